What follows belongs to an exercise in optimizing a design on an open flow for small area; a production flow would make more cautious choices.
Only simulation tests tie the RTL to the original design; equivalence was not proved.
The runs stand in the order in which they began. Some may have run side by side, so a run need not build on the results above it, and the first need not be the original design.
Not every run is shown, and edits may drop behaviour that the tests do not exercise.
The flow treats the clock pin as an ideal source. Dropping or thinning the clock tree relies on that and would not hold on a real chip.
No activity file was given, so power comes from the tool's default toggle rates.

===== flow/run.sh =====
#!/bin/bash
# synth_recipe.tcl (not shown) runs the flow's synth.tcl, then flattens the netlist and writes it again
# the make line also repeats each setting of config.mk as NAME=value (left out here)
make -C /OpenROAD-flow-scripts/flow DESIGN_CONFIG=/design/flow/config.mk WORK_HOME=/design/flow/orfs CLKGATE_MAP_FILE= SYNTH_SCRIPT=/design/flow/synth_recipe.tcl finish

===== flow/config.mk =====
export PLATFORM = sky130hd
export DESIGN_NAME = DemoSequentialBreathing
export DESIGN_NICKNAME = DemoSequentialBreathing
export VERILOG_FILES = /design/flow/design.v
export SDC_FILE = /design/flow/constraint.sdc
export NUM_CORES = 4
export LEC_CHECK = 0
export CAP_MARGIN = 20
export CORE_MARGIN = 2
export CORE_UTILIZATION = 40
export SLEW_MARGIN = 20

===== flow/constraint.sdc =====
create_clock -name core_clock -period 5.0 [get_ports {clk}]
set_input_delay 1.0000 -clock core_clock [delete_from_list [all_inputs] [get_ports {clk}]]
set_output_delay 1.0000 -clock core_clock [all_outputs]
set_load 0.01 [all_outputs]

===== flow/design.v =====
(* top *)
module DemoSequentialBreathing #(
  parameter IN_CLK_HZ = 400000,
  parameter DEPTH = 6
) (
  (* iopad_external_pin *) input  nreset,
  (* iopad_external_pin, clkbuf_inhibit *) input clk,
  (* iopad_external_pin *) output osc_en,
  (* iopad_external_pin *) output led_0,
  (* iopad_external_pin *) output led0_oe,
  (* iopad_external_pin *) output led_1,
  (* iopad_external_pin *) output led1_oe,
  (* iopad_external_pin *) output led_2,
  (* iopad_external_pin *) output led2_oe,
  (* iopad_external_pin *) output led_3,
  (* iopad_external_pin *) output led3_oe,
  (* iopad_external_pin *) output reg led_4,
  (* iopad_external_pin *) output led4_oe,
  (* iopad_external_pin *) output reg led_5,
  (* iopad_external_pin *) output led5_oe,
  (* iopad_external_pin *) output reg led_6,
  (* iopad_external_pin *) output led6_oe,
  (* iopad_external_pin *) output reg led_7,
  (* iopad_external_pin *) output led7_oe
);
  assign osc_en = 1'b1;
  assign led0_oe = 1;
  assign led1_oe = 1;
  assign led2_oe = 1;
  assign led3_oe = 1;
  assign led4_oe = 1;
  assign led5_oe = 1;
  assign led6_oe = 1;
  assign led7_oe = 1;
  localparam BLINK_1HZ = IN_CLK_HZ / 2;
  localparam BLINK_2HZ = IN_CLK_HZ / 4;
  localparam BLINK_4HZ = IN_CLK_HZ / 8;
  localparam BLINK_8HZ = IN_CLK_HZ / 16;
  reg [2:0] seq_counter;
  reg [26:0] blink_counter;
  reg [3:0] blink_count;
  reg [2:0] state;
  reg r_led;
  wire [7:0] done;   
  assign done[7:4] = 4'b0000;
  wire next = |done;
  wire [7:0] en;
  assign en = 8'b1 << seq_counter;
  always @(posedge clk) begin
    if (!nreset) begin
      seq_counter <= 0;
    end else if (next) begin
      seq_counter <= seq_counter + 1;
    end
  end
  always @(posedge clk) begin
    if (!nreset) begin
      state <= 3'b000;
      blink_counter <= 0;
      blink_count <= 0;
      r_led <= 0;
      led_4 <= 0;
      led_5 <= 0;
      led_6 <= 0;
      led_7 <= 0;
    end else begin
      case (state)
        3'b000: begin
          blink_counter <= 0;
          blink_count <= 0;
          r_led <= 0;
          led_4 <= 0;
          led_5 <= 0;
          led_6 <= 0;
          led_7 <= 0;
          if (en[4]) state <= 3'b001;
        end
        3'b001: begin
          if (blink_counter == BLINK_1HZ) begin
            blink_counter <= 0;
            r_led <= ~r_led;
            if (blink_count == 9) begin
              state <= 3'b010;
              r_led <= 0;
              blink_count <= 0;
            end else begin
              blink_count <= blink_count + 1;
            end
          end else begin
            blink_counter <= blink_counter + 1;
          end
          led_4 <= r_led;
        end
        3'b010: begin
          if (blink_counter == BLINK_2HZ) begin
            blink_counter <= 0;
            r_led <= ~r_led;
            if (blink_count == 9) begin
              state <= 3'b011;
              r_led <= 0;
              blink_count <= 0;
            end else begin
              blink_count <= blink_count + 1;
            end
          end else begin
            blink_counter <= blink_counter + 1;
          end
          led_5 <= r_led;
        end
        3'b011: begin
          if (blink_counter == BLINK_4HZ) begin
            blink_counter <= 0;
            r_led <= ~r_led;
            if (blink_count == 9) begin
              state <= 3'b100;
              r_led <= 0;
              blink_count <= 0;
            end else begin
              blink_count <= blink_count + 1;
            end
          end else begin
            blink_counter <= blink_counter + 1;
          end
          led_6 <= r_led;
        end
        3'b100: begin
          if (blink_counter == BLINK_8HZ) begin
            blink_counter <= 0;
            r_led <= ~r_led;
            if (blink_count == 9) begin
              state <= 3'b000;
              r_led <= 0;
              blink_count <= 0;
            end else begin
              blink_count <= blink_count + 1;
            end
          end else begin
            blink_counter <= blink_counter + 1;
          end
          led_7 <= r_led;
        end
        default: state <= 3'b000;
      endcase
    end
  end
  breathing #(
    .IN_CLK_HZ(IN_CLK_HZ),
    .DEPTH(DEPTH),
    .PWM_FREQ_HZ(50),
    .RAMP_MULT(1)
  ) breathing_led0 (
    .clk(clk), .nreset(nreset), .en(en[0]), .out(led_0), .done(done[0])
  );
  breathing #(
    .IN_CLK_HZ(IN_CLK_HZ),
    .DEPTH(DEPTH),
    .PWM_FREQ_HZ(100),
    .RAMP_MULT(1)
  ) breathing_led1 (
    .clk(clk), .nreset(nreset), .en(en[1]), .out(led_1), .done(done[1])
  );
  breathing #(
    .IN_CLK_HZ(IN_CLK_HZ),
    .DEPTH(DEPTH),
    .PWM_FREQ_HZ(500),
    .RAMP_MULT(2)
  ) breathing_led2 (
    .clk(clk), .nreset(nreset), .en(en[2]), .out(led_2), .done(done[2])
  );
  breathing #(
    .IN_CLK_HZ(IN_CLK_HZ),
    .DEPTH(DEPTH),
    .PWM_FREQ_HZ(1000),
    .RAMP_MULT(2)
  ) breathing_led3 (
    .clk(clk), .nreset(nreset), .en(en[3]), .out(led_3), .done(done[3])
  );
endmodule
`timescale 1ns / 1ps
module breathing #(
  parameter IN_CLK_HZ = 49000000,
  parameter DEPTH = 8,
  parameter PWM_FREQ_HZ = 400,
  parameter RAMP_MULT = 1
) (
  input clk,
  input nreset,
  input en,
  output reg out,
  output done  
);
  localparam CNT_SLOW = IN_CLK_HZ / PWM_FREQ_HZ / (2**DEPTH);
  localparam CNT_SLOW_WIDTH = $clog2(CNT_SLOW);
  localparam CNT_RAMP_WIDTH = $clog2(RAMP_MULT);
  reg clk_en;
  reg [CNT_SLOW_WIDTH-1:0] cnt_slow_reg;
  reg [DEPTH-1:0] cnt_pwm_reg;
  reg [DEPTH-1:0] cnt_duty_reg;
  reg [CNT_RAMP_WIDTH:0] cnt_ramp_reg;
  reg dir_reg;
  always @(posedge clk) begin
    if (!nreset) begin
      cnt_slow_reg <= 'h0;
      clk_en <= 1'b0;
    end else begin
      if (en) begin
        clk_en <= 1'b0;
        if (cnt_slow_reg < CNT_SLOW) begin
          cnt_slow_reg <= cnt_slow_reg + 1;
        end else begin
          cnt_slow_reg <= 'h0;
          clk_en <= 1'b1;
        end
      end
    end
  end
  always @(posedge clk) begin
    if (!nreset) begin
      cnt_pwm_reg <= 'h0;
      cnt_ramp_reg <= 'h0;
      cnt_duty_reg <= 'h0;
      dir_reg <= 1'b0;
    end else begin
      if (en) begin
        if (clk_en) begin
          cnt_pwm_reg <= cnt_pwm_reg + 1;
          if (&cnt_pwm_reg) begin
            cnt_pwm_reg <= 'h0;
            cnt_ramp_reg <= cnt_ramp_reg + 1;
            if (cnt_ramp_reg >= (RAMP_MULT-1)) begin
              cnt_ramp_reg <= 'h0;
              cnt_duty_reg <= cnt_duty_reg + 1;
              if (&cnt_duty_reg) begin
                cnt_duty_reg <= 'h0;
                dir_reg <= ~dir_reg;
              end
            end
          end
        end
      end
    end
  end
  always @(posedge clk) begin
    if (!nreset) begin
      out <= 1'b0;
    end else begin
      if (en) begin
        out <= (dir_reg==0) ? ((cnt_pwm_reg<cnt_duty_reg) ? 1:0) : ((cnt_pwm_reg<cnt_duty_reg) ? 0:1);
      end else begin
        out <= 1'b0;
      end
    end
  end
  reg [1:0] dir_fedge;
  always @(posedge clk) begin
    if (!nreset) dir_fedge <= 'h0;
    else begin
      dir_fedge[0] <= dir_reg;
      dir_fedge[1] <= dir_fedge[0];
    end
  end
  assign done = ~dir_fedge[0] & dir_fedge[1];
endmodule

==> results of run 1 <==
==> worst reg2reg max path, stage by stage, from the launching register on <==
cell and delay (ns):
dfxtp_1 0.34, inv_1 0.10, ha_1 0.14, nor3b_1 0.28, nand4_1 0.16, or4_4 0.59, a31oi_4 0.46, a21oi_2 0.30
buf_4 0.28, a21oi_1 0.15, mux2i_1 0.09
==> worst paths after layout <==
| path | slack (ns) | depth (start not counted) | from | endpoint |
|---|---|---|---|---|
| worst max register to register | 1.99 | 10 | blink_counter[0]$_SDFFE_PN0P_ | blink_counter[16]$_SDFFE_PN0P_ |
| worst min register to register | 0.44 | 2 | breathing_led2.dir_fedge[0]$_SDFF_PN0_ | breathing_led2.dir_fedge[1]$_SDFF_PN0_ |
| worst min-delay path | 0.44 | 2 | breathing_led2.dir_fedge[0]$_SDFF_PN0_ | breathing_led2.dir_fedge[1]$_SDFF_PN0_ |
| worst max-delay path | 1.99 | 10 | blink_counter[0]$_SDFFE_PN0P_ | blink_counter[16]$_SDFFE_PN0P_ |
==> layout by cell type, fill, tap and decap left out, types with 3 or more instances in the layout <==
cell / synthesis / routed
a211oi_1: 8 / 8
a21o_1: 9 / 9
a21oi_1: 48 / 47
a22oi_1: 3 / 3
a31oi_1: 6 / 6
and2_1: 10 / 11
and3_1: 15 / 15
and4_1: 5 / 5
buf_4: 9 / 5
bufinv_16: 0 / 3
clkbuf_1: 19 / 3
clkbuf_16: 0 / 17
clkdlybuf4s50_1: 0 / 9
clkinv_2: 0 / 3
conb_1: 1 / 9
dfxtp_1: 134 / 134
ha_1: 43 / 43
inv_1: 42 / 42
inv_6: 0 / 3
mux2i_1: 14 / 14
nand2_1: 72 / 72
nand2b_1: 9 / 9
nand3_1: 48 / 48
nand3b_1: 4 / 4
nand4_1: 27 / 27
nor2_1: 98 / 98
nor2b_1: 7 / 7
nor3_1: 19 / 19
nor3b_1: 5 / 5
o21ai_0: 41 / 41
o31ai_1: 7 / 7
or2_2: 3 / 3
or3_1: 6 / 6
xnor2_1: 31 / 31
xor2_1: 22 / 22
==> power by group through the flow <==
| stage | combinational (µW) | clock [µW] | sequential, µW |
|---|---|---|---|
| finish | 27.9 | 1270 | 1070 |
| floorplan | 25.2 | 0 | 1100 |
| global route | 31.8 | 1350 | 1070 |
| CTS | 28.4 | 1300 | 1070 |
| global placement | 28.0 | 0 | 1100 |
| detailed placement | 28.2 | 0 | 1100 |
==> routing by layer <==
metal  vias up  wire length [µm]  global-route usage, %
li1       2803                 -                      -
met1      2490              6760                   21.3
met2        90              5880                   24.8
met3        20               498                   4.57
met4         0               244                   5.56
met5         -                 0                      0
==> per-stage QoR <==
step / power, µW / hold slack, ns / cells / area (µm²) / worst slack (ns)
finish: 2370 / 0.438 / 1046 / 7580 / 1.99
global route: 2450 / 0.465 / 1046 / 7580 / 1.73
CTS: 2400 / 0.444 / 1046 / 7580 / 2.03
detailed placement: 1120 / 0.436 / 1014 / 6990 / 1.89
global placement: 1120 / 0.431 / 1014 / 6990 / 1.85
floorplan: 1120 / 0.411 / 819 / 6770 / 2.59
==> final cells by class <==
| cell class | count | area (µm²) |
|---|---|---|
| fill | 1629 | 8940 |
| timing repair buffer | 14 | 128 |
| clock buffer | 21 | 450 |
| tap | 220 | 275 |
| sequential | 134 | 2680 |
| inverter | 43 | 161 |
| multi-input combinational | 603 | 3740 |
| clock inverter | 11 | 146 |
==> logic make-up after synthesis <==
family,after synthesis,synth area share (%)
simple gates,343,25.3
compound gates,141,12.7
flops,134,39.8
buf+inv,82,5.18
xor+xnor,53,6.89
fa+ha+maj,43,7.99
mux,14,2.08
other cells,1,0.0557
==> impl_metrics.env, run 1 <==
export IMPL_grt_pass1_vias=5031
export IMPL_cts_setup_buffers=0
export IMPL_ys_warn_count=5
export IMPL_fin_crit_ns=3.01
export IMPL_critical_path_max_stage_delay_ns=0.59
export IMPL_ys_flop_type="dfxtp_1"
export IMPL_p_leak_uw=0.00270
export IMPL_worstSkewPairLatency_ns=0.42
export IMPL_max_cap_violations=0
export IMPL_status="timing/DRC/antenna clean"
export IMPL_tns_ns=0
export IMPL_clock_skew_final_ns=0.0119
export IMPL_clk_pin_slew_ns=0.06
export IMPL_p_sw_share_pct=20.9
export IMPL_p_int_uw=1870
export IMPL_fin_crit_sh_pct=60.2
export IMPL_synth_distinct_cells=60
export IMPL_grtUsageTotal_pct=16.0
export IMPL_syn_area_per_cell_um2=8.31
export IMPL_synth_commonest_cells="dfxtp_1 (134), nor2_1 (98), nand2_1 (72)"
export IMPL_dieHeight_um=134
export IMPL_async_flop_share_pct=0
export IMPL_synth_seq_area_share_pct=39.8
export IMPL_gp_congestion=0.786
export IMPL_synth_edff_count=0
export IMPL_path_class="reg2reg"
export IMPL_report_final_slew_viol_count=0
export IMPL_cp_num_buf_inv=2
export IMPL_postCtsHoldBufs=0
export IMPL_p_sw_uw=496
export IMPL_grt_max_degree=67
export IMPL_fin_nets=858
export IMPL_totalWireLength_mm=13.4
export IMPL_cp_start_kind="flop"
export IMPL_ioPinCount=19
export IMPL_route_detailed_drc=0
export IMPL_n_antenna_cell=0
export IMPL_max_slew_margin_pct=42.5
export IMPL_power_density_mw_per_mm2=313
export IMPL_cts_resized_gates=0
export IMPL_cts_root_buf="clkbuf_16"
export IMPL_yosys_area_top_type_share_pct=39.8
export IMPL_crit_path_top_delay_cell="or4_4"
export IMPL_p_seq_share_pct=45.3
export IMPL_path_cells="inv_1 > ha_1 > nor3b_1 > nand4_1 > or4_4 > a31oi_4 > a21oi_2 > buf_4 > a21oi_1 > mux2i_1"
export IMPL_synth_top_area_cell="dfxtp_1"
export IMPL_die_w_um=134
export IMPL_area_delta_synth_final_pct=12.6
export IMPL_dieArea_mm2=0.0179
export IMPL_ys_seq_elements=134
export IMPL_max_freq_ghz=0.332
export IMPL_worstPathArrival_ns=3.31
export IMPL_first_iter_violations=339
export IMPL_path_max_fanout=16
export IMPL_largest_reg_flops=27
export IMPL_wl_per_cell_um=12.8
export IMPL_setup_viol=0
export IMPL_power_share_clock_pct=53.6
export IMPL_ir_worst_vdd_v=0.000248
export IMPL_antenna_found_initial=0
export IMPL_layout_drive_gt1_share_pct=5.45
export IMPL_cts_tree="yes"
export IMPL_path_delay_family="simple AND/OR/NAND/NOR gates"
export IMPL_tightest_slew_ns=0.855
export IMPL_clockBufferDepth=2
export IMPL_coreArea_mm2=0.0165
export IMPL_rsz0062_at_grt="no"
export IMPL_rows=47
export IMPL_portBuffers=9
export IMPL_routed_via_density=5.17
export IMPL_cts_buffers=17
export IMPL_cp_required_ns=5.30
export IMPL_syn_inst=811
export IMPL_synth_most_common_cell="dfxtp_1"
export IMPL_syn_cell_area_mm2=0.00674
export IMPL_initial_utilization_pct=40.8
export IMPL_cts_sinks=134
export IMPL_dp_hpwl_mm=8.88
export IMPL_grt_pass1_wl_mm=23.4
export IMPL_final_antenna_net_count=0
export IMPL_grt_overflow_total=0
export IMPL_end_kind="flop"
export IMPL_fin_util_pct=45.9
export IMPL_combPwrFrac_pct=1.2
export IMPL_via_count=5403
export IMPL_hp_class="reg2reg"
export IMPL_hold_viol_final=0
export IMPL_netlist_top_cells_area="dfxtp_1 (40%), ha_1 (8.0%), nor2_1 (5.5%)"
export IMPL_drt_first_pass_iters=4
export IMPL_htreeDepth=4
==> inputs of run 2 (changes only) <==
==> flow/design.v (replaced) <==
module DemoSequentialBreathing #(
  parameter IN_CLK_HZ = 400000,
  parameter DEPTH = 6
) (
  input  nreset,
  input  clk,
  output osc_en,
  output led_0,
  output led0_oe,
  output led_1,
  output led1_oe,
  output led_2,
  output led2_oe,
  output led_3,
  output led3_oe,
  output led_4,
  output led4_oe,
  output led_5,
  output led5_oe,
  output led_6,
  output led6_oe,
  output led_7,
  output led7_oe
);
  assign osc_en  = 1'b1;
  assign led0_oe = 1'b1;
  assign led1_oe = 1'b1;
  assign led2_oe = 1'b1;
  assign led3_oe = 1'b1;
  assign led4_oe = 1'b1;
  assign led5_oe = 1'b1;
  assign led6_oe = 1'b1;
  assign led7_oe = 1'b1;
  localparam integer S0 = IN_CLK_HZ / 50   / (2**DEPTH);
  localparam integer S1 = IN_CLK_HZ / 100  / (2**DEPTH);
  localparam integer S2 = IN_CLK_HZ / 500  / (2**DEPTH);
  localparam integer S3 = IN_CLK_HZ / 1000 / (2**DEPTH);
  localparam integer H0 = IN_CLK_HZ / 2  + 1;
  localparam integer H1 = IN_CLK_HZ / 4  + 1;
  localparam integer H2 = IN_CLK_HZ / 8  + 1;
  localparam integer H3 = IN_CLK_HZ / 16 + 1;
  localparam [17:0] B0 = 262144 - H0;
  localparam [17:0] B1 = 262144 - H1;
  localparam [17:0] B2 = 262144 - H2;
  localparam [17:0] B3 = 262144 - H3;
  reg [2:0]  ph;
  reg [21:0] x;
  wire blink = ph[2];
  wire w7  = &x[6:0];
  wire w18 = &x[17:0];
  wire w22 = &x[21:0];
  reg [6:0] c_start;
  always @(*) begin
    case (ph[1:0])
      2'd0: c_start = 7'd127 - S0;
      2'd1: c_start = 7'd127 - S1;
      2'd2: c_start = 7'd127 - S2;
      default: c_start = 7'd127 - S3;
    endcase
  end
  reg [21:0] x_init;
  always @(*) begin
    case (ph[1:0])
      2'd0: x_init = {8'd0, 1'b1, 6'd0, 7'd125 - S1};
      2'd1: x_init = {8'd0, 1'b0, 6'd0, 7'd125 - S2};
      2'd2: x_init = {8'd0, 1'b0, 6'd0, 7'd125 - S3};
      default: x_init = {4'd6, B0 - 18'd2};
    endcase
  end
  reg [17:0] b_start;
  always @(*) begin
    case ({w22, ph[1:0]})
      3'b000: b_start = B0;
      3'b001: b_start = B1;
      3'b010: b_start = B2;
      3'b011: b_start = B3;
      3'b100: b_start = B1;
      3'b101: b_start = B2;
      3'b110: b_start = B3;
      default: b_start = B0 - 18'd1;
    endcase
  end
  reg [21:0] x_next;
  reg cy;
  integer i;
  always @(*) begin
    cy = 1'b1;
    for (i = 0; i < 22; i = i + 1) begin
      x_next[i] = x[i] ^ cy;
      cy = cy & x[i];
    end
    if (!blink && !ph[1]) x_next[13] = 1'b1;
    if (!blink && w7) x_next[6:0] = c_start;
    if (blink && w18) x_next[17:0] = b_start;
    if (blink && w22) x_next[21:18] = 4'd6;
    if (!blink && x[21]) x_next = x_init;
  end
  always @(posedge clk) begin
    if (!nreset) begin
      ph <= 3'd0;
      x <= 22'h002000;
    end else begin
      x <= x_next;
      if (!blink && x[21]) ph <= ph + 3'd1;
      else if (blink && w22) ph[1:0] <= ph[1:0] + 2'd1;
    end
  end
  reg lt;
  integer j;
  always @(*) begin
    lt = 1'b0;
    for (j = 0; j < 6; j = j + 1)
      lt = (~x[7+j] & x[14+j]) | (~(x[7+j] ^ x[14+j]) & lt);
  end
  wire pwm_on = x[20] ^ lt;
  assign led_0 = !blink && ph[1:0] == 2'd0 && pwm_on;
  assign led_1 = !blink && ph[1:0] == 2'd1 && pwm_on;
  assign led_2 = !blink && ph[1:0] == 2'd2 && pwm_on;
  assign led_3 = !blink && ph[1:0] == 2'd3 && pwm_on;
  wire r = x[18];
  assign led_4 = blink && (r || ph[1:0] != 2'd0);
  assign led_5 = blink && (ph[1] || (ph[0] && r));
  assign led_6 = blink && ph[1] && (ph[0] || r);
  assign led_7 = blink && ph[1] && ph[0] && r;
endmodule
==> impl_metrics.env, run 2 <==
export IMPL_status="timing/DRC/antenna clean"
export IMPL_gp_congestion=0.824
export IMPL_power_share_clock_pct=36.1
export IMPL_grt_overflow_total=0
export IMPL_hp_class="reg2reg"
export IMPL_final_cell_mix="ha_1 (31), nor2_1 (25), dfxtp_1 (25), inv_1 (12), a21oi_1 (11)"
export IMPL_critical_path_max_stage_delay_ns=0.32
export IMPL_wl_per_cell_um=15.4
export IMPL_netlist_top_cells_area="dfxtp_1 (27%), ha_1 (21%), nor2_1 (5.0%)"
export IMPL_worstReg2RegStart="x[0]$_SDFF_PN0_"
export IMPL_route_detailed_drc=0
export IMPL_synth_seq_area_share_pct=26.6
export IMPL_drt_first_pass_iters=4
export IMPL_ioPinCount=19
export IMPL_grt_pass1_vias=1449
export IMPL_hold_viol_final=0
export IMPL_path_class="reg2reg"
export IMPL_async_flop_share_pct=0
export IMPL_finalWorstSetupSlack_ns=0.612
export IMPL_ys_flop_type="dfxtp_1"
export IMPL_fin_nets=258
export IMPL_top_register="x"
export IMPL_crit_path_top_delay_cell="dfxtp_1"
export IMPL_cp_common_cell="ha_1"
export IMPL_synth_commonest_cells="ha_1 (31), dfxtp_1 (25), nor2_1 (25)"
export IMPL_largest_reg_flops=22
export IMPL_die_w_um=72.5
export IMPL_p_total_uw=338
export IMPL_fin_crit_ns=4.39
export IMPL_first_iter_violations=103
export IMPL_path_delay_family="adder cells"
export IMPL_initial_utilization_pct=42.3
export IMPL_cp_start_kind="flop"
export IMPL_synth_most_common_cell="ha_1"
export IMPL_combPwrFrac_pct=4.2
export IMPL_min_from="x[21]$_SDFF_PP0_"
export IMPL_syn_inst=221
export IMPL_area_delta_synth_final_pct=6.66
export IMPL_ys_warn_count=1
export IMPL_tightest_slew_ns=0.837
export IMPL_cts_resized_gates=0
export IMPL_rows=24
export IMPL_max_slew_margin_pct=43.6
export IMPL_p_sw_share_pct=22.7
export IMPL_clk_pin_slew_ns=0.09
export IMPL_synth_distinct_cells=51
export IMPL_dp_hpwl_mm=3.31
export IMPL_fin_util_pct=45.1
export IMPL_syn_cell_area_mm2=0.00188
export IMPL_worstSkewPairLatency_ns=0.28
export IMPL_cts_sinks=25
export IMPL_grt_pass1_wl_mm=7.06
export IMPL_totalWireLength_mm=4.25
export IMPL_p_int_uw=261
export IMPL_max_freq_ghz=0.228
export IMPL_ys_seq_elements=25
export IMPL_path_cells="ha_1 > ha_1 > ha_1 > ha_1 > ha_1 > ha_1 > ha_1 > ha_1 > ha_1 > ha_1 > ha_1 > ha_1 > ha_1 > ha_1 > ha_1 > ha_1 > ha_1 > ha_1 > ha_1 > ha_1 > inv_1 > nand3_1 > o22ai_1 > and2_1"
export IMPL_pre_cts_slack_ns=0.613
export IMPL_fin_crit_sh_pct=87.8
export IMPL_portBuffers=9
export IMPL_cts_root_buf="clkbuf_8"
export IMPL_layout_commonest_cell="ha_1"
export IMPL_p_sw_uw=76.7
export IMPL_n_antenna_cell=0
export IMPL_yosys_area_top_type_share_pct=26.6
export IMPL_dieHeight_um=72.5
export IMPL_coreArea_mm2=0.00444
export IMPL_clockBufferDepth=2
export IMPL_report_final_slew_viol_count=0
export IMPL_synth_edff_count=0
export IMPL_rsz0062_at_grt="no"
export IMPL_final_antenna_net_count=0
export IMPL_grt_max_degree=17
export IMPL_layout_drive_gt1_share_pct=5.36
export IMPL_power_density_mw_per_mm2=169
export IMPL_ir_worst_vdd_v=0.000116
export IMPL_startpoint="x[0]$_SDFF_PN0_"
export IMPL_antenna_found_initial=0
export IMPL_worstPathArrival_ns=4.61
export IMPL_cp_num_buf_inv=1
export IMPL_routed_via_density=5.75
export IMPL_end_kind="flop"
export IMPL_cp_required_ns=5.23
export IMPL_grtUsageTotal_pct=17.2
export IMPL_clock_skew_final_ns=0.0116
export IMPL_cts_tree="yes"
export IMPL_syn_area_per_cell_um2=8.50
export IMPL_postCtsHoldBufs=0
export IMPL_max_cap_violations=0
export IMPL_cts_buffers=3
export IMPL_tns_ns=0
export IMPL_setup_viol=0
export IMPL_p_leak_uw=0.000832
export IMPL_synth_top_area_cell="dfxtp_1"
export IMPL_p_seq_share_pct=59.7
export IMPL_htreeDepth=1
export IMPL_cts_setup_buffers=0
export IMPL_via_count=1586
export IMPL_dieArea_mm2=0.00526
export IMPL_path_max_fanout=2
-- run 2: final cells by class --
cell class / instances / area, µm²
clock buffer: 3 / 41.3
clock inverter: 1 / 5.00
fill: 468 / 2440
inverter: 13 / 48.8
multi-input combinational: 172 / 1250
sequential: 25 / 500
tap: 52 / 65.1
timing repair buffer: 10 / 97.6
-- run 2: worst paths after layout --
check                            end  slack (ns)  cells after the start
hold reg to reg   ph[2]$_SDFFE_PN0P_        0.58                      2
setup / recovery    x[21]$_SDFF_PP0_        0.61                     24
setup reg to reg    x[21]$_SDFF_PP0_        0.61                     24
hold / removal    ph[2]$_SDFFE_PN0P_        0.58                      2
-- run 2: power by group through the flow --
stage / sequential [µW] / combinational (µW) / clock, µW
3_3_place_gp: 207 / 14.1 / 0
6_report: 202 / 14.2 / 122
3_5_place_dp: 207 / 14.0 / 0
2_1_floorplan: 206 / 15.3 / 0
4_1_cts: 202 / 14.0 / 126
5_1_grt: 202 / 15.9 / 134
-- run 2: cells by family after synthesis --
logic type	after synthesis	synth area share (%)
buf+inv	32	8.65
mux	7	3.80
xor+xnor	1	0.466
other cells	1	0.200
fa+ha+maj	31	20.6
flops	25	26.6
compound gates	44	16.4
simple gates	80	23.2
-- run 2: metal layers --
metal | vias up | global-route usage [%] | share of wire [%]
met4 | 0 | 6.38 | 2.0
met1 | 738 | 24.8 | 48
met2 | 45 | 26.2 | 46
met3 | 9 | 2.08 | 4.5
li1 | 794 | - | -
met5 | - | 0 | 0
-- run 2: worst reg2reg max path: stages (launching register included) --
cell and delay, ns:
dfxtp_1 0.32, ha_1 0.22, ha_1 0.19, ha_1 0.18
ha_1 0.18, ha_1 0.18, ha_1 0.18, ha_1 0.18
ha_1 0.18, ha_1 0.18, ha_1 0.18, ha_1 0.18
ha_1 0.18, ha_1 0.18, ha_1 0.18, ha_1 0.18
ha_1 0.17, ha_1 0.19, ha_1 0.18, ha_1 0.18
ha_1 0.17, inv_1 0.07, nand3_1 0.08, o22ai_1 0.13
and2_1 0.13
-- run 2: metrics by stage --
stage,cell area [µm²],hold slack (ns),cells
floorplan,1910,0.511,229
global placement,1960,0.566,272
detailed placement,1960,0.572,272
CTS,2000,0.589,276
global route,2000,0.612,276
finish,2000,0.581,276
==> inputs of run 3 (changes only) <==
==> flow/design.v (replaced) <==
module DemoSequentialBreathing #(
  parameter IN_CLK_HZ = 400000,
  parameter DEPTH = 6
) (
  input  nreset,
  input  clk,
  output osc_en,
  output led_0,
  output led0_oe,
  output led_1,
  output led1_oe,
  output led_2,
  output led2_oe,
  output led_3,
  output led3_oe,
  output led_4,
  output led4_oe,
  output led_5,
  output led5_oe,
  output led_6,
  output led6_oe,
  output led_7,
  output led7_oe
);
  assign osc_en  = 1'b1;
  assign led0_oe = 1'b1;
  assign led1_oe = 1'b1;
  assign led2_oe = 1'b1;
  assign led3_oe = 1'b1;
  assign led4_oe = 1'b1;
  assign led5_oe = 1'b1;
  assign led6_oe = 1'b1;
  assign led7_oe = 1'b1;
  localparam [17:0] R = 262144 - (IN_CLK_HZ / 2 + 1);
  reg [2:0]  ph;
  reg [21:0] x;
  wire blink = ph[2];
  wire [1:0] q = ph[1:0];
  wire [22:0] cy;
  assign cy[0] = 1'b1;
  genvar g;
  generate
    for (g = 0; g < 22; g = g + 1) begin : chain
      assign cy[g+1] = cy[g] & x[g];
    end
  endgenerate
  wire [21:0] inc = x ^ cy[21:0];
  wire w7  = cy[7];     
  wire w18 = cy[18];    
  wire w22 = cy[22];    
  wire t_next  = !blink && x[21];                
  wire t_blink = t_next && q == 2'd3;            
  wire p_wrap  = !blink && w7;                   
  wire h_wrap  = blink && w18;                   
  wire c_wrap  = blink && w22;                   
  wire r_end   = c_wrap && q == 2'd3;            
  wire load_r  = h_wrap || t_blink;
  reg [21:0] force1;
  always @(*) begin
    force1 = 22'd0;
    force1[0]  = q != 2'd0;
    force1[1]  = blink && q[1];
    force1[2]  = blink && q == 2'd3;
    force1[4]  = !blink && q == 2'd3;
    force1[5]  = !blink && q[1];
    force1[6]  = !blink && q[1];
    force1[13] = !blink && !q[1];
  end
  reg [21:0] clr;
  always @(*) begin
    clr = 22'd0;
    clr[6:0] = {7{t_next}};
    clr[13]  = t_next;
    clr[21]  = t_next;
    clr[0]   = t_next || r_end;
  end
  reg [21:0] set1;
  always @(*) begin
    set1 = 22'd0;
    set1[17:0] = {18{load_r}} & R;
    set1[0]  = load_r && !r_end;                        
    set1[1]  = h_wrap || p_wrap;                        
    set1[2]  = load_r || (p_wrap && q == 2'd2) || (t_next && q == 2'd1);
    set1[19] = c_wrap || t_blink;
    set1[20] = c_wrap || t_blink;
  end
  always @(posedge clk) begin
    if (!nreset) begin
      ph <= 3'd0;
      x <= 22'd0;
    end else begin
      x <= ((inc | force1) & ~clr) | set1;
      if (t_next || c_wrap) ph <= {ph[2] | t_blink, q + 2'd1};
    end
  end
  reg lt;
  integer j;
  always @(*) begin
    lt = 1'b0;
    for (j = 0; j < 6; j = j + 1)
      lt = (~x[7+j] & x[14+j]) | (~(x[7+j] ^ x[14+j]) & lt);
  end
  wire pwm_on = x[20] ^ lt;
  assign led_0 = !blink && q == 2'd0 && pwm_on;
  assign led_1 = !blink && q == 2'd1 && pwm_on;
  assign led_2 = !blink && q == 2'd2 && pwm_on;
  assign led_3 = !blink && q == 2'd3 && pwm_on;
  wire r = x[18];
  assign led_4 = blink && (r || q != 2'd0);
  assign led_5 = blink && (q[1] || (q[0] && r));
  assign led_6 = blink && q[1] && (q[0] || r);
  assign led_7 = blink && q[1] && q[0] && r;
endmodule
==> impl_metrics.env, run 3 <==
export IMPL_synth_top_family_by_area="adder cells"
export IMPL_totalWireLength_mm=2.69
export IMPL_power_share_clock_pct=35.6
export IMPL_p_leak_uw=0.000808
export IMPL_synthAdderAreaFrac_pct=24.3
export IMPL_hp_class="reg2reg"
export IMPL_fin_crit_sh_pct=94.8
export IMPL_dieHeight_um=66.2
export IMPL_dieArea_mm2=0.00438
export IMPL_clock_skew_final_ns=0.00241
export IMPL_r2r_worst_path_cells=25
export IMPL_clk_pin_slew_ns=0.09
export IMPL_rsz0062_at_grt="no"
export IMPL_final_antenna_net_count=0
export IMPL_initial_utilization_pct=41.9
export IMPL_coreArea_mm2=0.00369
export IMPL_finalWorstSetupSlack_ns=0.262
export IMPL_htreeDepth=1
export IMPL_ys_seq_elements=25
export IMPL_antenna_found_initial=0
export IMPL_worstSkewPairLatency_ns=0.27
export IMPL_die_w_um=66.2
export IMPL_grt_max_degree=27
export IMPL_fin_crit_ns=4.74
export IMPL_regArea_um2=502
export IMPL_p_sw_uw=75.3
export IMPL_fillers=384
export IMPL_p_seq_share_pct=59.7
export IMPL_syn_inst=157
export IMPL_setup_viol=0
export IMPL_numPlacedInstances=207
export IMPL_synth_edff_count=0
export IMPL_max_slew_margin_pct=48.6
export IMPL_fin_util_pct=46.0
export IMPL_ioPinCount=19
export IMPL_synth_distinct_cells=32
export IMPL_yosys_area_top_type_share_pct=32.4
export IMPL_drt_first_pass_iters=4
export IMPL_largest_reg_flops=22
export IMPL_netlist_top_cells_area="dfxtp_1 (32%), ha_1 (24%), o21a_1 (5.3%)"
export IMPL_syn_area_per_cell_um2=9.85
export IMPL_fin_nets=196
export IMPL_rows=22
export IMPL_synth_top_area_cell="dfxtp_1"
export IMPL_synth_most_common_cell="ha_1"
export IMPL_tns_ns=0
export IMPL_cts_root_buf="clkbuf_8"
export IMPL_max_cap_violations=0
export IMPL_syn_cell_area_mm2=0.00155
export IMPL_area_delta_synth_final_pct=9.63
export IMPL_ys_flop_type="dfxtp_1"
export IMPL_multi_input_area_um2=967
export IMPL_worstHoldPathCells=3
export IMPL_async_flop_share_pct=0
export IMPL_cts_sinks=25
export IMPL_cts_buffers=3
export IMPL_n_antenna_cell=0
export IMPL_dp_hpwl_mm=2.03
export IMPL_portBuffers=9
export IMPL_p_int_uw=264
export IMPL_synth_commonest_cells="ha_1 (30), dfxtp_1 (25), o21a_1 (11)"
export IMPL_report_final_slew_viol_count=0
export IMPL_final_cell_mix="ha_1 (24), dfxtp_1 (24), o21a_1 (11)"
export IMPL_cts_tree="yes"
export IMPL_cp_required_ns=5.17
export IMPL_route_detailed_drc=0
export IMPL_routed_via_density=5.05
export IMPL_synth_xor_xnor_area_share_pct=0.566
export IMPL_via_count=1065
export IMPL_worstReg2RegStart="x[1]$_SDFF_PN0_"
export IMPL_max_freq_ghz=0.211
export IMPL_ir_worst_vdd_v=0.000132
export IMPL_power_density_mw_per_mm2=200
export IMPL_cp_start_kind="flop"
export IMPL_layout_drive_gt1_share_pct=12.3
export IMPL_min_from="x[0]$_SDFF_PN0_"
export IMPL_path_class="reg2reg"
export IMPL_path_max_fanout=4
export IMPL_synth_simple_area_share_pct=16.4
export IMPL_clockBufferDepth=2
export IMPL_top_register="x"
export IMPL_hold_viol_final=0
export IMPL_ys_warn_count=1
export IMPL_synth_mux_area_share_pct=4.21
export IMPL_grt_pass1_vias=1065
export IMPL_p_total_uw=339
export IMPL_synth_compound_area_share_pct=13.1
export IMPL_status="timing/DRC/antenna clean"
export IMPL_combPwrFrac_pct=4.7
export IMPL_gp_congestion=0.755
export IMPL_wl_per_cell_um=12.7
export IMPL_p_sw_share_pct=22.2
export IMPL_synth_seq_area_share_pct=32.4
export IMPL_first_iter_violations=35
export IMPL_grt_pass1_wl_mm=4.68
export IMPL_grt_overflow_total=0
export IMPL_startpoint="x[1]$_SDFF_PN0_"
export IMPL_end_kind="flop"
export IMPL_fin_cells=211
export IMPL_tightest_slew_ns=0.768
export IMPL_worstPathArrival_ns=4.90
export IMPL_grtUsageTotal_pct=13.8
export IMPL_pre_cts_slack_ns=0.00570
-- run 3: final timing paths --
path                                            to  slack [ns]
worst min-delay path               x[0]$_SDFF_PN0_        0.57
worst max-delay path            ph[1]$_SDFFE_PN0P_        0.26
worst max register to register  ph[1]$_SDFFE_PN0P_        0.26
worst min register to register     x[0]$_SDFF_PN0_        0.57
-- run 3: stage by stage --
step	hold WS [ns]	instance area, µm²
floorplan	0.512	1580
global placement	0.534	1620
detailed placement	0.549	1620
CTS	0.572	1670
global route	0.625	1700
finish	0.569	1700
-- run 3: critical path, stage by stage, from the launching register on --
cell     delay [ns]
dfxtp_1        0.32
ha_1           0.19
ha_1           0.19
ha_1           0.18
ha_1           0.19
ha_1           0.19
ha_2           0.19
ha_1           0.20
ha_1           0.19
ha_1           0.18
ha_1           0.18
ha_1           0.18
ha_2           0.17
ha_2           0.17
ha_1           0.18
ha_1           0.18
ha_2           0.19
ha_4           0.18
ha_1           0.18
ha_1           0.18
ha_1           0.18
ha_2           0.18
nand2_1        0.08
and2_4         0.17
mux2i_1        0.17
nor2b_1        0.06
-- run 3: what timing repair did --
item	4_1_cts	5_1_grt
setup endpoints to repair	1	4
hold buffers	0	0
pin swaps	0	0
setup buffers	0	0
resized for setup	1	8
-- run 3: kinds of logic after synthesis --
kind of cell	Yosys count
compound gates	28
buf+inv	23
flops	25
mux	6
xor+xnor	1
other cells	1
simple gates	43
fa+ha+maj	30
-- run 3: area by class of cell --
class,instances,area share [%]
flip-flops and latches,25,29.6
clock buffers,3,2.44
multi-input cells,117,57.0
well taps,48,3.54
clock inverters,1,0.295
repair buffers,9,5.31
inverters,8,1.77
-- run 3: per-layer routing --
| metal | part of all wire (%) | GRT usage, % | vias to the layer above | wire (µm) |
|---|---|---|---|---|
| met3 | 2.6 | 2.04 | 2 | 71 |
| met5 | 0 | 0 | - | 0 |
| met2 | 50 | 24.3 | 15 | 1340 |
| met1 | 47 | 17.4 | 512 | 1260 |
| li1 | - | - | 536 | - |
| met4 | 0.63 | 3.83 | 0 | 17 |
-- run 3: power by group through the flow --
stage / combinational (µW) / sequential, µW / clock [µW]
floorplan: 17.8 / 207 / 0
global placement: 15.4 / 207 / 0
detailed placement: 16.2 / 207 / 0
CTS: 16.4 / 203 / 123
global route: 18.1 / 203 / 133
finish: 16.1 / 203 / 121
==> inputs of run 4 (changes only) <==
--- a/flow/design.v
+++ b/flow/design.v
@@ -36,6 +36,10 @@
   reg [21:0] x;
   wire blink = ph[2];
   wire [1:0] q = ph[1:0];
+  wire n0 = q == 2'b00;
+  wire n1 = q == 2'b01;
+  wire n2 = q == 2'b11;
+  wire n3 = q == 2'b10;
   wire [22:0] cy;
   assign cy[0] = 1'b1;
   genvar g;
@@ -49,22 +53,22 @@
   wire w18 = cy[18];    
   wire w22 = cy[22];    
   wire t_next  = !blink && x[21];                
-  wire t_blink = t_next && q == 2'd3;            
+  wire t_blink = t_next && n3;            
   wire p_wrap  = !blink && w7;                   
   wire h_wrap  = blink && w18;                   
   wire c_wrap  = blink && w22;                   
-  wire r_end   = c_wrap && q == 2'd3;            
+  wire r_end   = c_wrap && n3;            
   wire load_r  = h_wrap || t_blink;
   reg [21:0] force1;
   always @(*) begin
     force1 = 22'd0;
-    force1[0]  = q != 2'd0;
-    force1[1]  = blink && q[1];
-    force1[2]  = blink && q == 2'd3;
-    force1[4]  = !blink && q == 2'd3;
-    force1[5]  = !blink && q[1];
-    force1[6]  = !blink && q[1];
-    force1[13] = !blink && !q[1];
+    force1[0]  = !n0;
+    force1[1]  = blink && (n2 || n3);
+    force1[2]  = blink && n3;
+    force1[4]  = !blink && n3;
+    force1[5]  = !blink && (n2 || n3);
+    force1[6]  = !blink && (n2 || n3);
+    force1[13] = !blink && (n0 || n1);
   end
   reg [21:0] clr;
   always @(*) begin
@@ -80,7 +84,7 @@
     set1[17:0] = {18{load_r}} & R;
     set1[0]  = load_r && !r_end;                        
     set1[1]  = h_wrap || p_wrap;                        
-    set1[2]  = load_r || (p_wrap && q == 2'd2) || (t_next && q == 2'd1);
+    set1[2]  = load_r || (p_wrap && n2) || (t_next && n1);
     set1[19] = c_wrap || t_blink;
     set1[20] = c_wrap || t_blink;
   end
@@ -90,7 +94,7 @@
       x <= 22'd0;
     end else begin
       x <= ((inc | force1) & ~clr) | set1;
-      if (t_next || c_wrap) ph <= {ph[2] | t_blink, q + 2'd1};
+      if (t_next || c_wrap) ph <= {ph[2] | t_blink, q[0], ~q[1]};
     end
   end
   reg lt;
@@ -98,16 +102,16 @@
   always @(*) begin
     lt = 1'b0;
     for (j = 0; j < 6; j = j + 1)
-      lt = (~x[7+j] & x[14+j]) | (~(x[7+j] ^ x[14+j]) & lt);
+      lt = (~x[7+j] & x[14+j]) | (~x[7+j] & lt) | (x[14+j] & lt);
   end
   wire pwm_on = x[20] ^ lt;
-  assign led_0 = !blink && q == 2'd0 && pwm_on;
-  assign led_1 = !blink && q == 2'd1 && pwm_on;
-  assign led_2 = !blink && q == 2'd2 && pwm_on;
-  assign led_3 = !blink && q == 2'd3 && pwm_on;
+  assign led_0 = !blink && n0 && pwm_on;
+  assign led_1 = !blink && n1 && pwm_on;
+  assign led_2 = !blink && n2 && pwm_on;
+  assign led_3 = !blink && n3 && pwm_on;
   wire r = x[18];
-  assign led_4 = blink && (r || q != 2'd0);
-  assign led_5 = blink && (q[1] || (q[0] && r));
-  assign led_6 = blink && q[1] && (q[0] || r);
-  assign led_7 = blink && q[1] && q[0] && r;
+  assign led_4 = blink && (r || !n0);
+  assign led_5 = blink && (n2 || n3 || (n1 && r));
+  assign led_6 = blink && (n3 || (n2 && r));
+  assign led_7 = blink && n3 && r;
 endmodule
--- a/flow/config.mk
+++ b/flow/config.mk
@@ -5,7 +5,11 @@
 export SDC_FILE = /design/flow/constraint.sdc
 export NUM_CORES = 4
 export LEC_CHECK = 0
+export ABC_AREA = 1
 export CAP_MARGIN = 20
 export CORE_MARGIN = 2
 export CORE_UTILIZATION = 40
+export CTS_BUF_LIST = sky130_fd_sc_hd__clkbuf_8
+export CTS_CLUSTER_DIAMETER = 200
+export CTS_CLUSTER_SIZE = 30
 export SLEW_MARGIN = 20
==> impl_metrics.env, run 4 <==
export IMPL_cts_sinks=25
export IMPL_final_cell_mix="nand2_1 (35), inv_1 (33), dfxtp_1 (25), ha_1 (19), a21oi_1 (12)"
export IMPL_power_density_mw_per_mm2=210
export IMPL_area_delta_synth_final_pct=9.76
export IMPL_tightest_slew_ns=0.794
export IMPL_layout_drive_gt1_share_pct=11.5
export IMPL_totalWireLength_mm=2.66
export IMPL_fin_nets=216
export IMPL_synth_distinct_cells=25
export IMPL_netlist_top_cells_area="dfxtp_1 (35%), ha_1 (18%), nand2_1 (9.1%)"
export IMPL_via_count=1126
export IMPL_async_flop_share_pct=0
export IMPL_synth_mux_area_share_pct=0
export IMPL_end_kind="flop"
export IMPL_synth_seq_area_share_pct=34.5
export IMPL_max_cap_violations=0
export IMPL_path_max_fanout=4
export IMPL_wl_per_cell_um=11.2
export IMPL_synth_compound_area_share_pct=13.6
export IMPL_syn_area_per_cell_um2=7.87
export IMPL_synth_commonest_cells="nand2_1 (35), inv_1 (33), dfxtp_1 (25)"
export IMPL_worstPathArrival_ns=4.85
export IMPL_syn_inst=184
export IMPL_rows=21
export IMPL_synthAdderAreaFrac_pct=18.1
export IMPL_worstHoldPathCells=3
export IMPL_syn_cell_area_mm2=0.00145
export IMPL_portBuffers=9
export IMPL_hp_class="reg2reg"
export IMPL_report_final_slew_viol_count=0
export IMPL_n_antenna_cell=0
export IMPL_drt_first_pass_iters=4
export IMPL_synth_simple_area_share_pct=17.3
export IMPL_synth_edff_count=0
export IMPL_first_iter_violations=39
export IMPL_fin_util_pct=46.6
export IMPL_grtUsageTotal_pct=14.6
export IMPL_clockBufferDepth=2
export IMPL_cts_tree="yes"
export IMPL_worstReg2RegStart="x[0]$_SDFF_PN0_"
export IMPL_ys_seq_elements=25
export IMPL_clk_pin_slew_ns=0.09
export IMPL_htreeDepth=1
export IMPL_synth_top_area_cell="dfxtp_1"
export IMPL_dp_hpwl_mm=2.12
export IMPL_max_freq_ghz=0.215
export IMPL_grt_max_degree=21
export IMPL_cts_buffers=3
export IMPL_rrSetupSlack_ns=0.35
export IMPL_antenna_found_initial=0
export IMPL_ioPinCount=19
export IMPL_cp_required_ns=5.20
export IMPL_status="timing/DRC/antenna clean"
export IMPL_clock_skew_final_ns=0.00428
export IMPL_grt_pass1_vias=1050
export IMPL_cts_setup_buffers=0
export IMPL_cp_start_kind="flop"
export IMPL_yosys_area_top_type_share_pct=34.5
export IMPL_multi_input_area_um2=753
export IMPL_hold_viol_final=0
export IMPL_setup_viol=0
export IMPL_dieArea_mm2=0.00412
export IMPL_min_to="x[18]$_SDFF_PN0_"
export IMPL_path_class="reg2reg"
export IMPL_die_w_um=64.2
export IMPL_top_register="x"
export IMPL_final_antenna_net_count=0
export IMPL_max_slew_margin_pct=46.9
export IMPL_gp_congestion=0.851
export IMPL_place_area_mm2=0.00154
export IMPL_ys_flop_type="dfxtp_1"
export IMPL_routed_via_density=4.73
export IMPL_fin_area_mm2=0.00159
export IMPL_initial_utilization_pct=42.4
export IMPL_regArea_um2=500
export IMPL_synth_most_common_cell="nand2_1"
export IMPL_worstSkewPairLatency_ns=0.27
export IMPL_rsz0062_at_grt="no"
export IMPL_largest_reg_flops=22
export IMPL_ir_worst_vdd_v=0.0000733
export IMPL_p_leak_uw=0.000878
export IMPL_r2r_end="ph[1]$_SDFFE_PN0P_"
export IMPL_grt_overflow_total=0
export IMPL_grt_pass1_wl_mm=4.63
export IMPL_ys_warn_count=1
export IMPL_fin_crit_ns=4.65
export IMPL_cts_root_buf="clkbuf_8"
export IMPL_synth_xor_xnor_area_share_pct=0
export IMPL_dieHeight_um=64.2
export IMPL_synth_top_family_by_area="adder cells"
export IMPL_r2r_worst_path_cells=26
export IMPL_tns_ns=0
export IMPL_fillers=346
export IMPL_layout_commonest_cell="nand2_1"
export IMPL_min_from="x[18]$_SDFF_PN0_"
export IMPL_fin_crit_sh_pct=93.0
export IMPL_route_detailed_drc=0
export IMPL_coreArea_mm2=0.00342
-- run 4: stage by stage --
step	std cells	hold WS (ns)	total power, µW	setup slack, ns
after global routing	238	0.639	349	0.00318
after floorplan	192	0.536	224	0.545
after CTS	238	0.599	338	0.186
after global placement	234	0.555	221	0.277
after detailed placement	234	0.574	221	0.214
final	238	0.594	335	0.351
-- run 4: what timing repair did --
item                                   in CTS  in global routing
hold buffers                                0                  0
endpoints found under the hold margin       0                  0
resized for setup                           0                  4
setup endpoints to repair                   0                  2
-- run 4: how the worst max path moves through the flow --
stage	start	to	slack, ns	cells after the start
floorplan	x[1]$_SDFF_PN0_	ph[1]$_SDFFE_PN0P_	0.54	26
global placement	x[1]$_SDFF_PN0_	ph[0]$_SDFFE_PN0P_	0.28	26
detailed placement	x[0]$_SDFF_PN0_	ph[1]$_SDFFE_PN0P_	0.21	26
CTS	x[0]$_SDFF_PN0_	ph[1]$_SDFFE_PN0P_	0.19	26
global route	x[1]$_SDFF_PN0_	ph[1]$_SDFFE_PN0P_	0.003	26
finish	x[0]$_SDFF_PN0_	ph[1]$_SDFFE_PN0P_	0.35	26
-- run 4: area by class of cell --
cell class	instances	share of cell area (%)
timing repair buffer	9	5.66
clock inverter	1	0.236
tap	46	3.62
inverter	37	9.05
sequential	25	31.5
multi-input combinational	117	47.4
clock buffer	3	2.60
-- run 4: routing by layer --
layer | share of wire (%) | track usage [%]
met1 | 47 | 17.9
met2 | 47 | 24.6
met3 | 4.3 | 3.17
met4 | 2.1 | 6.38
met5 | 0 | 0
-- run 4: power breakdown --
group	total [µW]	switching, µW	internal [µW]
Sequential	202	1.03	201
Combinational	14.0	9.60	4.41
Clock	118	63.3	55.0
Total	335	73.9	261
-- run 4: critical path, cell delays in order (launching register included) --
cell     delay, ns
dfxtp_1       0.33
ha_1          0.18
ha_1          0.18
ha_1          0.18
ha_1          0.18
ha_1          0.18
ha_2          0.18
ha_1          0.18
ha_1          0.18
ha_1          0.18
ha_1          0.17
ha_1          0.18
ha_1          0.18
ha_1          0.18
ha_1          0.18
ha_1          0.18
ha_1          0.18
ha_2          0.18
ha_1          0.18
ha_1          0.18
ha_1          0.19
ha_1          0.18
nand2_1       0.09
inv_2         0.07
nor2_4        0.10
o21ai_0       0.08
a21oi_1       0.16
-- run 4: cell families (layout without fill, tap and decap cells) --
family                     Yosys count  count (layout)
and+or+nand+nor                     54              54
buffers and inverters               50              50
AOI/OAI and AO/OA                   33              33
DFF                                 25              25
adders and majority gates           21              21
other                                1               9
==> inputs of run 5 (changes only) <==
--- a/flow/config.mk
+++ b/flow/config.mk
@@ -10,6 +10,4 @@
 export CORE_MARGIN = 2
 export CORE_UTILIZATION = 40
 export CTS_BUF_LIST = sky130_fd_sc_hd__clkbuf_8
-export CTS_CLUSTER_DIAMETER = 200
-export CTS_CLUSTER_SIZE = 30
 export SLEW_MARGIN = 20
==> impl_metrics.env, run 5 <==
export IMPL_pre_cts_slack_ns=0.214
export IMPL_cp_num_buf_inv=1
export IMPL_totalWireLength_mm=2.66
export IMPL_dp_hpwl_mm=2.12
export IMPL_p_leak_uw=0.000878
export IMPL_grt_pass1_vias=1050
export IMPL_grtUsageTotal_pct=14.6
export IMPL_initial_utilization_pct=42.4
export IMPL_min_to="x[18]$_SDFF_PN0_"
export IMPL_yosys_area_top_type_share_pct=34.5
export IMPL_power_density_mw_per_mm2=210
export IMPL_wl_per_cell_um=11.2
export IMPL_area_delta_synth_final_pct=9.76
export IMPL_min_from="x[18]$_SDFF_PN0_"
export IMPL_fin_crit_sh_pct=93.0
export IMPL_cp_common_cell="ha_1"
export IMPL_cts_buffers=3
export IMPL_final_cell_mix="nand2_1 (35), inv_1 (33), dfxtp_1 (25), ha_1 (19), a21oi_1 (12)"
export IMPL_grt_util_met1_pct=17.9
export IMPL_cts_setup_buffers=0
export IMPL_portBuffers=9
export IMPL_ys_warn_count=1
export IMPL_combPwrFrac_pct=4.2
export IMPL_async_flop_share_pct=0
export IMPL_r2r_end="ph[1]$_SDFFE_PN0P_"
export IMPL_hold_viol_final=0
export IMPL_dieArea_mm2=0.00412
export IMPL_setup_viol=0
export IMPL_grt_max_degree=21
export IMPL_cts_root_buf="clkbuf_8"
export IMPL_max_cap_violations=0
export IMPL_whs_ns=0.594
export IMPL_cp_start_kind="flop"
export IMPL_p_sw_share_pct=22.1
export IMPL_ir_worst_vdd_v=0.0000733
export IMPL_rrSetupSlack_ns=0.35
export IMPL_coreArea_mm2=0.00342
export IMPL_syn_cell_area_mm2=0.00145
export IMPL_p_seq_share_pct=60.5
export IMPL_fin_crit_ns=4.65
export IMPL_top_usage_layer="met2"
export IMPL_antenna_found_initial=0
export IMPL_drt_first_pass_iters=4
export IMPL_worstHoldPathCells=3
export IMPL_crit_path_top_delay_cell="dfxtp_1"
export IMPL_clk_pin_slew_ns=0.09
export IMPL_max_freq_ghz=0.215
export IMPL_rsz0062_at_grt="no"
export IMPL_worstSkewPairLatency_ns=0.27
export IMPL_largest_reg_flops=22
export IMPL_max_slew_margin_pct=46.9
export IMPL_path_delay_family="adder cells"
export IMPL_worstPathArrival_ns=4.85
export IMPL_status="timing/DRC/antenna clean"
export IMPL_final_antenna_net_count=0
export IMPL_dieHeight_um=64.2
export IMPL_top_register="x"
export IMPL_rows=21
export IMPL_grt_use_met2_pct=24.6
export IMPL_n_antenna_cell=0
export IMPL_cts_sinks=25
export IMPL_end_kind="flop"
export IMPL_ioPinCount=19
export IMPL_fin_nets=216
export IMPL_first_iter_violations=39
export IMPL_gp_congestion=0.851
export IMPL_tns_ns=0
export IMPL_p_total_uw=335
export IMPL_grtUsageMet3_pct=3.17
export IMPL_via_count=1126
export IMPL_cts_tree="yes"
export IMPL_synth_top_area_cell="dfxtp_1"
export IMPL_syn_inst=184
export IMPL_r2r_worst_path_cells=26
export IMPL_route_detailed_drc=0
export IMPL_fillers=346
export IMPL_synth_edff_count=0
export IMPL_finalWorstSetupSlack_ns=0.351
export IMPL_cp_required_ns=5.20
export IMPL_clockBufferDepth=2
export IMPL_layout_drive_gt1_share_pct=11.5
export IMPL_ys_flop_type="dfxtp_1"
export IMPL_path_class="reg2reg"
export IMPL_path_max_fanout=4
export IMPL_syn_area_per_cell_um2=7.87
export IMPL_ys_seq_elements=25
export IMPL_die_w_um=64.2
export IMPL_synth_seq_area_share_pct=34.5
export IMPL_htreeDepth=1
export IMPL_p_sw_uw=73.9
export IMPL_synth_distinct_cells=25
export IMPL_grt_overflow_total=0
export IMPL_synth_commonest_cells="nand2_1 (35), inv_1 (33), dfxtp_1 (25)"
export IMPL_critical_path_max_stage_delay_ns=0.33
export IMPL_worstReg2RegStart="x[0]$_SDFF_PN0_"
export IMPL_p_int_uw=261
export IMPL_hp_class="reg2reg"
export IMPL_synth_most_common_cell="nand2_1"
export IMPL_power_share_clock_pct=35.3
export IMPL_netlist_top_cells_area="dfxtp_1 (35%), ha_1 (18%), nand2_1 (9.1%)"
export IMPL_clock_skew_final_ns=0.00428
export IMPL_report_final_slew_viol_count=0
export IMPL_routed_via_density=4.73
export IMPL_grt_pass1_wl_mm=4.63
export IMPL_layout_commonest_cell="nand2_1"
export IMPL_tightest_slew_ns=0.794
## run 5: per-layer routing
layer,vias up,share of wire (%)
met5,-,0
met4,0,2.1
met3,6,4.3
met2,32,47
met1,512,47
li1,576,-
## run 5: final cells by class
cell class                      count  area, µm²  share of cell area, %
Clock buffer                        3       41.3                   2.60
Clock inverter                      1       3.75                  0.236
Inverter                           37        144                   9.05
Multi-Input combinational cell    117        753                   47.4
Sequential cell                    25        500                   31.5
Tap cell                           46       57.6                   3.62
Timing Repair Buffer                9       90.1                   5.66
## run 5: tightest hold or removal path: cells and delay by family, from the launching register on
| kind | cells | cell delay, ns |
|---|---|---|
| flip-flops | 1 | 0.35 |
| adder cells (fa/ha/maj) | 1 | 0.14 |
| AND/OR/NAND/NOR | 1 | 0.05 |
| buffers and inverters | 1 | 0.04 |
## run 5: metrics by stage
stage / utilization, % / cells / area, µm²
floorplan: - / 192 / 1480
detailed placement: 44.9 / 234 / 1540
CTS: 46.3 / 238 / 1580
finish: 46.6 / 238 / 1590
global route: 46.6 / 238 / 1590
global placement: 44.9 / 234 / 1540
## run 5: repair_timing
| item | 4_1_cts | 5_1_grt |
|---|---|---|
| hold endpoints to repair | 0 | 0 |
| resized for setup | 0 | 4 |
| hold buffers | 0 | 0 |
| setup endpoints to repair | 0 | 2 |
## run 5: worst max path at each step
| stage | from | end | slack, ns | cells past startpoint |
|---|---|---|---|---|
| after CTS | x[0]$_SDFF_PN0_ | ph[1]$_SDFFE_PN0P_ | 0.19 | 26 |
| after global routing | x[1]$_SDFF_PN0_ | ph[1]$_SDFFE_PN0P_ | 0.003 | 26 |
| after floorplan | x[1]$_SDFF_PN0_ | ph[1]$_SDFFE_PN0P_ | 0.54 | 26 |
| final | x[0]$_SDFF_PN0_ | ph[1]$_SDFFE_PN0P_ | 0.35 | 26 |
| after detailed placement | x[0]$_SDFF_PN0_ | ph[1]$_SDFFE_PN0P_ | 0.21 | 26 |
| after global placement | x[1]$_SDFF_PN0_ | ph[0]$_SDFFE_PN0P_ | 0.28 | 26 |
## run 5: logic make-up (layout without fill, tap and decap cells)
| kind of cell | count (synthesis) | after routing | share of synthesized area, % |
|---|---|---|---|
| and+or+nand+nor | 54 | 54 | 17.3 |
| buffers and inverters | 50 | 50 | 16.2 |
| AOI/OAI and AO/OA | 33 | 33 | 13.6 |
| DFF | 25 | 25 | 34.5 |
| adders and majority gates | 21 | 21 | 18.1 |
| other | 1 | 9 | 0.259 |
## run 5: power groups by stage
stage               Clock (µW)  Sequential (µW)  Combinational, µW
floorplan                    0              207               17.0
global route               130              203               16.3
detailed placement           0              207               13.8
CTS                        122              202               13.9
global placement             0              207               13.9
finish                     118              202               14.0
==> inputs of run 6 (changes only) <==
==> flow/flow/run.sh (new file) <==
#!/bin/bash
# Layout flow: the standard flow (standard.sh), with two changes:
#  - synthesis maps the logic with an area-oriented ABC script (flow/area.abc)
#    in place of ORFS's; everything else in synthesis is the standard flow's own script;
#  - the port buffers are sky130_fd_sc_hd__buf_1.
# Each tool's output goes to a log file in the work folder.
set -euo pipefail
W=$PWD
{
  echo 'proc abc {args} {'
  echo '  set i [lsearch -exact $args -script]'
  echo "  if {\$i >= 0} { lset args [expr {\$i + 1}] $W/flow/area.abc }"
  echo '  yosys abc {*}$args'
  echo '}'
  cat "$W/synth_recipe.tcl"
} > "$W/area_synth.tcl"
bash "$W/standard.sh" SYNTH_SCRIPT="$W/area_synth.tcl" \
  "BUFFER_PORTS_ARGS=-buffer_cell sky130_fd_sc_hd__buf_1" finish > "$W/flow.log" 2>&1
==> flow/flow/area.abc (new file) <==
strash
&get -n
&dch -f
&nf -p -a
&put
topo
==> flow/standard.sh (new file) <==
#!/bin/bash
# synth_recipe.tcl (not shown) runs the flow's synth.tcl, then flattens the netlist and writes it again
# the make line also repeats each setting of config.mk as NAME=value (left out here)
make -C /OpenROAD-flow-scripts/flow DESIGN_CONFIG=/design/flow/config.mk WORK_HOME=/design/flow/orfs CLKGATE_MAP_FILE= SYNTH_SCRIPT=/design/flow/synth_recipe.tcl "${@:-finish}"
--- a/flow/config.mk
+++ b/flow/config.mk
@@ -5,7 +5,6 @@
 export SDC_FILE = /design/flow/constraint.sdc
 export NUM_CORES = 4
 export LEC_CHECK = 0
-export ABC_AREA = 1
 export CAP_MARGIN = 20
 export CORE_MARGIN = 2
 export CORE_UTILIZATION = 40
removed: flow/run.sh
==> impl_metrics.env, run 6 <==
export IMPL_status="timing/DRC/antenna clean"
export IMPL_max_freq_ghz=0.212
export IMPL_synth_edff_count=0
export IMPL_routed_via_density=4.82
export IMPL_fin_nets=178
export IMPL_fin_crit_ns=4.71
export IMPL_layout_drive_gt1_share_pct=5.84
export IMPL_synth_most_common_cell="dfxtp_1"
export IMPL_fin_crit_sh_pct=94.2
export IMPL_hp_class="reg2reg"
export IMPL_cts_tree="yes"
export IMPL_worstPathArrival_ns=4.86
export IMPL_path_max_fanout=4
export IMPL_ys_warn_count=1
export IMPL_syn_inst=142
export IMPL_cts_root_buf="clkbuf_8"
export IMPL_clk_pin_slew_ns=0.09
export IMPL_ys_seq_elements=25
export IMPL_ioPinCount=19
export IMPL_yosys_area_top_type_share_pct=39.1
export IMPL_dieArea_mm2=0.00367
export IMPL_initial_utilization_pct=41.9
export IMPL_synth_seq_area_share_pct=39.1
export IMPL_cts_buffers=3
export IMPL_syn_area_per_cell_um2=9.01
export IMPL_portBuffers=9
export IMPL_antenna_found_initial=0
export IMPL_grtUsageMet3_pct=4.48
export IMPL_hold_viol_final=0
export IMPL_via_count=955
export IMPL_max_slew_margin_pct=63.3
export IMPL_ys_flop_type="dfxtp_1"
export IMPL_grt_overflow_total=0
export IMPL_grtUsageTotal_pct=14.9
export IMPL_p_total_uw=333
export IMPL_dp_hpwl_mm=1.74
export IMPL_coreArea_mm2=0.00305
export IMPL_syn_cell_area_mm2=0.00128
export IMPL_tns_ns=0
export IMPL_fin_util_pct=45.9
export IMPL_netlist_top_cells_area="dfxtp_1 (39%), ha_1 (21%), nor2_1 (7.0%)"
export IMPL_grt_util_met1_pct=18.5
export IMPL_dieHeight_um=60.6
export IMPL_final_antenna_net_count=0
export IMPL_report_final_slew_viol_count=0
export IMPL_cts_sinks=25
export IMPL_end_kind="flop"
export IMPL_wl_per_cell_um=11.8
export IMPL_synth_top_area_cell="dfxtp_1"
export IMPL_postCtsHoldBufs=0
export IMPL_p_leak_uw=0.000650
export IMPL_grt_pass1_wl_mm=4.06
export IMPL_setup_viol=0
export IMPL_cts_setup_buffers=0
export IMPL_first_iter_violations=29
export IMPL_grt_use_met2_pct=25.7
export IMPL_n_antenna_cell=0
export IMPL_ir_worst_vdd_v=0.000189
export IMPL_tightest_slew_ns=0.550
export IMPL_grt_pass1_vias=916
export IMPL_path_class="reg2reg"
export IMPL_top_register="x"
export IMPL_clockBufferDepth=2
export IMPL_clock_skew_final_ns=0.00882
export IMPL_die_w_um=60.6
export IMPL_synth_commonest_cells="dfxtp_1 (25), nor2_1 (24), ha_1 (21)"
export IMPL_totalWireLength_mm=2.33
export IMPL_drt_first_pass_iters=4
export IMPL_power_density_mw_per_mm2=238
export IMPL_cp_start_kind="flop"
export IMPL_final_cell_mix="dfxtp_1 (25), nor2_1 (24), ha_1 (17), a21oi_1 (10)"
export IMPL_grt_max_degree=17
export IMPL_area_delta_synth_final_pct=9.38
export IMPL_synth_distinct_cells=29
export IMPL_rows=20
export IMPL_max_cap_violations=0
export IMPL_rsz0062_at_grt="no"
export IMPL_async_flop_share_pct=0
export IMPL_route_detailed_drc=0
export IMPL_cp_required_ns=5.15
export IMPL_gp_congestion=0.700
export IMPL_largest_reg_flops=22
export IMPL_top_usage_layer="met2"
export IMPL_worstSkewPairLatency_ns=0.27
export IMPL_htreeDepth=1
export IMPL_layout_commonest_cell="dfxtp_1"
## run 6: changes by cell type after synthesis, sizes merged, moves of 3 or more
cell / previous run / this run
buf: 12 / 9
a21oi: 13 / 10
o21ai: 17 / 8
and2: 0 / 6
inv: 37 / 0
nand2b: 0 / 3
nor2b: 0 / 4
nand2: 37 / 7
nor2: 13 / 24
clkinv: 0 / 5
## run 6: final timing paths
check / end / slack, ns / cells after the start / from
max: ph[0]$_SDFFE_PN0P_ / 0.29 / 25 / x[1]$_SDFF_PN0_
min: ph[0]$_SDFFE_PN0P_ / 0.59 / 1 / ph[1]$_SDFFE_PN0P_
max reg2reg: ph[0]$_SDFFE_PN0P_ / 0.29 / 25 / x[1]$_SDFF_PN0_
min reg2reg: ph[0]$_SDFFE_PN0P_ / 0.59 / 1 / ph[1]$_SDFFE_PN0P_
## run 6: per-layer routing
layer  up-vias  wire, µm
li1        504         -
met2        11      1170
met1       438      1080
met4         0        17
met5         -         0
met3         2        70
## run 6: area by class of cell
type	instances	area, µm²
flip-flops and latches	25	500
clock buffers	3	41.3
well taps	44	55.1
repair buffers	9	33.8
fillers	327	1650
clock inverters	1	5.00
multi-input cells	111	746
inverters	5	18.8
## run 6: metrics by stage
stage,hold WS [ns],std cells,setup slack [ns],instance area [µm²]
6_report,0.590,198,0.290,1400
3_3_place_gp,0.569,194,0.162,1330
2_1_floorplan,0.510,150,0.535,1310
5_1_grt,0.641,198,0.0211,1400
4_1_cts,0.588,198,0.0517,1380
3_5_place_dp,0.567,194,0.0882,1330
## run 6: logic make-up (layout without fill, tap and decap cells)
kind of cell	count (synthesis)	after routing	synth area share, %
AOI/OAI and AO/OA	29	29	13.8
xor gates and xnor gates	1	1	0.684
adders and majority gates	21	21	20.5
buffers and inverters	14	18	6.74
DFF	25	25	39.1
other	1	9	0.293
and+or+nand+nor	51	51	18.9
## run 6: worst max-delay path, cell delays in order (launching register included)
cell     delay, ns
dfxtp_1       0.31
ha_1          0.19
ha_1          0.18
ha_1          0.19
ha_1          0.19
ha_1          0.18
ha_2          0.20
ha_1          0.19
ha_1          0.18
ha_1          0.18
ha_1          0.19
ha_1          0.18
ha_1          0.19
ha_1          0.19
ha_1          0.19
ha_1          0.19
ha_2          0.19
ha_4          0.17
ha_1          0.18
ha_1          0.18
ha_1          0.18
ha_2          0.18
nand2_2       0.08
nand2_1       0.09
o21ai_1       0.17
a21oi_1       0.05
## run 6: where the power goes
group          internal [µW]  leakage [µW]  switching, µW
registers                201      0.000202          0.851
logic                   3.23      0.000422           8.35
clock network           55.7     0.0000255           63.2
total                    260      0.000650           72.4
## run 6: repair_timing
action,in CTS,in global routing
endpoints found under the hold margin,0,0
resized for setup,0,8
endpoints found under the setup margin,0,4
==> inputs of run 7 (changes only) <==
==> flow/flow/run.sh (replaced) <==
#!/bin/bash
# Layout flow: the standard flow (standard.sh), with these changes:
#  - synthesis maps the logic with an area-oriented ABC script (flow/area.abc)
#    in place of ORFS's; everything else in synthesis is the standard flow's own script;
#  - the port buffers are sky130_fd_sc_hd__buf_1;
#  - the clock tree is one clkbuf_16 driving all flip-flops (flow/post_cts.tcl),
#    with no dummy load cells.
# Each tool's output goes to a log file in the work folder (ORFS's own
# per-step logs are under orfs/logs).
set -euo pipefail
W=$PWD
{
  echo 'proc abc {args} {'
  echo '  set i [lsearch -exact $args -script]'
  echo "  if {\$i >= 0} { lset args [expr {\$i + 1}] $W/flow/area.abc }"
  echo '  yosys abc {*}$args'
  echo '}'
  cat "$W/synth_recipe.tcl"
} > "$W/area_synth.tcl"
bash "$W/standard.sh" SYNTH_SCRIPT="$W/area_synth.tcl" \
  "BUFFER_PORTS_ARGS=-buffer_cell sky130_fd_sc_hd__buf_1" \
  "CTS_ARGS=-sink_clustering_enable -repair_clock_nets -buf_list sky130_fd_sc_hd__clkbuf_8 -dont_use_dummy_load" \
  POST_CTS_TCL="$W/flow/post_cts.tcl" \
  finish > "$W/flow.log" 2>&1
==> flow/flow/post_cts.tcl (new file) <==
# Runs at the end of ORFS's CTS step (POST_CTS_TCL). The design has only 25
# flip-flops, so one clock buffer can drive them all: move the loads of the
# clock tree's second-level buffers onto the root buffer's net, remove those
# buffers, and size the root buffer to drive all the flip-flops.
set block [ord::get_db_block]
set port_net [[$block findBTerm clk] getNet]
set root ""
foreach it [$port_net getITerms] {
  if {[string match "sky130_fd_sc_hd__clkbuf_*" [[[$it getInst] getMaster] getName]]} {
    set root [$it getInst]
  }
}
if {$root eq ""} { error "post_cts: no root clock buffer" }
set root_net [[$root findITerm X] getNet]
foreach it [$root_net getITerms] {
  set inst [$it getInst]
  if {$inst == $root} continue
  if {![string match "sky130_fd_sc_hd__clkbuf_*" [[$inst getMaster] getName]]} continue
  set leaf_net [[$inst findITerm X] getNet]
  foreach lt [$leaf_net getITerms] {
    if {[$lt getInst] == $inst} continue
    $lt disconnect
    $lt connect $root_net
  }
  puts "post_cts: removing [$inst getName]"
  odb::dbInst_destroy $inst
  odb::dbNet_destroy $leaf_net
}
replace_cell [$root getName] sky130_fd_sc_hd__clkbuf_16
detailed_placement
check_placement -verbose
estimate_parasitics -placement
report_clock_skew
report_worst_slack -min
report_worst_slack -max
==> impl_metrics.env, run 7 <==
export IMPL_area_delta_synth_final_pct=7.72
export IMPL_yosys_area_top_type_share_pct=39.1
export IMPL_min_to="ph[0]$_SDFFE_PN0P_"
export IMPL_initial_utilization_pct=41.9
export IMPL_wl_per_cell_um=12.0
export IMPL_grt_pass1_wl_mm=4.03
export IMPL_max_freq_ghz=0.213
export IMPL_final_antenna_net_count=0
export IMPL_path_class="reg2reg"
export IMPL_layout_drive_gt1_share_pct=3.97
export IMPL_critical_path_max_stage_delay_ns=0.31
export IMPL_grtUsageMet3_pct=2.13
export IMPL_syn_inst=142
export IMPL_cp_num_buf_inv=0
export IMPL_antenna_found_initial=0
export IMPL_grt_overflow_total=0
export IMPL_r2r_worst_path_cells=25
export IMPL_path_max_fanout=4
export IMPL_largest_reg_flops=22
export IMPL_fin_crit_sh_pct=94.0
export IMPL_clk_pin_slew_ns=0.10
export IMPL_routed_via_density=5.07
export IMPL_p_leak_uw=0.000637
export IMPL_max_cap_violations=0
export IMPL_ys_seq_elements=25
export IMPL_setup_viol=0
export IMPL_top_register="x"
export IMPL_grt_util_met1_pct=23.1
export IMPL_hp_class="reg2reg"
export IMPL_grt_max_degree=26
export IMPL_worstPathArrival_ns=4.74
export IMPL_multi_input_area_um2=746
export IMPL_totalWireLength_mm=2.33
export IMPL_layout_commonest_cell="dfxtp_1"
export IMPL_coreArea_mm2=0.00305
export IMPL_syn_area_per_cell_um2=9.01
export IMPL_report_final_slew_viol_count=0
export IMPL_first_iter_violations=53
export IMPL_cp_required_ns=5.05
export IMPL_synth_seq_area_share_pct=39.1
export IMPL_ioPinCount=19
export IMPL_synth_commonest_cells="dfxtp_1 (25), nor2_1 (24), ha_1 (21)"
export IMPL_power_density_mw_per_mm2=220
export IMPL_clock_skew_final_ns=0.00349
export IMPL_route_detailed_drc=0
export IMPL_r2r_end="ph[0]$_SDFFE_PN0P_"
export IMPL_async_flop_share_pct=0
export IMPL_ys_warn_count=1
export IMPL_final_cell_mix="dfxtp_1 (25), nor2_1 (24), ha_1 (17), a21oi_1 (10)"
export IMPL_p_sw_share_pct=20.3
export IMPL_fin_nets=176
export IMPL_fin_crit_ns=4.70
export IMPL_fillers=326
export IMPL_worstReg2RegStart="x[1]$_SDFF_PN0_"
export IMPL_cts_sinks=25
export IMPL_syn_cell_area_mm2=0.00128
export IMPL_power_share_clock_pct=29.4
export IMPL_end_kind="flop"
export IMPL_synth_top_area_cell="dfxtp_1"
export IMPL_pre_cts_slack_ns=0.0882
export IMPL_rows=20
export IMPL_n_antenna_cell=0
export IMPL_cp_common_cell="ha_1"
export IMPL_hold_viol_final=0
export IMPL_gp_congestion=0.700
export IMPL_synth_edff_count=0
export IMPL_combPwrFrac_pct=3.8
export IMPL_path_delay_family="adder cells"
export IMPL_worstSkewPairLatency_ns=0.16
export IMPL_synth_distinct_cells=29
export IMPL_crit_path_top_delay_cell="dfxtp_1"
export IMPL_portBuffers=9
export IMPL_p_int_uw=242
export IMPL_dp_hpwl_mm=1.74
export IMPL_rrSetupSlack_ns=0.30
export IMPL_max_slew_margin_pct=63.6
export IMPL_regArea_um2=500
export IMPL_dieArea_mm2=0.00367
export IMPL_p_sw_uw=61.5
export IMPL_netlist_top_cells_area="dfxtp_1 (39%), ha_1 (21%), nor2_1 (7.0%)"
export IMPL_p_seq_share_pct=66.8
export IMPL_grt_pass1_vias=911
export IMPL_grt_use_met2_pct=29.6
export IMPL_drt_first_pass_iters=6
export IMPL_dieHeight_um=60.6
export IMPL_status="timing/DRC/antenna clean"
export IMPL_synth_most_common_cell="dfxtp_1"
export IMPL_grtUsageTotal_pct=17.2
export IMPL_ir_worst_vdd_v=0.0000871
export IMPL_cp_start_kind="flop"
export IMPL_tightest_slew_ns=0.545
export IMPL_finalWorstSetupSlack_ns=0.302
export IMPL_ys_flop_type="dfxtp_1"
export IMPL_worstHoldPathCells=1
export IMPL_min_from="ph[1]$_SDFFE_PN0P_"
export IMPL_top_usage_layer="met2"
export IMPL_via_count=989
export IMPL_die_w_um=60.6
export IMPL_rsz0062_at_grt="no"
export IMPL_tns_ns=0
==> run 7: cell counts after synthesis <==
No cell type changed its count.
==> run 7: area by class of cell <==
class                   instances  area share, %
multi-input cells             111           54.1
flip-flops and latches         25           36.3
well taps                      44           3.99
repair buffers                  9           2.45
clock buffers                   1           1.81
inverters                       5           1.36
==> run 7: worst max-delay path by stage <==
| stage | startpoint | to | slack [ns] | depth (start not counted) |
|---|---|---|---|---|
| 5_1_grt | x[0]$_SDFF_PN0_ | ph[0]$_SDFFE_PN0P_ | 0.02 | 25 |
| 2_1_floorplan | x[1]$_SDFF_PN0_ | ph[0]$_SDFFE_PN0P_ | 0.54 | 25 |
| 3_5_place_dp | x[0]$_SDFF_PN0_ | ph[0]$_SDFFE_PN0P_ | 0.09 | 25 |
| 6_report | x[1]$_SDFF_PN0_ | ph[0]$_SDFFE_PN0P_ | 0.30 | 25 |
| 3_3_place_gp | x[1]$_SDFF_PN0_ | ph[0]$_SDFFE_PN0P_ | 0.16 | 25 |
==> run 7: cell families after synthesis <==
group	count (synthesis)	share of synthesized area (%)
AOI/OAI and AO/OA	29	13.8
buffers and inverters	14	6.74
adders and majority gates	21	20.5
other	1	0.293
xor gates and xnor gates	1	0.684
and+or+nand+nor	51	18.9
DFF	25	39.1
==> run 7: routing by layer <==
metal | vias up | part of all wire (%)
met5 | - | 0
met4 | 0 | 0.90
met3 | 4 | 5.6
met2 | 30 | 49
met1 | 459 | 45
li1 | 496 | -
==> run 7: worst reg2reg max path, cell delays in order (launching register included) <==
cell	delay, ns
dfxtp_1	0.31
ha_1	0.19
ha_1	0.18
ha_1	0.19
ha_1	0.19
ha_1	0.18
ha_2	0.20
ha_1	0.19
ha_1	0.18
ha_1	0.18
ha_1	0.19
ha_1	0.18
ha_1	0.19
ha_1	0.18
ha_1	0.19
ha_1	0.19
ha_2	0.18
ha_4	0.17
ha_1	0.18
ha_1	0.18
ha_1	0.18
ha_2	0.18
nand2_2	0.08
nand2_1	0.09
o21ai_1	0.17
a21oi_1	0.05
==> run 7: power by group through the flow <==
stage                     logic, µW  registers (µW)  clock network [µW]
final                          11.6             202                89.2
after floorplan                13.9             207                   0
after detailed placement       11.4             207                   0
after global placement         11.3             207                   0
after global routing           13.2             203                99.6
==> run 7: per-stage QoR <==
stage	util, %	hold WS, ns	instances	total power (µW)	cell area, µm²
2_1_floorplan	-	0.510	150	221	1310
3_3_place_gp	43.6	0.569	194	218	1330
3_5_place_dp	43.6	0.567	194	218	1330
5_1_grt	45.2	0.648	195	315	1380
6_report	45.2	0.594	195	303	1380
==> inputs of run 8 (changes only) <==
--- a/flow/config.mk
+++ b/flow/config.mk
@@ -7,6 +7,7 @@
 export LEC_CHECK = 0
 export CAP_MARGIN = 20
 export CORE_MARGIN = 2
-export CORE_UTILIZATION = 40
+export CORE_UTILIZATION = 70
 export CTS_BUF_LIST = sky130_fd_sc_hd__clkbuf_8
+export PLACE_DENSITY = 0.8
 export SLEW_MARGIN = 20
==> impl_metrics.env, run 8 <==
export IMPL_p_total_uw=302
export IMPL_grt_pass1_vias=845
export IMPL_synth_seq_area_share_pct=39.1
export IMPL_status="timing/DRC/antenna clean"
export IMPL_coreArea_mm2=0.00173
export IMPL_critical_path_max_stage_delay_ns=0.33
export IMPL_yosys_area_top_type_share_pct=39.1
export IMPL_die_w_um=46.8
export IMPL_dp_hpwl_mm=1.85
export IMPL_layout_commonest_cell="dfxtp_1"
export IMPL_max_slew_margin_pct=66.6
export IMPL_route_detailed_drc=0
export IMPL_rows=15
export IMPL_end_kind="flop"
export IMPL_dieHeight_um=46.8
export IMPL_fin_nets=176
export IMPL_largest_reg_flops=22
export IMPL_cp_start_kind="flop"
export IMPL_syn_area_per_cell_um2=9.01
export IMPL_grt_max_degree=26
export IMPL_fin_util_pct=78.3
export IMPL_portBuffers=9
export IMPL_clock_skew_final_ns=0.00675
export IMPL_final_antenna_net_count=0
export IMPL_crit_path_top_delay_cell="dfxtp_1"
export IMPL_fin_crit_sh_pct=95.1
export IMPL_finalWorstSetupSlack_ns=0.243
export IMPL_max_freq_ghz=0.210
export IMPL_tightest_slew_ns=0.500
export IMPL_ir_worst_vdd_v=0.000197
export IMPL_drt_first_pass_iters=6
export IMPL_power_density_mw_per_mm2=224
export IMPL_cp_required_ns=5.05
export IMPL_path_max_fanout=4
export IMPL_ys_warn_count=1
export IMPL_netlist_top_cells_area="dfxtp_1 (39%), ha_1 (21%), nor2_1 (7.0%)"
export IMPL_max_cap_violations=0
export IMPL_grt_overflow_total=0
export IMPL_ioPinCount=19
export IMPL_syn_inst=142
export IMPL_path_class="reg2reg"
export IMPL_synth_commonest_cells="dfxtp_1 (25), nor2_1 (24), ha_1 (21)"
export IMPL_synth_most_common_cell="dfxtp_1"
export IMPL_grt_pass1_wl_mm=3.77
export IMPL_antenna_found_initial=0
export IMPL_tns_ns=0
export IMPL_totalWireLength_mm=2.51
export IMPL_initial_utilization_pct=74.1
export IMPL_hp_class="reg2reg"
export IMPL_clk_pin_slew_ns=0.10
export IMPL_final_cell_mix="dfxtp_1 (25), nor2_1 (24), ha_1 (18), a21oi_1 (10)"
export IMPL_synth_distinct_cells=29
export IMPL_synth_top_area_cell="dfxtp_1"
export IMPL_rsz0062_at_grt="no"
export IMPL_n_antenna_cell=0
export IMPL_fin_crit_ns=4.76
export IMPL_p_leak_uw=0.000640
export IMPL_pre_cts_slack_ns=0.123
export IMPL_routed_via_density=6.02
export IMPL_dieArea_mm2=0.00219
export IMPL_layout_drive_gt1_share_pct=3.31
export IMPL_hold_viol_final=0
export IMPL_fillers=129
export IMPL_syn_cell_area_mm2=0.00128
export IMPL_cts_sinks=25
export IMPL_cp_common_cell="ha_1"
export IMPL_wl_per_cell_um=14.3
export IMPL_via_count=1060
export IMPL_worstSkewPairLatency_ns=0.16
export IMPL_async_flop_share_pct=0
export IMPL_worstPathArrival_ns=4.80
export IMPL_ys_seq_elements=25
export IMPL_area_delta_synth_final_pct=5.67
export IMPL_ys_flop_type="dfxtp_1"
export IMPL_top_register="x"
export IMPL_report_final_slew_viol_count=0
export IMPL_synth_edff_count=0
export IMPL_gp_congestion=0.803
export IMPL_first_iter_violations=67
export IMPL_grtUsageTotal_pct=28.1
export IMPL_setup_viol=0
## run 8: cell type report
class                   instances  area (µm²)  share of cell area [%]
multi-input cells             111         743                    54.9
flip-flops and latches         25         500                    37.0
repair buffers                  9        33.8                    2.50
well taps                      25        31.3                    2.31
clock buffers                   1        25.0                    1.85
inverters                       5        18.8                    1.39
## run 8: worst paths after layout
path / from / end / slack [ns] / cells past startpoint
setup / recovery: x[0]$_SDFF_PN0_ / ph[0]$_SDFFE_PN0P_ / 0.24 / 25
hold / removal: ph[1]$_SDFFE_PN0P_ / ph[0]$_SDFFE_PN0P_ / 0.59 / 1
setup reg to reg: x[0]$_SDFF_PN0_ / ph[0]$_SDFFE_PN0P_ / 0.24 / 25
hold reg to reg: ph[1]$_SDFFE_PN0P_ / ph[0]$_SDFFE_PN0P_ / 0.59 / 1
## run 8: worst max-delay path: cells and delay by family, from the launching register on
kind,cells,cell delay [ns]
AOI/OAI and AO/OA,2,0.22
adders and majority gates,21,3.93
DFF,1,0.33
and+or+nand+nor,2,0.18
## run 8: cells by family (layout without fill, tap and decap cells)
family                   count (synthesis)  in the layout  synth area share (%)
XOR/XNOR                                 1              1                 0.684
AO/OA/AOI/OAI                           29             29                  13.8
other                                    1              9                 0.293
buffers and inverters                   14             15                  6.74
adder cells (fa/ha/maj)                 21             21                  20.5
AND/OR/NAND/NOR                         51             51                  18.9
flip-flops                              25             25                  39.1
## run 8: metrics by stage
step	cell area [µm²]	hold slack, ns	std cells
after floorplan	1310	0.510	150
after global placement	1310	0.563	175
after detailed placement	1310	0.571	175
after global routing	1350	0.636	176
final	1350	0.589	176
## run 8: routing by layer
metal,vias up,share of wire (%),global-route usage (%)
li1,497,-,-
met1,489,41,42.0
met2,67,48,43.8
met5,-,0,0
met4,0,1.6,6.11
met3,7,9.0,2.69
## run 8: where the power goes
part / switching, µW / leakage [µW] / internal, µW
clock: 51.2 / 0.0000123 / 36.9
combinational: 8.60 / 0.000426 / 3.26
sequential: 1.01 / 0.000202 / 201
total: 60.8 / 0.000640 / 242
==> inputs of run 9 (changes only) <==
--- a/flow/design.v
+++ b/flow/design.v
@@ -51,7 +51,7 @@
   wire [21:0] inc = x ^ cy[21:0];
   wire w7  = cy[7];     
   wire w18 = cy[18];    
-  wire w22 = cy[22];    
+  wire w22 = w18 && (&x[21:18]);    
   wire t_next  = !blink && x[21];                
   wire t_blink = t_next && n3;            
   wire p_wrap  = !blink && w7;                   
--- a/flow/config.mk
+++ b/flow/config.mk
@@ -7,7 +7,6 @@
 export LEC_CHECK = 0
 export CAP_MARGIN = 20
 export CORE_MARGIN = 2
-export CORE_UTILIZATION = 70
+export CORE_UTILIZATION = 40
 export CTS_BUF_LIST = sky130_fd_sc_hd__clkbuf_8
-export PLACE_DENSITY = 0.8
 export SLEW_MARGIN = 20
==> impl_metrics.env, run 9 <==
export IMPL_path_max_fanout=8
export IMPL_syn_area_per_cell_um2=8.84
export IMPL_antenna_found_initial=0
export IMPL_hold_viol_final=0
export IMPL_ys_seq_elements=25
export IMPL_totalWireLength_mm=2.31
export IMPL_fin_area_mm2=0.00135
export IMPL_rsz0062_at_grt="no"
export IMPL_largest_reg_flops=22
export IMPL_area_delta_synth_final_pct=6.00
export IMPL_initial_utilization_pct=42.0
export IMPL_synth_commonest_cells="dfxtp_1 (25), nor2_1 (24), ha_1 (20)"
export IMPL_coreArea_mm2=0.00303
export IMPL_synthAdderAreaFrac_pct=19.7
export IMPL_final_cell_mix="dfxtp_1 (25), nor2_1 (24), ha_1 (20), nand2_1 (10)"
export IMPL_synth_compound_area_share_pct=11.7
export IMPL_worstSkewPairLatency_ns=0.16
export IMPL_combPwrFrac_pct=3.9
export IMPL_grt_pass1_wl_mm=4.18
export IMPL_netlist_top_cells_area="dfxtp_1 (39%), ha_1 (20%), nor2_1 (7.1%)"
export IMPL_p_sw_uw=60.3
export IMPL_power_density_mw_per_mm2=224
export IMPL_worstPathArrival_ns=4.47
export IMPL_grt_overflow_total=0
export IMPL_p_seq_share_pct=67.1
export IMPL_p_leak_uw=0.000618
export IMPL_end_kind="flop"
export IMPL_grt_pass1_vias=903
export IMPL_clk_pin_slew_ns=0.10
export IMPL_top_register="x"
export IMPL_die_w_um=60.4
export IMPL_grt_max_degree=26
export IMPL_synth_simple_area_share_pct=20.6
export IMPL_max_cap_violations=0
export IMPL_async_flop_share_pct=0
export IMPL_setup_viol=0
export IMPL_final_antenna_net_count=0
export IMPL_report_final_slew_viol_count=0
export IMPL_tns_ns=0
export IMPL_fin_crit_sh_pct=88.4
export IMPL_layout_drive_gt1_share_pct=0.654
export IMPL_grtUsageTotal_pct=17.7
export IMPL_synth_top_family_by_area="simple AND/OR/NAND/NOR gates"
export IMPL_max_slew_margin_pct=44.3
export IMPL_synth_mux_area_share_pct=0
export IMPL_syn_inst=144
export IMPL_ys_warn_count=1
export IMPL_synth_most_common_cell="dfxtp_1"
export IMPL_cp_start_kind="flop"
export IMPL_path_class="reg2reg"
export IMPL_route_detailed_drc=0
export IMPL_first_iter_violations=56
export IMPL_ys_flop_type="dfxtp_1"
export IMPL_portBuffers=9
export IMPL_n_antenna_cell=0
export IMPL_synth_top_area_cell="dfxtp_1"
export IMPL_tightest_slew_ns=0.826
export IMPL_layout_commonest_cell="dfxtp_1"
export IMPL_wl_per_cell_um=11.7
export IMPL_hp_class="reg2reg"
export IMPL_synth_distinct_cells=26
export IMPL_via_count=976
export IMPL_p_int_uw=241
export IMPL_fin_crit_ns=4.42
export IMPL_drt_first_pass_iters=8
export IMPL_p_sw_share_pct=20.0
export IMPL_ir_worst_vdd_v=0.000120
export IMPL_p_total_uw=302
export IMPL_ioPinCount=19
export IMPL_max_freq_ghz=0.226
export IMPL_status="timing/DRC/antenna clean"
export IMPL_synth_seq_area_share_pct=39.3
export IMPL_cp_required_ns=5.04
export IMPL_dieHeight_um=60.4
export IMPL_routed_via_density=4.95
export IMPL_power_share_clock_pct=29.0
export IMPL_dieArea_mm2=0.00365
export IMPL_fin_util_pct=44.5
export IMPL_gp_congestion=0.897
export IMPL_rows=20
export IMPL_dp_hpwl_mm=1.82
export IMPL_synth_edff_count=0
export IMPL_syn_cell_area_mm2=0.00127
export IMPL_synth_xor_xnor_area_share_pct=1.38
export IMPL_fin_nets=177
export IMPL_clock_skew_final_ns=0.00289
export IMPL_place_area_mm2=0.00132
export IMPL_yosys_area_top_type_share_pct=39.3
export IMPL_cts_sinks=25
-- run 9: cell types whose count changed in the layout (fill, tap and decap cells not counted), sizes merged, moves of 2 or more --
cell and delta:
a21oi -4, nor3 +4, nand2 +3, a31oi -2, o22ai +2
-- run 9: layer usage --
layer	vias to the layer above	GRT usage, %	share of wire (%)
met4	0	3.49	0.86
met5	-	0	0
met2	45	29.0	48
met3	2	2.56	7.7
li1	499	-	-
met1	430	25.0	44
-- run 9: layout make-up --
cell class              instances  area [µm²]
fillers                       304        1680
multi-input cells             112         712
inverters                       6        22.5
flip-flops and latches         25         500
well taps                      44        55.1
clock buffers                   1        25.0
repair buffers                  9        33.8
-- run 9: worst max-delay path, stage by stage, from the launching register on --
cell and delay (ns):
dfxtp_1 0.33, ha_1 0.18, ha_1 0.18, ha_1 0.18
ha_1 0.18, ha_1 0.18, ha_1 0.21, ha_1 0.20
ha_1 0.19, ha_1 0.19, ha_1 0.18, ha_1 0.18
ha_1 0.18, ha_1 0.18, ha_1 0.18, ha_1 0.20
ha_1 0.19, ha_1 0.20, nand2_1 0.15, o21ai_0 0.32
nand2_1 0.23, o21ai_0 0.10
-- run 9: path summary, 6_finish.rpt --
| check | slack (ns) | end | depth (start not counted) | from |
|---|---|---|---|---|
| min reg2reg | 0.56 | x[21]$_SDFF_PN0_ | 2 | x[21]$_SDFF_PN0_ |
| max | 0.58 | x[4]$_SDFF_PN0_ | 21 | x[0]$_SDFF_PN0_ |
| max reg2reg | 0.58 | x[4]$_SDFF_PN0_ | 21 | x[0]$_SDFF_PN0_ |
| min | 0.56 | x[21]$_SDFF_PN0_ | 2 | x[21]$_SDFF_PN0_ |
-- run 9: power groups by stage --
stage	sequential (µW)	combinational (µW)	clock, µW
after floorplan	207	13.5	0
after global routing	203	13.8	99.2
final	202	11.7	87.5
after detailed placement	207	11.7	0
after global placement	207	11.5	0
-- run 9: kinds of logic after synthesis --
| kind of cell | Yosys count |
|---|---|
| buf+inv | 15 |
| flops | 25 |
| other cells | 1 |
| compound gates | 24 |
| xor+xnor | 2 |
| fa+ha+maj | 20 |
| simple gates | 57 |
-- run 9: stage by stage --
stage / hold slack, ns / setup WS, ns / cells
2_1_floorplan: 0.505 / 0.909 / 152
3_3_place_gp: 0.541 / 0.646 / 196
3_5_place_dp: 0.531 / 0.553 / 196
5_1_grt: 0.591 / 0.240 / 197
6_report: 0.560 / 0.579 / 197
==> inputs of run 10 (changes only) <==
==> flow/flow/area.abc (replaced) <==
strash
dc2
dc2
strash
&get -n
&dch -f
&nf -R 1000
&put
topo
==> impl_metrics.env, run 10 <==
export IMPL_status="timing/DRC/antenna clean"
export IMPL_grtUsageTotal_pct=18.1
export IMPL_synth_commonest_cells="dfxtp_1 (25), ha_1 (20), nor2_1 (18)"
export IMPL_fin_crit_sh_pct=89.2
export IMPL_dp_hpwl_mm=1.78
export IMPL_p_leak_uw=0.000642
export IMPL_portBuffers=9
export IMPL_synth_most_common_cell="dfxtp_1"
export IMPL_grt_overflow_total=0
export IMPL_max_freq_ghz=0.224
export IMPL_ys_seq_elements=25
export IMPL_fillers=296
export IMPL_synth_compound_area_share_pct=13.0
export IMPL_layout_drive_gt1_share_pct=1.31
export IMPL_wl_per_cell_um=12.1
export IMPL_numPlacedInstances=196
export IMPL_tightest_slew_ns=0.646
export IMPL_power_density_mw_per_mm2=225
export IMPL_ys_flop_type="dfxtp_1"
export IMPL_dieHeight_um=60.0
export IMPL_max_slew_margin_pct=57.0
export IMPL_setup_viol=0
export IMPL_ir_worst_vdd_v=0.000136
export IMPL_synth_top_area_cell="dfxtp_1"
export IMPL_totalWireLength_mm=2.38
export IMPL_p_int_uw=242
export IMPL_place_area_mm2=0.00132
export IMPL_syn_inst=143
export IMPL_hp_class="reg2reg"
export IMPL_grt_pass1_wl_mm=4.24
export IMPL_grt_max_degree=26
export IMPL_fin_area_mm2=0.00134
export IMPL_synth_seq_area_share_pct=39.8
export IMPL_fin_crit_ns=4.46
export IMPL_p_seq_share_pct=67.2
export IMPL_path_class="reg2reg"
export IMPL_cp_start_kind="flop"
export IMPL_largest_reg_flops=22
export IMPL_ioPinCount=19
export IMPL_layout_commonest_cell="dfxtp_1"
export IMPL_synth_xor_xnor_area_share_pct=1.39
export IMPL_synth_top_family_by_area="adder cells"
export IMPL_syn_cell_area_mm2=0.00126
export IMPL_rows=20
export IMPL_clk_pin_slew_ns=0.09
export IMPL_fin_cells=197
export IMPL_p_sw_share_pct=19.7
export IMPL_hold_viol_final=0
export IMPL_n_antenna_cell=0
export IMPL_power_share_clock_pct=28.8
export IMPL_ys_warn_count=1
export IMPL_clock_skew_final_ns=0.00229
export IMPL_drt_first_pass_iters=4
export IMPL_async_flop_share_pct=0
export IMPL_top_register="x"
export IMPL_tns_ns=0
export IMPL_synth_simple_area_share_pct=17.4
export IMPL_routed_via_density=5.15
export IMPL_yosys_area_top_type_share_pct=39.8
export IMPL_antenna_found_initial=0
export IMPL_synth_mux_area_share_pct=0
export IMPL_cts_sinks=25
export IMPL_fin_nets=177
export IMPL_worstSkewPairLatency_ns=0.16
export IMPL_worstPathArrival_ns=4.52
export IMPL_report_final_slew_viol_count=0
export IMPL_gp_congestion=0.836
export IMPL_cp_required_ns=5.06
export IMPL_netlist_top_cells_area="dfxtp_1 (40%), ha_1 (20%), buf_4 (5.4%)"
export IMPL_area_delta_synth_final_pct=6.67
export IMPL_end_kind="flop"
export IMPL_combPwrFrac_pct=4.0
export IMPL_max_cap_violations=0
export IMPL_path_max_fanout=3
export IMPL_whs_ns=0.562
export IMPL_grt_pass1_vias=926
export IMPL_final_antenna_net_count=0
export IMPL_coreArea_mm2=0.00303
export IMPL_initial_utilization_pct=41.5
export IMPL_via_count=1014
export IMPL_fin_util_pct=44.3
export IMPL_route_detailed_drc=0
export IMPL_first_iter_violations=57
export IMPL_final_cell_mix="dfxtp_1 (25), ha_1 (20), nor2_1 (18), nand2_1 (17)"
export IMPL_syn_area_per_cell_um2=8.78
export IMPL_synthAdderAreaFrac_pct=19.9
export IMPL_rsz0062_at_grt="no"
export IMPL_die_w_um=60.0
export IMPL_p_sw_uw=59.2
export IMPL_synth_edff_count=0
export IMPL_synth_distinct_cells=24
export IMPL_dieArea_mm2=0.00360
run 10: cell types whose count changed in the layout (fill, tap and decap cells not counted), moves of 2 or more:
| cell | before | now |
|---|---|---|
| nor3_1 | 6 | 4 |
| nand2_1 | 10 | 17 |
| a32oi_1 | 0 | 2 |
| clkinv_1 | 6 | 9 |
| a21oi_1 | 6 | 8 |
| a221oi_1 | 0 | 2 |
| nor2b_1 | 3 | 1 |
| nor2_1 | 24 | 18 |
| a31oi_1 | 0 | 2 |
| nand2b_1 | 4 | 0 |
run 10: power by group through the flow:
stage          Clock, µW  Sequential, µW  Combinational, µW
2_1_floorplan          0             207               13.7
3_3_place_gp           0             207               11.9
3_5_place_dp           0             207               11.9
5_1_grt             97.8             203               14.6
6_report            86.6             202               12.1
run 10: critical path: stages (launching register included):
cell	delay [ns]
dfxtp_1	0.33
ha_1	0.18
ha_1	0.18
ha_1	0.17
ha_1	0.18
ha_1	0.18
ha_1	0.23
ha_1	0.20
ha_1	0.18
ha_1	0.18
ha_1	0.17
ha_1	0.18
ha_1	0.18
ha_1	0.18
ha_1	0.18
ha_1	0.20
ha_1	0.19
ha_1	0.19
ha_1	0.18
ha_1	0.17
ha_1	0.27
nor3_1	0.19
nor2_1	0.06
run 10: path summary, 6_finish.rpt:
check,start,to,slack [ns],cells past startpoint
worst min register to register,x[0]$_SDFF_PN0_,x[0]$_SDFF_PN0_,0.56,2
worst min-delay path,x[0]$_SDFF_PN0_,x[0]$_SDFF_PN0_,0.56,2
worst max register to register,x[0]$_SDFF_PN0_,x[20]$_SDFF_PN0_,0.54,22
worst max-delay path,x[0]$_SDFF_PN0_,x[20]$_SDFF_PN0_,0.54,22
run 10: final cells by class:
class / instances / area (µm²) / share of cell area (%)
tap: 44 / 55.1 / 4.11
sequential: 25 / 500 / 37.3
inverter: 9 / 33.8 / 2.52
multi-input combinational: 108 / 684 / 51.1
timing repair buffer: 10 / 41.3 / 3.08
clock buffer: 1 / 25.0 / 1.87
run 10: layer usage:
layer / wire [µm] / track usage, % / vias to the layer above
met5: 0 / 0 / -
met1: 933 / 24.2 / 476
met3: 158 / 1.95 / 4
met4: 33 / 2.86 / 0
met2: 1250 / 31.8 / 30
li1: - / - / 504
run 10: kinds of logic (layout without fill, tap and decap cells):
family,after synthesis,in the layout
simple gates,50,50
flops,25,25
xor+xnor,2,2
buf+inv,18,20
fa+ha+maj,20,20
other cells,1,9
compound gates,27,27
run 10: metrics by stage:
stage          power [µW]  setup WS [ns]
2_1_floorplan         220          0.703
3_3_place_gp          219          0.558
3_5_place_dp          219          0.521
5_1_grt               315          0.250
6_report              301          0.538
==> inputs of run 11 (changes only) <==
--- a/flow/flow/run.sh
+++ b/flow/flow/run.sh
@@ -4,7 +4,8 @@
 #    in place of ORFS's; everything else in synthesis is the standard flow's own script;
 #  - the port buffers are sky130_fd_sc_hd__buf_1;
 #  - the clock tree is one clkbuf_16 driving all flip-flops (flow/post_cts.tcl),
-#    with no dummy load cells.
+#    with no dummy load cells;
+#  - the constant outputs share one tie cell (SKIP_REPAIR_TIE_FANOUT).
 # Each tool's output goes to a log file in the work folder (ORFS's own
 # per-step logs are under orfs/logs).
 set -euo pipefail
@@ -21,4 +22,5 @@
   "BUFFER_PORTS_ARGS=-buffer_cell sky130_fd_sc_hd__buf_1" \
   "CTS_ARGS=-sink_clustering_enable -repair_clock_nets -buf_list sky130_fd_sc_hd__clkbuf_8 -dont_use_dummy_load" \
   POST_CTS_TCL="$W/flow/post_cts.tcl" \
+  SKIP_REPAIR_TIE_FANOUT=1 \
   finish > "$W/flow.log" 2>&1
==> impl_metrics.env, run 11 <==
export IMPL_status="timing/DRC/antenna clean"
export IMPL_drt_first_pass_iters=5
export IMPL_tightest_slew_ns=0.662
export IMPL_path_class="reg2reg"
export IMPL_clock_skew_final_ns=0.00206
export IMPL_p_leak_uw=0.000616
export IMPL_antenna_found_initial=0
export IMPL_p_int_uw=242
export IMPL_fin_nets=169
export IMPL_yosys_area_top_type_share_pct=39.8
export IMPL_combPwrFrac_pct=4.2
export IMPL_clk_pin_slew_ns=0.09
export IMPL_final_cell_mix="dfxtp_1 (25), ha_1 (20), nor2_1 (18), nand2_1 (17)"
export IMPL_fin_crit_sh_pct=91.0
export IMPL_ioPinCount=19
export IMPL_grt_max_degree=26
export IMPL_portBuffers=9
export IMPL_hold_viol_final=0
export IMPL_grt_pass1_vias=952
export IMPL_top_register="x"
export IMPL_end_kind="flop"
export IMPL_dp_hpwl_mm=1.74
export IMPL_syn_inst=143
export IMPL_critical_path_max_stage_delay_ns=0.33
export IMPL_p_sw_uw=59.2
export IMPL_coreArea_mm2=0.00303
export IMPL_netlist_top_cells_area="dfxtp_1 (40%), ha_1 (20%), buf_4 (5.4%)"
export IMPL_r2r_worst_path_cells=22
export IMPL_cp_start_kind="flop"
export IMPL_async_flop_share_pct=0
export IMPL_fin_crit_ns=4.55
export IMPL_highest_layer="met4"
export IMPL_die_w_um=60.0
export IMPL_dieHeight_um=60.0
export IMPL_ys_seq_elements=25
export IMPL_cts_sinks=25
export IMPL_first_iter_violations=59
export IMPL_crit_path_top_delay_cell="dfxtp_1"
export IMPL_ys_flop_type="dfxtp_1"
export IMPL_power_share_clock_pct=28.6
export IMPL_synth_most_common_cell="dfxtp_1"
export IMPL_totalWireLength_mm=2.30
export IMPL_wl_per_cell_um=12.1
export IMPL_gp_congestion=0.803
export IMPL_routed_via_density=5.15
export IMPL_rsz0062_at_grt="no"
export IMPL_route_detailed_drc=0
export IMPL_layout_commonest_cell="dfxtp_1"
export IMPL_path_cells="ha_1 > ha_1 > ha_1 > ha_1 > ha_1 > ha_1 > ha_1 > ha_1 > ha_1 > ha_1 > ha_1 > ha_1 > ha_1 > ha_1 > ha_1 > ha_1 > ha_1 > ha_1 > ha_1 > ha_1 > nor3_1 > nor2_1"
export IMPL_p_sw_share_pct=19.7
export IMPL_synth_commonest_cells="dfxtp_1 (25), ha_1 (20), nor2_1 (18)"
export IMPL_cp_common_cell="ha_1"
export IMPL_initial_utilization_pct=41.5
export IMPL_p_seq_share_pct=67.2
export IMPL_worstHoldPathCells=2
export IMPL_worstPathArrival_ns=4.60
export IMPL_syn_cell_area_mm2=0.00126
export IMPL_syn_area_per_cell_um2=8.78
export IMPL_wl_met1_um=968
export IMPL_largest_reg_flops=22
export IMPL_synth_edff_count=0
export IMPL_fillers=314
export IMPL_max_cap_violations=0
export IMPL_hp_class="reg2reg"
export IMPL_via_count=973
export IMPL_grt_pass1_wl_mm=4.02
export IMPL_grtUsageTotal_pct=17.0
export IMPL_report_final_slew_viol_count=0
export IMPL_cp_required_ns=5.06
export IMPL_synth_top_area_cell="dfxtp_1"
export IMPL_met2_length_mm=1.15
export IMPL_synth_distinct_cells=24
export IMPL_wl_met3_um=126
export IMPL_p_total_uw=301
export IMPL_dieArea_mm2=0.00360
export IMPL_path_max_fanout=3
export IMPL_max_freq_ghz=0.220
export IMPL_synth_seq_area_share_pct=39.8
export IMPL_rows=20
export IMPL_ir_worst_vdd_v=0.000128
export IMPL_layout_drive_gt1_share_pct=1.38
export IMPL_ys_warn_count=1
export IMPL_setup_viol=0
export IMPL_tns_ns=0
export IMPL_max_slew_margin_pct=55.8
export IMPL_final_antenna_net_count=0
export IMPL_power_density_mw_per_mm2=230
export IMPL_n_antenna_cell=0
export IMPL_worstSkewPairLatency_ns=0.16
export IMPL_grt_overflow_total=0
export IMPL_area_delta_synth_final_pct=4.28
-- run 11: final cells by class --
cell class,instances,area (µm²),share of cell area (%)
clock buffer,1,25.0,1.91
tap,44,55.1,4.20
timing repair buffer,10,41.3,3.15
sequential,25,500,38.2
inverter,9,33.8,2.58
multi-input combinational,100,654,50.0
-- run 11: layer usage --
layer  vias to the layer above  global-route usage, %
met5                         -                      0
met4                         0                   4.44
met3                         7                   1.95
met2                        29                   29.0
met1                       451                   22.8
li1                        486                      -
-- run 11: cells by family after synthesis --
kind of cell	count (synthesis)	share of synthesized area, %
simple gates	50	17.4
compound gates	27	13.0
flops	25	39.8
fa+ha+maj	20	19.9
buf+inv	18	8.07
xor+xnor	2	1.39
other cells	1	0.299
-- run 11: through the flow --
stage | setup WS (ns) | cells | util, % | area [µm²] | hold slack, ns
floorplan | 0.703 | 143 | - | 1260 | 0.498
global placement | 0.546 | 188 | 42.4 | 1280 | 0.523
detailed placement | 0.448 | 188 | 42.4 | 1280 | 0.527
global route | 0.219 | 189 | 43.3 | 1310 | 0.596
finish | 0.452 | 189 | 43.3 | 1310 | 0.539
-- run 11: power groups by stage --
stage,logic (µW),clock network [µW],registers (µW)
floorplan,13.7,0,207
global placement,12.3,0,207
detailed placement,12.2,0,207
global route,14.4,98.4,203
finish,12.6,86.3,202
-- run 11: worst paths after layout --
kind,to,startpoint,slack (ns)
worst max-delay path,x[20]$_SDFF_PN0_,x[0]$_SDFF_PN0_,0.45
worst min-delay path,x[0]$_SDFF_PN0_,x[0]$_SDFF_PN0_,0.54
worst max register to register,x[20]$_SDFF_PN0_,x[0]$_SDFF_PN0_,0.45
worst min register to register,x[0]$_SDFF_PN0_,x[0]$_SDFF_PN0_,0.54
-- run 11: critical path, delay by kind of cell, from the launching register on --
family	cells	cell delay, ns
and+or+nand+nor	2	0.26
adders and majority gates	20	3.86
DFF	1	0.33
==> inputs of run 12 (changes only) <==
--- a/flow/design.v
+++ b/flow/design.v
@@ -33,7 +33,9 @@
   assign led7_oe = 1'b1;
   localparam [17:0] R = 262144 - (IN_CLK_HZ / 2 + 1);
   reg [2:0]  ph;
-  reg [21:0] x;
+  localparam [21:0] INV = 22'h001f80;
+  reg [21:0] xs;
+  wire [21:0] x = xs ^ INV;
   wire blink = ph[2];
   wire [1:0] q = ph[1:0];
   wire n0 = q == 2'b00;
@@ -91,9 +93,9 @@
   always @(posedge clk) begin
     if (!nreset) begin
       ph <= 3'd0;
-      x <= 22'd0;
+      xs <= INV;
     end else begin
-      x <= ((inc | force1) & ~clr) | set1;
+      xs <= (((inc | force1) & ~clr) | set1) ^ INV;
       if (t_next || c_wrap) ph <= {ph[2] | t_blink, q[0], ~q[1]};
     end
   end
==> impl_metrics.env, run 12 <==
export IMPL_cp_start_kind="flop"
export IMPL_worstPathArrival_ns=4.62
export IMPL_ir_worst_vdd_v=0.000117
export IMPL_fillers=307
export IMPL_dp_hpwl_mm=1.71
export IMPL_final_antenna_net_count=0
export IMPL_portBuffers=9
export IMPL_totalWireLength_mm=2.29
export IMPL_hold_viol_final=0
export IMPL_synth_commonest_cells="dfxtp_1 (25), ha_1 (20), nand2_1 (15)"
export IMPL_dieArea_mm2=0.00359
export IMPL_end_kind="flop"
export IMPL_grt_pass1_wl_mm=3.83
export IMPL_max_cap_violations=0
export IMPL_rows=20
export IMPL_largest_reg_flops=22
export IMPL_first_iter_violations=78
export IMPL_area_delta_synth_final_pct=3.20
export IMPL_worstSkewPairLatency_ns=0.16
export IMPL_netlist_top_cells_area="dfxtp_1 (40%), ha_1 (20%), buf_4 (5.4%)"
export IMPL_fin_util_pct=43.0
export IMPL_cp_required_ns=5.06
export IMPL_grt_pass1_vias=837
export IMPL_setup_viol=0
export IMPL_synth_seq_area_share_pct=40.0
export IMPL_path_delay_family="adder cells"
export IMPL_report_final_slew_viol_count=0
export IMPL_gp_congestion=0.777
export IMPL_path_class="reg2reg"
export IMPL_coreArea_mm2=0.00300
export IMPL_cp_num_buf_inv=0
export IMPL_grtUsageTotal_pct=16.5
export IMPL_ys_flop_type="dfxtp_1"
export IMPL_synth_most_common_cell="dfxtp_1"
export IMPL_routed_via_density=5.57
export IMPL_die_w_um=59.9
export IMPL_ys_seq_elements=25
export IMPL_clock_skew_final_ns=0.00268
export IMPL_dieHeight_um=59.9
export IMPL_final_cell_mix="dfxtp_1 (25), ha_1 (20), nand2_1 (15), nor2_1 (13), o21ai_0 (13)"
export IMPL_hp_class="reg2reg"
export IMPL_drt_first_pass_iters=7
export IMPL_cts_sinks=25
export IMPL_tns_ns=0
export IMPL_async_flop_share_pct=0
export IMPL_rsz0062_at_grt="no"
export IMPL_fin_crit_ns=4.56
export IMPL_power_density_mw_per_mm2=235
export IMPL_top_register="xs"
export IMPL_cp_common_cell="ha_1"
export IMPL_grt_max_degree=26
export IMPL_fin_nets=165
export IMPL_ys_warn_count=1
export IMPL_wl_per_cell_um=13.1
export IMPL_synth_edff_count=0
export IMPL_tightest_slew_ns=0.637
export IMPL_status="timing/DRC/antenna clean"
export IMPL_crit_path_top_delay_cell="dfxtp_1"
export IMPL_ioPinCount=19
export IMPL_via_count=969
export IMPL_max_slew_margin_pct=57.1
export IMPL_synth_top_area_cell="dfxtp_1"
export IMPL_route_detailed_drc=0
export IMPL_p_leak_uw=0.000603
export IMPL_grt_overflow_total=0
export IMPL_path_max_fanout=2
export IMPL_antenna_found_initial=0
export IMPL_critical_path_max_stage_delay_ns=0.33
export IMPL_clk_pin_slew_ns=0.10
export IMPL_path_cells="ha_1 > ha_1 > ha_1 > ha_1 > ha_1 > ha_1 > ha_1 > ha_1 > ha_1 > ha_1 > ha_1 > ha_1 > ha_1 > ha_1 > ha_1 > ha_1 > ha_1 > ha_1 > ha_1 > ha_1 > o31a_1"
export IMPL_syn_inst=139
export IMPL_max_freq_ghz=0.219
export IMPL_yosys_area_top_type_share_pct=40.0
export IMPL_syn_cell_area_mm2=0.00125
export IMPL_layout_drive_gt1_share_pct=1.42
export IMPL_fin_crit_sh_pct=91.2
export IMPL_synth_distinct_cells=26
export IMPL_n_antenna_cell=0
export IMPL_initial_utilization_pct=41.7
export IMPL_syn_area_per_cell_um2=9.00
export IMPL_layout_commonest_cell="dfxtp_1"
## run 12: path summary, 6_finish.rpt
path | end | start | depth (start not counted) | slack [ns]
worst min-delay path | xs[8]$_SDFF_PN1_ | xs[8]$_SDFF_PN1_ | 3 | 0.57
worst max-delay path | xs[20]$_SDFF_PN0_ | xs[0]$_SDFF_PN0_ | 21 | 0.44
worst max register to register | xs[20]$_SDFF_PN0_ | xs[0]$_SDFF_PN0_ | 21 | 0.44
worst min register to register | xs[8]$_SDFF_PN1_ | xs[8]$_SDFF_PN1_ | 3 | 0.57
## run 12: per-layer routing
layer	share of wire [%]	up-vias	track usage, %	routed length [µm]
met5	0	-	0	0
met4	1.2	0	4.13	27
met3	6.1	4	1.95	140
met2	51	29	28.6	1170
met1	42	448	21.6	950
li1	-	488	-	-
## run 12: worst min-delay path, stage by stage, from the launching register on
cell and delay [ns]:
dfxtp_1 0.34, clkinv_1 0.05, ha_1 0.11, nand2_1 0.04
## run 12: area by class of cell
class,instances,area (µm²),share of cell area (%)
Multi-Input combinational cell,96,649,50.3
Timing Repair Buffer,10,41.3,3.20
Clock buffer,1,25.0,1.94
Sequential cell,25,500,38.8
Tap cell,33,41.3,3.20
Inverter,9,33.8,2.62
## run 12: power by group
group | switching (µW) | total, µW | internal [µW]
clock network | 50.9 | 87.7 | 36.8
registers | 1.04 | 203 | 201
logic | 8.55 | 12.7 | 4.13
## run 12: through the flow
stage | std cells | worst slack (ns) | hold slack [ns] | power [µW] | cell area, µm²
after floorplan | 139 | 0.756 | 0.510 | 220 | 1250
after global placement | 173 | 0.483 | 0.550 | 219 | 1270
after detailed placement | 173 | 0.449 | 0.562 | 220 | 1270
after global routing | 174 | 0.187 | 0.610 | 314 | 1290
final | 174 | 0.439 | 0.571 | 303 | 1290
## run 12: kinds of logic after synthesis
family,share of synthesized area [%]
AOI/OAI and AO/OA,16.2
and+or+nand+nor,14.0
buffers and inverters,8.10
adders and majority gates,20.0
DFF,40.0
xor gates and xnor gates,1.40
other,0.300
==> inputs of run 13 (changes only) <==
--- a/flow/flow/run.sh
+++ b/flow/flow/run.sh
@@ -5,9 +5,7 @@
 #  - the port buffers are sky130_fd_sc_hd__buf_1;
 #  - the clock tree is one clkbuf_16 driving all flip-flops (flow/post_cts.tcl),
 #    with no dummy load cells;
-#  - the constant outputs share one tie cell (SKIP_REPAIR_TIE_FANOUT).
-# Each tool's output goes to a log file in the work folder (ORFS's own
-# per-step logs are under orfs/logs).
+#  - the constant outputs share one tie cell (SKIP_REPAIR_TIE_FANOUT);
 set -euo pipefail
 W=$PWD
 {
@@ -23,4 +21,5 @@
   "CTS_ARGS=-sink_clustering_enable -repair_clock_nets -buf_list sky130_fd_sc_hd__clkbuf_8 -dont_use_dummy_load" \
   POST_CTS_TCL="$W/flow/post_cts.tcl" \
   SKIP_REPAIR_TIE_FANOUT=1 \
+  REMOVE_ABC_BUFFERS=1 \
   finish > "$W/flow.log" 2>&1
==> flow/flow/area.abc (replaced) <==
strash
dc2
dc2
strash
&get -n
&dch -f
&nf -R 1000
&put
topo
strash
dc2
&get -n
&dch -f
&nf -R 1000
&put
topo
--- a/flow/config.mk
+++ b/flow/config.mk
@@ -9,4 +9,5 @@
 export CORE_MARGIN = 2
 export CORE_UTILIZATION = 40
 export CTS_BUF_LIST = sky130_fd_sc_hd__clkbuf_8
+export GPL_TIMING_DRIVEN = 0
 export SLEW_MARGIN = 20
==> impl_metrics.env, run 13 <==
export IMPL_status="timing/DRC/antenna clean"
export IMPL_worstPathArrival_ns=4.47
export IMPL_synth_seq_area_share_pct=40.1
export IMPL_synth_most_common_cell="dfxtp_1"
export IMPL_worstSkewPairLatency_ns=0.15
export IMPL_dp_hpwl_mm=1.72
export IMPL_worstHoldPathCells=2
export IMPL_p_int_uw=241
export IMPL_top_register="xs"
export IMPL_path_cells="ha_1 > ha_1 > ha_1 > ha_1 > ha_1 > ha_1 > ha_1 > ha_1 > ha_1 > ha_1 > ha_1 > ha_1 > ha_1 > ha_1 > ha_1 > ha_1 > ha_1 > ha_1 > ha_1 > ha_1 > nor2_1 > nor2_1"
export IMPL_first_iter_violations=56
export IMPL_yosys_area_top_type_share_pct=40.1
export IMPL_power_density_mw_per_mm2=233
export IMPL_p_sw_uw=57.5
export IMPL_cp_start_kind="flop"
export IMPL_totalWireLength_mm=2.18
export IMPL_path_delay_family="adder cells"
export IMPL_cp_common_cell="ha_1"
export IMPL_finalWorstSetupSlack_ns=0.588
export IMPL_via_count=962
export IMPL_grt_overflow_total=0
export IMPL_tns_ns=0
export IMPL_syn_inst=144
export IMPL_largest_reg_flops=22
export IMPL_initial_utilization_pct=41.5
export IMPL_max_freq_ghz=0.227
export IMPL_p_seq_share_pct=67.7
export IMPL_hold_viol_final=0
export IMPL_final_cell_mix="dfxtp_1 (25), nor2_1 (21), ha_1 (20), nand2_1 (17), o21ai_0 (11)"
export IMPL_wl_per_cell_um=12.2
export IMPL_grtUsageTotal_pct=15.7
export IMPL_syn_cell_area_mm2=0.00125
export IMPL_fin_crit_ns=4.41
export IMPL_combPwrFrac_pct=3.8
export IMPL_hp_class="reg2reg"
export IMPL_grt_pass1_wl_mm=3.63
export IMPL_n_antenna_cell=0
export IMPL_p_sw_share_pct=19.3
export IMPL_grt_pass1_vias=847
export IMPL_power_share_clock_pct=28.5
export IMPL_tightest_slew_ns=0.609
export IMPL_cp_num_buf_inv=0
export IMPL_clk_pin_slew_ns=0.09
export IMPL_die_w_um=59.8
export IMPL_netlist_top_cells_area="dfxtp_1 (40%), ha_1 (20%), nor2_1 (6.3%)"
export IMPL_rows=20
export IMPL_min_from="xs[0]$_SDFF_PN0_"
export IMPL_end_kind="flop"
export IMPL_crit_path_top_delay_cell="dfxtp_1"
export IMPL_dieArea_mm2=0.00358
export IMPL_portBuffers=9
export IMPL_path_class="reg2reg"
export IMPL_min_to="xs[0]$_SDFF_PN0_"
export IMPL_drt_first_pass_iters=4
export IMPL_ir_worst_vdd_v=0.000147
export IMPL_async_flop_share_pct=0
export IMPL_area_delta_synth_final_pct=2.61
export IMPL_worstReg2RegStart="xs[0]$_SDFF_PN0_"
export IMPL_path_max_fanout=3
export IMPL_cts_sinks=25
export IMPL_synth_top_area_cell="dfxtp_1"
export IMPL_routed_via_density=5.40
export IMPL_fin_nets=169
export IMPL_critical_path_max_stage_delay_ns=0.32
export IMPL_numPlacedInstances=177
export IMPL_rrSetupSlack_ns=0.59
export IMPL_r2r_worst_path_cells=22
export IMPL_report_final_slew_viol_count=0
export IMPL_r2r_end="xs[20]$_SDFF_PN0_"
export IMPL_final_antenna_net_count=0
export IMPL_synth_distinct_cells=25
export IMPL_layout_commonest_cell="dfxtp_1"
export IMPL_layout_drive_gt1_share_pct=0.690
export IMPL_max_cap_violations=0
export IMPL_syn_area_per_cell_um2=8.66
export IMPL_setup_viol=0
export IMPL_fin_cells=178
export IMPL_pre_cts_slack_ns=0.574
export IMPL_synth_commonest_cells="dfxtp_1 (25), nor2_1 (21), ha_1 (20)"
export IMPL_synth_edff_count=0
export IMPL_dieHeight_um=59.8
export IMPL_rsz0062_at_grt="no"
export IMPL_fin_crit_sh_pct=88.2
export IMPL_grt_max_degree=26
export IMPL_antenna_found_initial=0
export IMPL_ys_flop_type="dfxtp_1"
export IMPL_ys_seq_elements=25
export IMPL_ys_warn_count=1
export IMPL_p_leak_uw=0.000606
export IMPL_cp_required_ns=5.05
export IMPL_gp_congestion=0.858
export IMPL_ioPinCount=19
export IMPL_max_slew_margin_pct=59.4
export IMPL_route_detailed_drc=0
export IMPL_coreArea_mm2=0.00300
export IMPL_clock_skew_final_ns=0.00251
[run 13: changes by cell type after synthesis, moves of 2 or more]
| cell | delta |
|---|---|
| o21ai_0 | -2 |
| o31a_1 | -3 |
| nor2_1 | +8 |
| a21boi_0 | -2 |
| nand2_1 | +2 |
[run 13: worst max-delay path by stage]
stage / depth (start not counted) / end / startpoint / slack (ns)
final: 22 / xs[20]$_SDFF_PN0_ / xs[0]$_SDFF_PN0_ / 0.59
after global routing: 22 / xs[21]$_SDFF_PN0_ / xs[0]$_SDFF_PN0_ / 0.32
after detailed placement: 22 / xs[20]$_SDFF_PN0_ / xs[0]$_SDFF_PN0_ / 0.57
after global placement: 22 / xs[20]$_SDFF_PN0_ / xs[0]$_SDFF_PN0_ / 0.62
after floorplan: 22 / xs[20]$_SDFF_PN0_ / xs[1]$_SDFF_PN0_ / 0.90
[run 13: metrics by stage]
| step | cell area, µm² | hold slack (ns) | utilization, % | power [µW] |
|---|---|---|---|---|
| 2_1_floorplan | 1180 | 0.498 | - | 215 |
| 3_3_place_gp | 1250 | 0.528 | 41.8 | 218 |
| 3_5_place_dp | 1250 | 0.544 | 41.8 | 218 |
| 5_1_grt | 1280 | 0.603 | 42.6 | 311 |
| 6_report | 1280 | 0.550 | 42.6 | 299 |
[run 13: cell type report]
type	instances	area [µm²]
Tap cell	33	41.3
Fill cell	322	1720
Clock buffer	1	25.0
Timing Repair Buffer	9	33.8
Sequential cell	25	500
Multi-Input combinational cell	100	642
Inverter	10	37.5
[run 13: tightest hold or removal path, stage by stage (launching register included)]
cell     delay [ns]
dfxtp_1        0.34
a21o_1         0.11
a21oi_1        0.06
[run 13: power groups by stage]
stage	registers, µW	clock network, µW	logic [µW]
finish	202	85.1	11.3
global route	203	95.4	12.9
detailed placement	207	0	11.4
global placement	207	0	11.2
floorplan	207	0	8.05
[run 13: metal layers]
metal / global-route usage (%) / vias up / routed length (µm)
met1: 22.1 / 449 / 996
met5: 0 / - / 0
met4: 2.86 / 0 / 27
met3: 1.95 / 2 / 126
met2: 26.1 / 21 / 1030
li1: - / 490 / -
[run 13: cells by family after synthesis]
kind of cell | after synthesis | share of synthesized area, %
AO/OA/AOI/OAI | 27 | 12.6
XOR/XNOR | 2 | 1.40
adder cells (fa/ha/maj) | 20 | 20.1
buffers and inverters | 19 | 8.43
flip-flops | 25 | 40.1
other | 1 | 0.301
AND/OR/NAND/NOR | 50 | 17.1
==> inputs of run 14 (changes only) <==
--- a/flow/design.v
+++ b/flow/design.v
@@ -53,12 +53,11 @@
   wire [21:0] inc = x ^ cy[21:0];
   wire w7  = cy[7];     
   wire w18 = cy[18];    
-  wire w22 = w18 && (&x[21:18]);    
   wire t_next  = !blink && x[21];                
   wire t_blink = t_next && n3;            
   wire p_wrap  = !blink && w7;                   
   wire h_wrap  = blink && w18;                   
-  wire c_wrap  = blink && w22;                   
+  wire c_wrap  = blink && w18 && x[21] && x[18];  
   wire r_end   = c_wrap && n3;            
   wire load_r  = h_wrap || t_blink;
   reg [21:0] force1;
@@ -77,7 +76,10 @@
     clr = 22'd0;
     clr[6:0] = {7{t_next}};
     clr[13]  = t_next;
-    clr[21]  = t_next;
+    clr[21]  = t_next || c_wrap;
+    clr[18]  = c_wrap;
+    clr[19]  = c_wrap;
+    clr[20]  = c_wrap;
     clr[0]   = t_next || r_end;
   end
   reg [21:0] set1;
@@ -87,8 +89,6 @@
     set1[0]  = load_r && !r_end;                        
     set1[1]  = h_wrap || p_wrap;                        
     set1[2]  = load_r || (p_wrap && n2) || (t_next && n1);
-    set1[19] = c_wrap || t_blink;
-    set1[20] = c_wrap || t_blink;
   end
   always @(posedge clk) begin
     if (!nreset) begin
==> impl_metrics.env, run 14 <==
export IMPL_fin_nets=163
export IMPL_cp_start_kind="flop"
export IMPL_n_antenna_cell=0
export IMPL_clock_skew_final_ns=0.00406
export IMPL_ioPinCount=19
export IMPL_end_kind="flop"
export IMPL_fin_util_pct=42.4
export IMPL_grt_pass1_vias=835
export IMPL_synth_distinct_cells=27
export IMPL_rows=20
export IMPL_cp_common_cell="ha_1"
export IMPL_portBuffers=9
export IMPL_syn_cell_area_mm2=0.00124
export IMPL_synth_commonest_cells="dfxtp_1 (25), ha_1 (20), nand2_1 (17)"
export IMPL_routed_via_density=5.43
export IMPL_path_max_fanout=3
export IMPL_coreArea_mm2=0.00300
export IMPL_synth_seq_area_share_pct=40.3
export IMPL_drt_first_pass_iters=5
export IMPL_critical_path_max_stage_delay_ns=0.32
export IMPL_path_class="reg2reg"
export IMPL_r2r_worst_path_cells=22
export IMPL_ir_worst_vdd_v=0.000218
export IMPL_syn_area_per_cell_um2=8.99
export IMPL_crit_path_top_delay_cell="dfxtp_1"
export IMPL_rrSetupSlack_ns=0.60
export IMPL_synth_edff_count=0
export IMPL_r2r_end="xs[21]$_SDFF_PN0_"
export IMPL_cts_sinks=25
export IMPL_status="timing/DRC/antenna clean"
export IMPL_grt_pass1_wl_mm=3.66
export IMPL_layout_drive_gt1_share_pct=0.719
export IMPL_max_cap_violations=0
export IMPL_ys_warn_count=1
export IMPL_hold_viol_final=0
export IMPL_report_final_slew_viol_count=0
export IMPL_worstPathArrival_ns=4.45
export IMPL_dp_hpwl_mm=1.63
export IMPL_dieHeight_um=59.7
export IMPL_fin_crit_sh_pct=88.1
export IMPL_crit_end="xs[21]$_SDFF_PN0_"
export IMPL_yosys_area_top_type_share_pct=40.3
export IMPL_rsz0062_at_grt="no"
export IMPL_route_detailed_drc=0
export IMPL_multi_input_area_um2=639
export IMPL_cp_num_buf_inv=0
export IMPL_top_register="xs"
export IMPL_clk_pin_slew_ns=0.09
export IMPL_worstSkewPairLatency_ns=0.16
export IMPL_cp_required_ns=5.04
export IMPL_setup_viol=0
export IMPL_async_flop_share_pct=0
export IMPL_p_leak_uw=0.000620
export IMPL_ys_flop_type="dfxtp_1"
export IMPL_startpoint="xs[0]$_SDFF_PN0_"
export IMPL_largest_reg_flops=22
export IMPL_totalWireLength_mm=2.11
export IMPL_netlist_top_cells_area="dfxtp_1 (40%), ha_1 (20%), buf_4 (5.4%)"
export IMPL_area_delta_synth_final_pct=2.62
export IMPL_syn_inst=138
export IMPL_final_cell_mix="dfxtp_1 (25), ha_1 (20), nand2_1 (17), o21ai_0 (12), nor2_1 (10)"
export IMPL_path_cells="ha_1 > ha_1 > ha_1 > ha_1 > ha_1 > ha_1 > ha_1 > ha_1 > ha_1 > ha_1 > ha_1 > ha_1 > ha_1 > ha_1 > ha_1 > ha_1 > ha_1 > ha_1 > ha_1 > ha_1 > o21ai_0 > a211oi_1"
export IMPL_path_delay_family="adder cells"
export IMPL_regArea_um2=500
export IMPL_final_antenna_net_count=0
export IMPL_fillers=305
export IMPL_hp_class="reg2reg"
export IMPL_synth_most_common_cell="dfxtp_1"
export IMPL_synth_top_area_cell="dfxtp_1"
export IMPL_path_depth=22
export IMPL_fin_crit_ns=4.40
export IMPL_grt_max_degree=26
export IMPL_max_freq_ghz=0.227
export IMPL_ys_seq_elements=25
export IMPL_grt_overflow_total=0
export IMPL_whs_ns=0.544
export IMPL_first_iter_violations=61
export IMPL_wl_per_cell_um=12.3
export IMPL_die_w_um=59.7
export IMPL_via_count=934
export IMPL_power_density_mw_per_mm2=235
export IMPL_layout_commonest_cell="dfxtp_1"
export IMPL_tns_ns=0
export IMPL_initial_utilization_pct=41.3
export IMPL_max_slew_margin_pct=51.7
export IMPL_antenna_found_initial=0
export IMPL_worstReg2RegStart="xs[0]$_SDFF_PN0_"
export IMPL_dieArea_mm2=0.00356
export IMPL_tightest_slew_ns=0.725
export IMPL_gp_congestion=0.799
export IMPL_grtUsageTotal_pct=15.2
[run 14: report_power, final]
part	switching, µW	internal, µW	total, µW
Combinational	8.34	3.19	11.5
Sequential	0.841	201	202
Clock	48.2	36.7	84.9
[run 14: per-stage QoR]
step	cell area, µm²	setup WS, ns	instances	power [µW]
after floorplan	1170	0.885	129	215
after global placement	1250	0.594	171	218
after detailed placement	1250	0.566	171	219
after global routing	1270	0.249	172	309
final	1270	0.597	172	299
[run 14: kinds of logic (layout without fill, tap and decap cells)]
kind of cell	Yosys count	after routing	share of synthesized area [%]
AO/OA/AOI/OAI	30	30	14.5
XOR/XNOR	1	1	0.706
adder cells (fa/ha/maj)	20	20	20.2
buffers and inverters	18	19	8.16
flip-flops	25	25	40.3
other	1	1	0.302
AND/OR/NAND/NOR	43	43	15.8
[run 14: worst min-delay path by stage]
stage	from	to	slack, ns	cells past startpoint
after floorplan	xs[21]$_SDFF_PN0_	xs[21]$_SDFF_PN0_	0.49	1
after global placement	xs[0]$_SDFF_PN0_	xs[0]$_SDFF_PN0_	0.53	2
after detailed placement	xs[0]$_SDFF_PN0_	xs[0]$_SDFF_PN0_	0.53	2
after global routing	xs[0]$_SDFF_PN0_	xs[0]$_SDFF_PN0_	0.58	2
final	xs[0]$_SDFF_PN0_	xs[0]$_SDFF_PN0_	0.54	2
[run 14: worst min-delay path, stage by stage, from the launching register on]
cell     delay [ns]
dfxtp_1        0.34
a21o_1         0.11
a21oi_1        0.05
[run 14: area by class of cell]
type | count | area share (%)
Inverter | 9 | 2.65
Sequential cell | 25 | 39.3
Tap cell | 33 | 3.24
Multi-Input combinational cell | 95 | 50.2
Clock buffer | 1 | 1.96
Timing Repair Buffer | 9 | 2.65
[run 14: metal layers]
metal  global-route usage (%)  share of wire (%)
met2                     25.2                 46
met4                     4.13                1.3
met3                     1.30                3.9
met5                        0                  0
met1                     21.1                 48

## re-timing with driven ports
In the flow no input, the clock included, has a driving cell. The finished layouts below were timed again as built, in two steps.
Step 1 sets driving cells, clkbuf_16 on the clock port and buf_2 on the other inputs (assumed; they add their load-dependent delay and slew).
Step 2 times the ports against the registers' clock, not the clock port: input delays grow and output delays shrink by t, the midpoint of the rising clock arrivals with the driver on.
Slacks: ideal / step 1 / step 2; pairs: ideal / step 1.
run | t, ns | setup slack, ns | cell pins on the clock port's net
run 1 | 0.458 | 1.989 / 1.989 / 1.846 | 1
run 2 | 0.295 | 0.612 / 0.612 / 0.612 | 1
run 3 | 0.290 | 0.262 / 0.262 / 0.262 | 1
run 4 | 0.295 | 0.351 / 0.351 / 0.351 | 1
run 5 | 0.295 | 0.351 / 0.351 / 0.351 | 1
run 6 | 0.289 | 0.290 / 0.290 / 0.290 | 1
run 7 | 0.187 | 0.302 / 0.302 / 0.302 | 1
run 8 | 0.185 | 0.243 / 0.243 / 0.243 | 1
run 9 | 0.185 | 0.579 / 0.579 / 0.579 | 1
run 10 | 0.183 | 0.538 / 0.538 / 0.538 | 1
run 11 | 0.182 | 0.452 / 0.452 / 0.452 | 1
run 12 | 0.186 | 0.439 / 0.439 / 0.439 | 1
run 13 | 0.184 | 0.588 / 0.588 / 0.588 | 1
run 14 | 0.181 | 0.597 / 0.597 / 0.597 | 1
After both steps setup and hold are still met in every run listed. The setup slack of run 1, which loses most, moves by 0.000 ns with the drivers and by -0.143 ns with both steps.
